This is an optimization exercise on Yosys and OpenROAD, whose aim is small area and a short achievable clock period, not a production implementation.
The RTL was checked by simulation tests, not by an equivalence proof against the original design.
Order is by start time. A run may have started before the one above it ended, and the first run may already hold edits.
The series may have gaps, and a smaller design here may also do less where the tests do not look.

File: design.v
`timescale 1ns / 1ps
module pe #(
    parameter DATA_WIDTH = 8,   
    parameter ACC_WIDTH = 32    
) (
    input wire                  clk,        
    input wire                  rst,        
    input wire [DATA_WIDTH-1:0] a_in,       
    input wire [DATA_WIDTH-1:0] b_in,       
    output wire [DATA_WIDTH-1:0] a_out,      
    output wire [DATA_WIDTH-1:0] b_out,      
    output wire [ACC_WIDTH-1:0]  p_sum_out   
);
    reg [DATA_WIDTH-1:0] a_reg;        
    reg [DATA_WIDTH-1:0] b_reg;        
    reg [ACC_WIDTH-1:0]  p_sum_reg;    
    always @(posedge clk) begin
        if (rst) begin
            a_reg     <= 0;
            b_reg     <= 0;
            p_sum_reg <= 0;
        end else begin
            a_reg <= a_in;
            b_reg <= b_in;
            p_sum_reg <= p_sum_reg + (a_in * b_in);
        end
    end
    assign a_out = a_reg;        
    assign b_out = b_reg;        
    assign p_sum_out = p_sum_reg;  
endmodule
`timescale 1ns / 1ps
module systolic_array_8x8 #(
    parameter N = 8,                 
    parameter DATA_WIDTH = 8,        
    parameter ACC_WIDTH = 32         
) (
    input wire clk,                   
    input wire rst,                   
    input wire [N*DATA_WIDTH-1:0] a_in_top,     
    input wire [N*DATA_WIDTH-1:0] b_in_left,    
    output wire [N*N*ACC_WIDTH-1:0] c_out_matrix
);
    wire [DATA_WIDTH-1:0] b_wires [N-1:0][N:0];
    wire [DATA_WIDTH-1:0] a_wires [N:0][N-1:0];
    genvar i, j;  
    generate
        for (i = 0; i < N; i = i + 1) begin : input_assign
            assign a_wires[0][i] = a_in_top[i*DATA_WIDTH +: DATA_WIDTH];
            assign b_wires[i][0] = b_in_left[i*DATA_WIDTH +: DATA_WIDTH];
        end
    endgenerate
    generate
        for (i = 0; i < N; i = i + 1) begin : row_gen
            for (j = 0; j < N; j = j + 1) begin : col_gen
                pe #(
                    .DATA_WIDTH(DATA_WIDTH),
                    .ACC_WIDTH(ACC_WIDTH)
                ) u_pe (
                    .clk(clk),
                    .rst(rst),
                    .a_in(a_wires[i][j]),
                    .b_in(b_wires[i][j]),
                    .a_out(a_wires[i+1][j]),
                    .b_out(b_wires[i][j+1]),
                    .p_sum_out(c_out_matrix[ (i*N + j)*ACC_WIDTH +: ACC_WIDTH ])
                );
            end
        end
    endgenerate
endmodule
File: run.sh
#!/bin/bash
# synth_recipe.tcl (not shown) runs the flow's synth.tcl, then flattens the netlist and writes it again
# the make line also repeats each setting of config.mk as NAME=value (left out here)
make -C /OpenROAD-flow-scripts/flow DESIGN_CONFIG=/design/flow/config.mk WORK_HOME=/design/flow/orfs CLKGATE_MAP_FILE= SYNTH_SCRIPT=/design/flow/synth_recipe.tcl finish
File: config.mk
export PLATFORM = sky130hd
export DESIGN_NAME = systolic_array_8x8
export DESIGN_NICKNAME = systolic_array_8x8
export VERILOG_FILES = /design/flow/design.v
export SDC_FILE = /design/flow/constraint.sdc
export NUM_CORES = 4
export LEC_CHECK = 0
export CAP_MARGIN = 20
export CORE_MARGIN = 2
export CORE_UTILIZATION = 40
export SLEW_MARGIN = 20
File: constraint.sdc
create_clock -name core_clock -period 7.0 [get_ports {clk}]
set_input_delay 1.4000 -clock core_clock [delete_from_list [all_inputs] [get_ports {clk}]]
set_output_delay 1.4000 -clock core_clock [all_outputs]
set_load 0.01 [all_outputs]
==> impl_metrics.env, run 1 <==
export IMPL_finalHoldViolCount=0
export IMPL_fillers=64920
export IMPL_synth_edff_count=0
export IMPL_async_flop_share_pct=0
export IMPL_cts_buffers=376
export IMPL_critPathArrivalTime_ns=7.60
export IMPL_slew_violations=0
export IMPL_maxCapViolations=0
export IMPL_num_vias=221360
export IMPL_hold_class="flop to flop"
export IMPL_numPortBuffers=2177
export IMPL_syn_avg_cell_area_sq_um=8.909
export IMPL_drive_above_1_share_pct=5.426
export IMPL_rr_worst_depth=22
export IMPL_crit_path_start_kind="flop"
export IMPL_grt_max_degree=178
export IMPL_dpl_hpwl_mm=743.4
export IMPL_cp_max_fo=9
export IMPL_areaGrowthSynthToFinish_pct=19.25
export IMPL_ys_ff_latch=2944
export IMPL_syn_inst=30650
export IMPL_grt_pass1_wl_mm=1372
export IMPL_critical_path_max_stage_delay_ns=0.56
export IMPL_crit_family="adder cells"
export IMPL_place_inst=42345
export IMPL_status="timing/DRC/antenna clean"
export IMPL_die_h_microns=830.2
export IMPL_yosysTopAreaCell="dfxtp_1"
export IMPL_fmax_mhz=149.7
export IMPL_drt_antenna_violating_nets=0
export IMPL_fp_row_count=303
export IMPL_grt_usage_pct=25.51
export IMPL_skew_ns=0.06259
export IMPL_tightest_slew_ns=1.398
export IMPL_core_sq_um=680500
export IMPL_grt_pass1_vias=222803
export IMPL_endpoint_kind="flop"
export IMPL_fin_crit_sh_pct=95.43
export IMPL_gp_congestion=0.9540
export IMPL_yosys_most_used_dff="dfxtp_1"
export IMPL_ioPinCount=2178
export IMPL_yosysUniqueCellTypes=110
export IMPL_synth_common_cells="3771 x inv_1, 3595 x and2_1, 3453 x ha_1"
export IMPL_rsz0062_at_grt="false"
export IMPL_start_util_pct=40.12
export IMPL_r2r_end="row_gen[3].col_gen[1].u_pe.p_sum_reg[31]"
export IMPL_drt_wl_total_mm=901.0
export IMPL_largest_reg_flops=2048
export IMPL_yosysMostFrequentCell="inv_1"
export IMPL_fin_crit_ns=6.680
export IMPL_instances_no_fill=43144
export IMPL_crit_required_ns=7.92
export IMPL_netlist_area_leader_share_pct=21.58
export IMPL_hp_start="row_gen[6].col_gen[2].u_pe.p_sum_reg[31]"
export IMPL_ys_warn_count=2
export IMPL_fin_tns_setup_ns=0
export IMPL_multi_input_area_sq_um=198300
export IMPL_wl_per_cell_microns=20.88
export IMPL_hold_depth=2
export IMPL_antenna_found_initial=66
export IMPL_drtIter0Drc=11846
export IMPL_chipWidth_microns=830.2
export IMPL_ctsLongestPathBuffers=4
export IMPL_drc=0
export IMPL_worstSetupPathType="flop to flop"
export IMPL_cts_tree="yes"
export IMPL_post_drt_via_cell_ratio=5.131
export IMPL_cp_common_cell="fa_1"
export IMPL_nets=39679
export IMPL_ctsHtreeMaxLevel=5
export IMPL_path_buf_inv=4
export IMPL_grt_overflow_total=0
export IMPL_die_area_sq_um=689200
export IMPL_r2r_slack_ns=0.32
export IMPL_setup_viol=0
export IMPL_slew_headroom_pct=6.640
export IMPL_cp_startpoint="row_gen[2].col_gen[1].u_pe.a_reg[5]"
export IMPL_syn_nets=36601
export IMPL_min_to="row_gen[6].col_gen[2].u_pe.p_sum_reg[31]"
export IMPL_r2r_start="row_gen[2].col_gen[1].u_pe.a_reg[5]"
export IMPL_regArea_sq_um=58950
export IMPL_clock_latency_ns=1.02
export IMPL_dr_pass1_iters=6
export IMPL_clk_pin_slew_ns=0.06
export IMPL_clock_sinks=2944
export IMPL_synth_area_top_cells="dfxtp_1 22%, fa_1 17%, ha_1 16%"
export IMPL_synthesis_area_sq_um=273000
export IMPL_cts_root_buf="clkbuf_16"
export IMPL_seq_area_frac_synth_pct=21.58
export IMPL_crit_chain="nand2_1 > fa_1 > fa_1 > inv_1 > fa_1 > inv_1 > fa_1 > inv_1 > ha_1 > a21oi_1 > o21ai_0 > a211oi_1 > a21oi_1 > nor2_1 > xnor2_1 > ha_1 > and3_1 > nand2_1 > o32ai_2 > nor3b_1 > buf_4 > mux2_2"
export IMPL_slowest_stage="fa_1"
-- metal layers --
metal	vias to the layer above	track usage (%)	wire length, microns
met5	-	0	245
met4	34	13.90	58320
met1	108221	30.51	364300
met2	4544	43.37	427500
met3	1320	4.692	50580
li1	107241	-	-
-- tightest hold or removal path: stages (launching register included) --
cell,delay [ns]
dfxtp_1,0.32
o31ai_1,0.06
a21oi_1,0.05
-- cells in the final DEF, fill, tap and decap left out, types with 231 or more instances in the layout --
master / netlist / routed
or3_1: 231 / 231
o21bai_1: 319 / 319
nor2b_1: 1243 / 1242
a21o_1: 842 / 842
clkbuf_16: 0 / 379
clkdlybuf4s50_1: 0 / 2165
buf_4: 2 / 963
xnor2_1: 1393 / 1393
nand2_1: 1597 / 1597
inv_1: 3771 / 3770
fa_1: 2368 / 2368
nor3_1: 271 / 270
o21ai_0: 790 / 790
nand3_1: 458 / 458
a21oi_1: 1660 / 1660
ha_1: 3453 / 3453
dfxtp_1: 2944 / 2936
nor2_1: 2129 / 2129
and2_1: 3595 / 3595
and3_1: 336 / 336
xor2_1: 812 / 812
-- worst max path at each step --
stage / to / slack [ns] / cells after the start
2_1_floorplan: row_gen[0].col_gen[3].u_pe.p_sum_reg[31] / 0.22 / 23
3_3_place_gp: row_gen[1].col_gen[0].u_pe.p_sum_reg[26] / -0.59 / 26
3_5_place_dp: row_gen[1].col_gen[0].u_pe.p_sum_reg[22] / -0.64 / 26
4_1_cts: row_gen[4].col_gen[4].u_pe.p_sum_reg[28] / 0.11 / 25
5_1_grt: row_gen[5].col_gen[5].u_pe.p_sum_reg[30] / 0.0005 / 22
6_report: row_gen[3].col_gen[1].u_pe.p_sum_reg[31] / 0.32 / 22
-- area by class of cell --
type                       instances  area share (%)
multi-input combinational      23487           60.90
sequential                      2944           18.10
timing repair buffer            3145           8.983
inverter                        3774           4.353
tap                             8997           3.457
clock buffer                     509           3.259
clock inverter                   181          0.8665
antenna                          107         0.08223
-- cell families (layout without fill, tap and decap cells) --
family	Yosys count	in the layout	synth area share [%]
other	0	107	0
xor gates and xnor gates	2205	2205	7.073
and+or+nand+nor	10523	10523	20.57
DFF	2944	2944	21.58
buffers and inverters	4219	7609	5.810
adders and majority gates	5821	5821	33.18
AOI/OAI and AO/OA	4883	4883	11.55
muxes	55	55	0.2255
-- through the flow --
step | hold WS [ns] | area, sq um | setup slack (ns) | util, %
CTS | 0.4823 | 325300 | 0.1115 | 47.80
floorplan | 0.4923 | 273000 | 0.2164 | -
global route | 0.5121 | 325600 | 0.0005347 | 47.84
global placement | 0.4594 | 311800 | -0.5938 | 45.82
detailed placement | 0.4733 | 311800 | -0.6385 | 45.83
finish | 0.4782 | 325600 | 0.3202 | 47.85
-- what timing repair did --
item                                    4_1_cts  5_1_grt
pin swaps                                     0        2
hold endpoints to repair                      0        0
buffers inserted                              0        2
resized for setup                             1       15
hold buffers                                  0        0
endpoints found under the setup margin        6       28
Power of run 1 is not shown: the default activity estimate is doubtful for this run.
==> run 2: changes to the inputs <==
==> design.v (replaced) <==
`timescale 1ns / 1ps
module pe (
    input  wire        clk,
    input  wire        rst,
    input  wire [7:0]  a_in,
    input  wire [7:0]  b_in,
    output wire [31:0] p_sum_out
);
    reg  [31:0] acc;
    wire [31:0] nxt;
    mac32 u_mac (.a(a_in), .b(b_in), .c(acc), .y(nxt));
    always @(posedge clk) begin
        if (rst) acc <= 32'd0;
        else     acc <= nxt;
    end
    assign p_sum_out = acc;
endmodule
module mac32 (
  input  wire [7:0] a,
  input  wire [7:0] b,
  input  wire [31:0] c,
  output wire [31:0] y
);
  wire [63:0] pp;
  genvar gi, gj;
  generate for (gi = 0; gi < 8; gi = gi + 1) begin : g_pp
    for (gj = 0; gj < 8; gj = gj + 1) begin : g_ppj
      assign pp[gi*8+gj] = a[gi] & b[gj];
    end
  end endgenerate
  wire s1 = pp[5] ^ pp[12];
  wire c2 = pp[5] & pp[12];
  wire s3 = pp[6] ^ pp[13] ^ pp[20];
  wire c4 = (pp[6] & pp[13]) | (pp[6] & pp[20]) | (pp[13] & pp[20]);
  wire s5 = pp[27] ^ pp[34];
  wire c6 = pp[27] & pp[34];
  wire s7 = pp[7] ^ pp[14] ^ pp[21];
  wire c8 = (pp[7] & pp[14]) | (pp[7] & pp[21]) | (pp[14] & pp[21]);
  wire s9 = pp[28] ^ pp[35] ^ pp[42];
  wire c10 = (pp[28] & pp[35]) | (pp[28] & pp[42]) | (pp[35] & pp[42]);
  wire s11 = pp[49] ^ pp[56];
  wire c12 = pp[49] & pp[56];
  wire s13 = pp[15] ^ pp[22] ^ pp[29];
  wire c14 = (pp[15] & pp[22]) | (pp[15] & pp[29]) | (pp[22] & pp[29]);
  wire s15 = pp[36] ^ pp[43] ^ pp[50];
  wire c16 = (pp[36] & pp[43]) | (pp[36] & pp[50]) | (pp[43] & pp[50]);
  wire s17 = pp[57] ^ c[8];
  wire c18 = pp[57] & c[8];
  wire s19 = pp[23] ^ pp[30] ^ pp[37];
  wire c20 = (pp[23] & pp[30]) | (pp[23] & pp[37]) | (pp[30] & pp[37]);
  wire s21 = pp[44] ^ pp[51] ^ pp[58];
  wire c22 = (pp[44] & pp[51]) | (pp[44] & pp[58]) | (pp[51] & pp[58]);
  wire s23 = pp[31] ^ pp[38] ^ pp[45];
  wire c24 = (pp[31] & pp[38]) | (pp[31] & pp[45]) | (pp[38] & pp[45]);
  wire s25 = pp[3] ^ pp[10];
  wire c26 = pp[3] & pp[10];
  wire s27 = pp[4] ^ pp[11] ^ pp[18];
  wire c28 = (pp[4] & pp[11]) | (pp[4] & pp[18]) | (pp[11] & pp[18]);
  wire s29 = pp[25] ^ pp[32];
  wire c30 = pp[25] & pp[32];
  wire s31 = s1 ^ pp[19] ^ pp[26];
  wire c32 = (s1 & pp[19]) | (s1 & pp[26]) | (pp[19] & pp[26]);
  wire s33 = pp[33] ^ pp[40] ^ c[5];
  wire c34 = (pp[33] & pp[40]) | (pp[33] & c[5]) | (pp[40] & c[5]);
  wire s35 = c2 ^ s3 ^ s5;
  wire c36 = (c2 & s3) | (c2 & s5) | (s3 & s5);
  wire s37 = pp[41] ^ pp[48] ^ c[6];
  wire c38 = (pp[41] & pp[48]) | (pp[41] & c[6]) | (pp[48] & c[6]);
  wire s39 = c4 ^ c6 ^ s7;
  wire c40 = (c4 & c6) | (c4 & s7) | (c6 & s7);
  wire s41 = s9 ^ s11 ^ c[7];
  wire c42 = (s9 & s11) | (s9 & c[7]) | (s11 & c[7]);
  wire s43 = c8 ^ c10 ^ c12;
  wire c44 = (c8 & c10) | (c8 & c12) | (c10 & c12);
  wire s45 = s13 ^ s15 ^ s17;
  wire c46 = (s13 & s15) | (s13 & s17) | (s15 & s17);
  wire s47 = c14 ^ c16 ^ c18;
  wire c48 = (c14 & c16) | (c14 & c18) | (c16 & c18);
  wire s49 = s19 ^ s21 ^ c[9];
  wire c50 = (s19 & s21) | (s19 & c[9]) | (s21 & c[9]);
  wire s51 = c20 ^ c22 ^ s23;
  wire c52 = (c20 & c22) | (c20 & s23) | (c22 & s23);
  wire s53 = pp[52] ^ pp[59] ^ c[10];
  wire c54 = (pp[52] & pp[59]) | (pp[52] & c[10]) | (pp[59] & c[10]);
  wire s55 = c24 ^ pp[39] ^ pp[46];
  wire c56 = (c24 & pp[39]) | (c24 & pp[46]) | (pp[39] & pp[46]);
  wire s57 = pp[53] ^ pp[60] ^ c[11];
  wire c58 = (pp[53] & pp[60]) | (pp[53] & c[11]) | (pp[60] & c[11]);
  wire s59 = pp[47] ^ pp[54] ^ pp[61];
  wire c60 = (pp[47] & pp[54]) | (pp[47] & pp[61]) | (pp[54] & pp[61]);
  wire s61 = pp[2] ^ pp[9];
  wire c62 = pp[2] & pp[9];
  wire s63 = s25 ^ pp[17] ^ pp[24];
  wire c64 = (s25 & pp[17]) | (s25 & pp[24]) | (pp[17] & pp[24]);
  wire s65 = c26 ^ s27 ^ s29;
  wire c66 = (c26 & s27) | (c26 & s29) | (s27 & s29);
  wire s67 = c28 ^ c30 ^ s31;
  wire c68 = (c28 & c30) | (c28 & s31) | (c30 & s31);
  wire s69 = c32 ^ c34 ^ s35;
  wire c70 = (c32 & c34) | (c32 & s35) | (c34 & s35);
  wire s71 = c36 ^ c38 ^ s39;
  wire c72 = (c36 & c38) | (c36 & s39) | (c38 & s39);
  wire s73 = c40 ^ c42 ^ s43;
  wire c74 = (c40 & c42) | (c40 & s43) | (c42 & s43);
  wire s75 = c44 ^ c46 ^ s47;
  wire c76 = (c44 & c46) | (c44 & s47) | (c46 & s47);
  wire s77 = c48 ^ c50 ^ s51;
  wire c78 = (c48 & c50) | (c48 & s51) | (c50 & s51);
  wire s79 = c52 ^ c54 ^ s55;
  wire c80 = (c52 & c54) | (c52 & s55) | (c54 & s55);
  wire s81 = c56 ^ c58 ^ s59;
  wire c82 = (c56 & c58) | (c56 & s59) | (c58 & s59);
  wire s83 = c60 ^ pp[55] ^ pp[62];
  wire c84 = (c60 & pp[55]) | (c60 & pp[62]) | (pp[55] & pp[62]);
  wire s85 = pp[1] ^ pp[8];
  wire c86 = pp[1] & pp[8];
  wire s87 = s61 ^ pp[16] ^ c[2];
  wire c88 = (s61 & pp[16]) | (s61 & c[2]) | (pp[16] & c[2]);
  wire s89 = c62 ^ s63 ^ c[3];
  wire c90 = (c62 & s63) | (c62 & c[3]) | (s63 & c[3]);
  wire s91 = c64 ^ s65 ^ c[4];
  wire c92 = (c64 & s65) | (c64 & c[4]) | (s65 & c[4]);
  wire s93 = c66 ^ s67 ^ s33;
  wire c94 = (c66 & s67) | (c66 & s33) | (s67 & s33);
  wire s95 = c68 ^ s69 ^ s37;
  wire c96 = (c68 & s69) | (c68 & s37) | (s69 & s37);
  wire s97 = c70 ^ s71 ^ s41;
  wire c98 = (c70 & s71) | (c70 & s41) | (s71 & s41);
  wire s99 = c72 ^ s73 ^ s45;
  wire c100 = (c72 & s73) | (c72 & s45) | (s73 & s45);
  wire s101 = c74 ^ s75 ^ s49;
  wire c102 = (c74 & s75) | (c74 & s49) | (s75 & s49);
  wire s103 = c76 ^ s77 ^ s53;
  wire c104 = (c76 & s77) | (c76 & s53) | (s77 & s53);
  wire s105 = c78 ^ s79 ^ s57;
  wire c106 = (c78 & s79) | (c78 & s57) | (s79 & s57);
  wire s107 = c80 ^ s81 ^ c[12];
  wire c108 = (c80 & s81) | (c80 & c[12]) | (s81 & c[12]);
  wire s109 = c82 ^ s83 ^ c[13];
  wire c110 = (c82 & s83) | (c82 & c[13]) | (s83 & c[13]);
  wire s111 = c84 ^ pp[63] ^ c[14];
  wire c112 = (c84 & pp[63]) | (c84 & c[14]) | (pp[63] & c[14]);
  wire s113 = pp[0] ^ c[0];
  wire c114 = pp[0] & c[0];
  wire s115 = s85 ^ c[1];
  wire c116 = s85 & c[1];
  wire s117 = c86 ^ s87;
  wire c118 = c86 & s87;
  wire s119 = c88 ^ s89;
  wire c120 = c88 & s89;
  wire s121 = c90 ^ s91;
  wire c122 = c90 & s91;
  wire s123 = c92 ^ s93;
  wire c124 = c92 & s93;
  wire s125 = c94 ^ s95;
  wire c126 = c94 & s95;
  wire s127 = c96 ^ s97;
  wire c128 = c96 & s97;
  wire s129 = c98 ^ s99;
  wire c130 = c98 & s99;
  wire s131 = c100 ^ s101;
  wire c132 = c100 & s101;
  wire s133 = c102 ^ s103;
  wire c134 = c102 & s103;
  wire s135 = c104 ^ s105;
  wire c136 = c104 & s105;
  wire s137 = c106 ^ s107;
  wire c138 = c106 & s107;
  wire s139 = c108 ^ s109;
  wire c140 = c108 & s109;
  wire s141 = c110 ^ s111;
  wire c142 = c110 & s111;
  wire s143 = c112 ^ c[15];
  wire c144 = c112 & c[15];
  wire G145 = c116 | (s115 & c114);
  wire P146 = s115 & s113;
  wire G147 = c120 | (s119 & c118);
  wire P148 = s119 & s117;
  wire G149 = c124 | (s123 & c122);
  wire P150 = s123 & s121;
  wire G151 = c128 | (s127 & c126);
  wire P152 = s127 & s125;
  wire G153 = c132 | (s131 & c130);
  wire P154 = s131 & s129;
  wire G155 = c136 | (s135 & c134);
  wire P156 = s135 & s133;
  wire G157 = c140 | (s139 & c138);
  wire P158 = s139 & s137;
  wire G159 = c144 | (s143 & c142);
  wire P160 = s143 & s141;
  wire G161 = c118 | (s117 & G145);
  wire P162 = s117 & P146;
  wire G163 = G147 | (P148 & G145);
  wire P164 = P148 & P146;
  wire G165 = c126 | (s125 & G149);
  wire P166 = s125 & P150;
  wire G167 = G151 | (P152 & G149);
  wire P168 = P152 & P150;
  wire G169 = c134 | (s133 & G153);
  wire P170 = s133 & P154;
  wire G171 = G155 | (P156 & G153);
  wire P172 = P156 & P154;
  wire G173 = c142 | (s141 & G157);
  wire P174 = s141 & P158;
  wire G175 = G159 | (P160 & G157);
  wire P176 = P160 & P158;
  wire G177 = c122 | (s121 & G163);
  wire P178 = s121 & P164;
  wire G179 = G149 | (P150 & G163);
  wire P180 = P150 & P164;
  wire G181 = G165 | (P166 & G163);
  wire P182 = P166 & P164;
  wire G183 = G167 | (P168 & G163);
  wire P184 = P168 & P164;
  wire G185 = c138 | (s137 & G171);
  wire P186 = s137 & P172;
  wire G187 = G157 | (P158 & G171);
  wire P188 = P158 & P172;
  wire G189 = G173 | (P174 & G171);
  wire P190 = P174 & P172;
  wire G191 = G175 | (P176 & G171);
  wire P192 = P176 & P172;
  wire G193 = c130 | (s129 & G183);
  wire P194 = s129 & P184;
  wire G195 = G153 | (P154 & G183);
  wire P196 = P154 & P184;
  wire G197 = G169 | (P170 & G183);
  wire P198 = P170 & P184;
  wire G199 = G171 | (P172 & G183);
  wire P200 = P172 & P184;
  wire G201 = G185 | (P186 & G183);
  wire P202 = P186 & P184;
  wire G203 = G187 | (P188 & G183);
  wire P204 = P188 & P184;
  wire G205 = G189 | (P190 & G183);
  wire P206 = P190 & P184;
  wire G207 = G191 | (P192 & G183);
  wire P208 = P192 & P184;
  assign y[0] = s113;
  assign y[1] = s115 ^ c114;
  assign y[2] = s117 ^ G145;
  assign y[3] = s119 ^ G161;
  assign y[4] = s121 ^ G163;
  assign y[5] = s123 ^ G177;
  assign y[6] = s125 ^ G179;
  assign y[7] = s127 ^ G181;
  assign y[8] = s129 ^ G183;
  assign y[9] = s131 ^ G193;
  assign y[10] = s133 ^ G195;
  assign y[11] = s135 ^ G197;
  assign y[12] = s137 ^ G199;
  assign y[13] = s139 ^ G201;
  assign y[14] = s141 ^ G203;
  assign y[15] = s143 ^ G205;
  assign y[16] = c[16] ^ G207;
  assign y[17] = c[17] ^ (G207 & c[16]);
  wire R209 = c[16] & c[17];
  assign y[18] = c[18] ^ (G207 & R209);
  wire R210 = R209 & c[18];
  assign y[19] = c[19] ^ (G207 & R210);
  wire R211 = R210 & c[19];
  assign y[20] = c[20] ^ (G207 & R211);
  wire R212 = R211 & c[20];
  assign y[21] = c[21] ^ (G207 & R212);
  wire R213 = R212 & c[21];
  assign y[22] = c[22] ^ (G207 & R213);
  wire R214 = R213 & c[22];
  assign y[23] = c[23] ^ (G207 & R214);
  wire R215 = R214 & c[23];
  assign y[24] = c[24] ^ (G207 & R215);
  wire R216 = R215 & c[24];
  assign y[25] = c[25] ^ (G207 & R216);
  wire R217 = R216 & c[25];
  assign y[26] = c[26] ^ (G207 & R217);
  wire R218 = R217 & c[26];
  assign y[27] = c[27] ^ (G207 & R218);
  wire R219 = R218 & c[27];
  assign y[28] = c[28] ^ (G207 & R219);
  wire R220 = R219 & c[28];
  assign y[29] = c[29] ^ (G207 & R220);
  wire R221 = R220 & c[29];
  assign y[30] = c[30] ^ (G207 & R221);
  wire R222 = R221 & c[30];
  assign y[31] = c[31] ^ (G207 & R222);
  wire R223 = R222 & c[31];
endmodule
`timescale 1ns / 1ps
module systolic_array_8x8 #(
    parameter N = 8,
    parameter DATA_WIDTH = 8,
    parameter ACC_WIDTH = 32
) (
    input  wire clk,
    input  wire rst,
    input  wire [N*DATA_WIDTH-1:0] a_in_top,
    input  wire [N*DATA_WIDTH-1:0] b_in_left,
    output wire [N*N*ACC_WIDTH-1:0] c_out_matrix
);
    wire [7:0] a_d [0:N-1][0:N-1];
    wire [7:0] b_d [0:N-1][0:N-1];
    reg  [7:0] a_reg [0:N-2][0:N-1];
    reg  [7:0] b_reg [0:N-1][0:N-2];
    genvar i, j;
    generate
        for (i = 0; i < N; i = i + 1) begin : g_row
            for (j = 0; j < N; j = j + 1) begin : g_col
                if (i == 0) begin : g_atop
                    assign a_d[i][j] = a_in_top[j*8 +: 8];
                end else begin : g_ain
                    assign a_d[i][j] = a_reg[i-1][j];
                end
                if (j == 0) begin : g_bleft
                    assign b_d[i][j] = b_in_left[i*8 +: 8];
                end else begin : g_bin
                    assign b_d[i][j] = b_reg[i][j-1];
                end
                if (i < N-1) begin : g_areg
                    always @(posedge clk)
                        a_reg[i][j] <= rst ? 8'd0 : a_d[i][j];
                end
                if (j < N-1) begin : g_breg
                    always @(posedge clk)
                        b_reg[i][j] <= rst ? 8'd0 : b_d[i][j];
                end
                pe u_pe (.clk(clk), .rst(rst), .a_in(a_d[i][j]), .b_in(b_d[i][j]),
                         .p_sum_out(c_out_matrix[(i*N + j)*ACC_WIDTH +: ACC_WIDTH]));
            end
        end
    endgenerate
endmodule
--- a/config.mk
+++ b/config.mk
@@ -9,3 +9,4 @@
 export CORE_MARGIN = 2
-export CORE_UTILIZATION = 40
+export CORE_UTILIZATION = 55
+export SETUP_SLACK_MARGIN = 2.0
 export SLEW_MARGIN = 20
==> run 2 against run 1 <==
Effect of this change:
- still clean
- worst setup slack gained 1.7 ns
- sequential share of layout area grew 3.0 points
- first-iteration DRC count shrank 21%
- worst hold slack gained 0.0058 ns
- clock-buffer cell count shrank 30
- flip-flop and latch count is the same
- core utilization grew 19 points
==> impl_metrics.env, run 2 <==
export IMPL_hp_start="g_row[7].g_col[2].u_pe.acc[31]"
export IMPL_grt_overflow_total=0
export IMPL_rsz0062_at_grt="true"
export IMPL_drt_antenna_violating_nets=0
export IMPL_ys_warn_count=6
export IMPL_syn_nets=30293
export IMPL_endpoint_kind="flop"
export IMPL_layout_common_cells="4534 x inv_1, 3273 x fa_1, 2817 x and2_1"
export IMPL_async_flop_share_pct=0
export IMPL_die_h_microns=659.2
export IMPL_cts_tree="yes"
export IMPL_fp_row_count=240
export IMPL_stdcell_area_sq_um=285300
export IMPL_dpl_hpwl_mm=619.7
export IMPL_cts_root_buf="clkbuf_16"
export IMPL_gp_congestion=0.9649
export IMPL_fillers=35254
export IMPL_min_to="g_row[7].g_col[2].u_pe.acc[31]"
export IMPL_clock_sinks=2944
export IMPL_critPathArrivalTime_ns=5.81
export IMPL_synth_edff_count=0
export IMPL_synth_area_top_cells="fa_1 28%, dfxtp_1 25%, ha_1 8.1%"
export IMPL_maxCapViolations=0
export IMPL_fin_tns_setup_ns=0
export IMPL_r2r_end="g_row[2].g_col[2].u_pe.acc[21]"
export IMPL_chipWidth_microns=659.2
export IMPL_start_util_pct=55.25
export IMPL_die_area_sq_um=434500
export IMPL_numPortBuffers=2177
export IMPL_skew_ns=0.03489
export IMPL_num_vias=176550
export IMPL_largest_reg_flops=2048
export IMPL_cp_max_fo=9
export IMPL_dpl_instance_area_sq_um=266100
export IMPL_crit_path_start_kind="flop"
export IMPL_cp_startpoint="a_reg[10][5]"
export IMPL_worstSetupPathType="flop to flop"
export IMPL_grt_max_degree=182
export IMPL_yosysMostFrequentCell="inv_1"
export IMPL_syn_avg_cell_area_sq_um=9.332
export IMPL_yosys_most_used_dff="dfxtp_1"
export IMPL_r2r_slack_ns=2.06
export IMPL_synth_common_cells="4571 x inv_1, 3328 x fa_1, 2944 x dfxtp_1"
export IMPL_syn_inst=25299
export IMPL_drt_wl_total_mm=762.4
export IMPL_r2r_start="a_reg[10][5]"
export IMPL_fin_crit_ns=4.936
export IMPL_dr_pass1_iters=6
export IMPL_yosysTopAreaCell="fa_1"
export IMPL_seq_area_frac_synth_pct=24.96
export IMPL_ctsHtreeMaxLevel=5
export IMPL_drc=0
export IMPL_grt_usage_pct=34.85
export IMPL_status="timing/DRC/antenna clean"
export IMPL_final_common_cell="inv_1"
export IMPL_slew_headroom_pct=24.35
export IMPL_ioPinCount=2178
export IMPL_yosysUniqueCellTypes=84
export IMPL_clock_latency_ns=0.99
export IMPL_wl_per_cell_microns=22.63
export IMPL_rr_worst_depth=17
export IMPL_finalHoldViolCount=0
export IMPL_grt_pass1_wl_mm=1141
export IMPL_clk_pin_slew_ns=0.06
export IMPL_hold_buffers=0
export IMPL_netlist_area_leader_share_pct=28.22
export IMPL_setup_viol=0
export IMPL_synthesis_area_sq_um=236100
export IMPL_fin_crit_sh_pct=70.51
export IMPL_drive_above_1_share_pct=8.934
export IMPL_ctsLongestPathBuffers=4
export IMPL_grt_pass1_vias=180754
export IMPL_areaGrowthSynthToFinish_pct=20.83
export IMPL_nets=32700
export IMPL_antenna_found_initial=46
export IMPL_slew_violations=0
export IMPL_drtIter0Drc=9335
export IMPL_fmax_mhz=202.6
export IMPL_tightest_slew_ns=1.132
export IMPL_hold_class="flop to flop"
export IMPL_hold_depth=2
export IMPL_post_drt_via_cell_ratio=5.239
export IMPL_core_sq_um=427300
export IMPL_cts_buffers=348
export IMPL_crit_required_ns=7.88
export IMPL_ys_ff_latch=2944
## run 2: worst max-delay path by stage
stage                                     end
2_1_floorplan  g_row[0].g_col[4].u_pe.acc[17]
3_3_place_gp   g_row[3].g_col[0].u_pe.acc[14]
3_5_place_dp   g_row[3].g_col[0].u_pe.acc[14]
4_1_cts        g_row[5].g_col[4].u_pe.acc[29]
5_1_grt        g_row[5].g_col[4].u_pe.acc[29]
6_report       g_row[2].g_col[2].u_pe.acc[21]
## run 2: final cells by class
type	instances	area [sq um]	share of cell area, %
multi-input cells	17270	163600	57.35
flip-flops and latches	2944	60230	21.11
repair buffers	2571	24980	8.758
inverters	4571	17160	6.016
clock buffers	479	10010	3.508
well taps	5687	7116	2.494
clock inverters	148	2100	0.7360
diodes	28	70.07	0.02456
## run 2: timing repair
item / 4_1_cts / 5_1_grt
gates resized for setup: 687 / 1165
pin swaps: 82 / 347
gates cloned: 1 / 9
endpoints found under the setup margin: 815 / 860
endpoints found under the hold margin: 0 / 0
buffers inserted: 61 / 233
## run 2: per-layer routing
layer,up-vias,global-route usage [%],wire length [microns]
met3,1354,9.583,60260
met2,4299,57.21,356400
met4,2,21.32,58650
met5,-,0,11
li1,82233,-,-
met1,88662,40.62,287100
## run 2: stage by stage
| stage | cells | setup WS (ns) | hold WS (ns) | util (%) |
|---|---|---|---|---|
| 6_report | 33698 | 2.064 | 0.4840 | 66.76 |
| 5_1_grt | 33684 | 1.901 | 0.5082 | 66.75 |
| 4_1_cts | 33428 | 1.920 | 0.4899 | 65.57 |
| 3_5_place_dp | 32739 | 0.2404 | 0.4793 | 62.26 |
| 3_3_place_gp | 32739 | 0.2384 | 0.4702 | 62.26 |
| 2_1_floorplan | 25299 | 1.455 | 0.4963 | - |
## run 2: logic make-up (layout without fill, tap and decap cells)
logic type	Yosys count	in the layout	share of synthesized area [%]
flops	2944	2944	24.96
xor+xnor	1429	1429	5.301
mux	15	15	0.07154
simple gates	9101	9101	20.20
fa+ha+maj	4864	4864	36.36
buf+inv	5087	7769	8.093
compound gates	1859	1861	5.012
other cells	0	28	0
## run 2: worst max-delay path, cell delays in order (launching register included)
cell     delay [ns]
dfxtp_4        0.39
and2_1         0.19
fa_1           0.54
inv_1          0.06
fa_1           0.54
inv_1          0.06
fa_1           0.56
fa_1           0.46
ha_4           0.31
and3_4         0.20
nand4_1        0.28
a21oi_4        0.39
buf_4          0.18
o21ai_2        0.09
buf_4          0.19
a21oi_1        0.16
xnor2_1        0.14
nor2_1         0.06
Power of run 2 is not shown: the default activity estimate is doubtful for this run.
==> run 3: changes to the inputs <==
--- a/design.v
+++ b/design.v
@@ -8,16 +8,51 @@
 );
-    reg  [31:0] acc;
-    wire [31:0] nxt;
-    mac32 u_mac (.a(a_in), .b(b_in), .c(acc), .y(nxt));
+    reg  [15:0] lo;
+    reg  [15:0] hi;
+    reg         cy;
+    wire [16:0] nxt;
+    wire [15:0] hi_v;
+    mac17 u_mac (.a(a_in), .b(b_in), .c(lo), .y(nxt));
+    inc16 u_inc (.x(hi), .ci(cy), .y(hi_v));
     always @(posedge clk) begin
-        if (rst) acc <= 32'd0;
-        else     acc <= nxt;
+        if (rst) begin
+            lo <= 16'd0;
+            hi <= 16'd0;
+            cy <= 1'b0;
+        end else begin
+            lo <= nxt[15:0];
+            hi <= hi_v;
+            cy <= nxt[16];
+        end
     end
-    assign p_sum_out = acc;
+    assign p_sum_out = {hi_v, lo};
 endmodule
-module mac32 (
+module inc16 (
+    input  wire [15:0] x,
+    input  wire        ci,
+    output wire [15:0] y
+);
+    wire [3:0] blk;
+    wire [3:0] bc;
+    wire [15:0] t;
+    genvar q;
+    generate for (q = 0; q < 4; q = q + 1) begin : g_blk
+        assign blk[q] = &x[4*q +: 4];
+    end endgenerate
+    assign bc[0] = ci;
+    assign bc[1] = ci & blk[0];
+    assign bc[2] = ci & blk[0] & blk[1];
+    assign bc[3] = ci & blk[0] & blk[1] & blk[2];
+    generate for (q = 0; q < 4; q = q + 1) begin : g_in
+        assign t[4*q]   = bc[q];
+        assign t[4*q+1] = bc[q] & x[4*q];
+        assign t[4*q+2] = bc[q] & x[4*q] & x[4*q+1];
+        assign t[4*q+3] = bc[q] & x[4*q] & x[4*q+1] & x[4*q+2];
+    end endgenerate
+    assign y = x ^ t;
+endmodule
+module mac17 (
   input  wire [7:0] a,
   input  wire [7:0] b,
-  input  wire [31:0] c,
-  output wire [31:0] y
+  input  wire [15:0] c,
+  output wire [16:0] y
 );
@@ -254,33 +289,3 @@
   assign y[15] = s143 ^ G205;
-  assign y[16] = c[16] ^ G207;
-  assign y[17] = c[17] ^ (G207 & c[16]);
-  wire R209 = c[16] & c[17];
-  assign y[18] = c[18] ^ (G207 & R209);
-  wire R210 = R209 & c[18];
-  assign y[19] = c[19] ^ (G207 & R210);
-  wire R211 = R210 & c[19];
-  assign y[20] = c[20] ^ (G207 & R211);
-  wire R212 = R211 & c[20];
-  assign y[21] = c[21] ^ (G207 & R212);
-  wire R213 = R212 & c[21];
-  assign y[22] = c[22] ^ (G207 & R213);
-  wire R214 = R213 & c[22];
-  assign y[23] = c[23] ^ (G207 & R214);
-  wire R215 = R214 & c[23];
-  assign y[24] = c[24] ^ (G207 & R215);
-  wire R216 = R215 & c[24];
-  assign y[25] = c[25] ^ (G207 & R216);
-  wire R217 = R216 & c[25];
-  assign y[26] = c[26] ^ (G207 & R217);
-  wire R218 = R217 & c[26];
-  assign y[27] = c[27] ^ (G207 & R218);
-  wire R219 = R218 & c[27];
-  assign y[28] = c[28] ^ (G207 & R219);
-  wire R220 = R219 & c[28];
-  assign y[29] = c[29] ^ (G207 & R220);
-  wire R221 = R220 & c[29];
-  assign y[30] = c[30] ^ (G207 & R221);
-  wire R222 = R221 & c[30];
-  assign y[31] = c[31] ^ (G207 & R222);
-  wire R223 = R222 & c[31];
+  assign y[16] = 1'b0 ^ G207;
 endmodule
==> flow/run.sh (new file) <==
#!/bin/bash
# Own layout flow:
#  1. the standard synthesis, unchanged;
#  2. flow/polfix.py re-chooses which full-adder cells work on complemented
#     signals (a full adder is self-dual), and simple gates (and2 or nand2, ...) use the complement cell, removing most of the inverters that
#     synthesis leaves between adder cells; registers are not touched;
#  3. the standard ORFS layout from floorplan to finish, with sky130 buf_1
#     cells as the port buffers.
# Each step's full output goes to its own log file in this folder.
set -euo pipefail
R=orfs/results/sky130hd/systolic_array_8x8/base
bash standard.sh synth > synth.log 2>&1
cp "$R/1_2_yosys.v" "$R/1_2_yosys_std.v"
python3 flow/polfix.py "$R/1_2_yosys_std.v" "$R/1_2_yosys.v" > polfix.log 2>&1
rm -f "$R/1_synth.odb" "$R/1_synth.sdc"
export BUFFER_PORTS_ARGS="-buffer_cell sky130_fd_sc_hd__buf_1"
bash standard.sh finish > layout.log 2>&1
==> flow/polfix.py (new file) <==
#!/usr/bin/env python3
"""Polarity clean-up of a flat sky130hd gate-level netlist (Yosys output).

A full adder is self-dual: complementing its three inputs complements both
outputs.  Simple gates have a complement cell with the same inputs (and2 and
nand2, xor2 and xnor2, a21o and a21oi, ...).  This script chooses, for every
full adder whether it works on complemented signals and, for every such gate,
which of the pair to use, so that the inverters the netlist needs, plus the
gates' area, are as small as a greedy local search finds.  Registers and all
other cells are left as they are.
Usage: polfix2.py IN.v OUT.v"""
import re, sys, collections

P = 'sky130_fd_sc_hd__'
COMP = [('and2_1', 'nand2_1'), ('and3_1', 'nand3_1'), ('and4_1', 'nand4_1'),
        ('or2_1', 'nor2_1'), ('or3_1', 'nor3_1'), ('or4_1', 'nor4_1'),
        ('xor2_1', 'xnor2_1'), ('a21o_1', 'a21oi_1'), ('o21a_1', 'o21ai_0'),
        ('and2b_1', 'nand2b_1'), ('or2b_1', 'nor2b_1'), ('and3b_1', 'nand3b_1'),
        ('or3b_1', 'nor3b_1'), ('a22o_1', 'a22oi_1'), ('o22a_1', 'o22ai_1'),
        ('a31o_1', 'a31oi_1'), ('a211o_1', 'a211oi_1'), ('o211a_1', 'o211ai_1'),
        ('o31a_1', 'o31ai_1'), ('a21bo_1', 'a21boi_0')]
AREA = {'and2_1': 6.256, 'nand2_1': 3.7536, 'and3_1': 6.256, 'nand3_1': 5.0048,
        'and4_1': 8.7584, 'nand4_1': 6.256, 'or2_1': 6.256, 'nor2_1': 3.7536,
        'or3_1': 6.256, 'nor3_1': 5.0048, 'or4_1': 7.5072, 'nor4_1': 6.256,
        'xor2_1': 8.7584, 'xnor2_1': 8.7584, 'a21o_1': 7.5072, 'a21oi_1': 5.0048,
        'o21a_1': 7.5072, 'o21ai_0': 5.0048, 'and2b_1': 7.5072, 'nand2b_1': 6.256,
        'or2b_1': 7.5072, 'nor2b_1': 6.256, 'and3b_1': 8.7584, 'nand3b_1': 7.5072,
        'or3b_1': 8.7584, 'nor3b_1': 7.5072, 'a22o_1': 8.7584, 'a22oi_1': 7.5072,
        'o22a_1': 8.7584, 'o22ai_1': 6.256, 'a31o_1': 8.7584, 'a31oi_1': 6.256,
        'a211o_1': 8.7584, 'a211oi_1': 7.5072, 'o211a_1': 10.0096, 'o211ai_1': 7.5072,
        'o31a_1': 8.7584, 'o31ai_1': 7.5072, 'a21bo_1': 10.0096, 'a21boi_0': 7.5072}
INV_AREA = 3.7536
comp = {}
for a, b in COMP:
    comp[P + a] = P + b
    comp[P + b] = P + a

src = open(sys.argv[1]).read()
inst_re = re.compile(r'^(\s*)(sky130_fd_sc_hd__\w+)\s+(\S+)\s*\((.*?)\);\n', re.S | re.M)
pin_re = re.compile(r'\.(\w+)\(\s*(.*?)\s*\)(?=\s*[,\n]|\s*$)', re.S)
cells = []
for m in inst_re.finditer(src):
    pins = collections.OrderedDict()
    for pm in pin_re.finditer(m.group(4)):
        pins[pm.group(1)] = pm.group(2).strip()
    cells.append([m.start(), m.end(), m.group(2), m.group(3), pins, m.group(1)])

OUTPINS = {'X', 'Y', 'Q', 'Q_N', 'SUM', 'COUT', 'HI', 'LO'}
ports = set()
for m in re.finditer(r'^\s*(input|output|inout)\s+(\[[^\]]*\]\s*)?(\S+?)\s*;', src, re.M):
    ports.add(m.group(3))
def is_port(net):
    return net.split('[')[0].strip() in ports or net in ports
assign_nets = set()
for l, r in re.findall(r'^\s*assign\s+(.*?)\s*=\s*(.*?)\s*;', src, re.M):
    assign_nets.add(l.strip()); assign_nets.add(r.strip())

driver = {}
for ci, c in enumerate(cells):
    for p, n in c[4].items():
        if p in OUTPINS:
            driver[n] = (ci, p)
def is_inv(ci):
    t = cells[ci][2]
    return t.startswith(P + 'inv_') or t.startswith(P + 'clkinv_')
removable = set()
for ci, c in enumerate(cells):
    if is_inv(ci):
        y = c[4]['Y']; a = c[4]['A']
        if is_port(y) or y in assign_nets:
            continue
        if a in driver and is_inv(driver[a][0]):
            continue
        removable.add(ci)

fas = [ci for ci, c in enumerate(cells) if c[2].startswith(P + 'fa_')]
faset = set(fas)
gates = [ci for ci, c in enumerate(cells) if c[2] in comp]
gateset = set(gates)
def resolve(net):
    if net in driver and driver[net][0] in removable:
        return cells[driver[net][0]][4]['A'], 1
    return net, 0
need = collections.defaultdict(list)
for ci, c in enumerate(cells):
    if ci in removable:
        continue
    for p, n in c[4].items():
        if p in OUTPINS:
            continue
        s, pol = resolve(n)
        need[s].append((ci if ci in faset else None, pol))
for s in list(driver.keys()):
    if is_port(s) or s in assign_nets:
        need[s].append((None, 0))
unit_of_sig = {}
for ci in fas:
    for p in ('SUM', 'COUT'):
        unit_of_sig[cells[ci][4][p]] = ci
for ci in gates:
    for p, n in cells[ci][4].items():
        if p in OUTPINS:
            unit_of_sig[n] = ci
x = collections.defaultdict(int)
def gate_area(ci):
    t = cells[ci][2] if not x[ci] else comp[cells[ci][2]]
    return AREA[t[len(P):]]
def avail(s):
    u = unit_of_sig.get(s)
    return x[u] if u is not None else 0
def sig_cost(s):
    a = avail(s)
    c = 0.0
    u = unit_of_sig.get(s)
    if u is not None and u in gateset:
        c += gate_area(u)
    for (g, p) in need.get(s, ()):
        if p ^ (x[g] if g is not None else 0) != a:
            c += INV_AREA
            break
    return c
sigs_of = collections.defaultdict(set)
for ci in fas:
    for p in ('A', 'B', 'CIN'):
        sigs_of[ci].add(resolve(cells[ci][4][p])[0])
    for p in ('SUM', 'COUT'):
        sigs_of[ci].add(cells[ci][4][p])
for ci in gates:
    for p, n in cells[ci][4].items():
        if p in OUTPINS:
            sigs_of[ci].add(n)
allsigs = set(need.keys()) | set(unit_of_sig.keys())
before = sum(sig_cost(s) for s in allsigs)
units = fas + gates
# gates driving each full adder's inputs: a full-adder flip re-chooses them too
in_gates = collections.defaultdict(list)
for ci in fas:
    for p in ('A', 'B', 'CIN'):
        s = resolve(cells[ci][4][p])[0]
        u = unit_of_sig.get(s)
        if u is not None and u in gateset:
            in_gates[ci].append(u)
def best_gate(g):
    s0 = sum(sig_cost(s) for s in sigs_of[g])
    x[g] ^= 1
    s1 = sum(sig_cost(s) for s in sigs_of[g])
    if s1 >= s0 - 1e-9:
        x[g] ^= 1
improved = True; it = 0
while improved and it < 100:
    improved = False; it += 1
    for ci in units:
        gs = in_gates.get(ci, [])
        ss = set(sigs_of[ci])
        for g in gs:
            ss |= sigs_of[g]
        old = [(g, x[g]) for g in gs]
        c0 = sum(sig_cost(s) for s in ss)
        x[ci] ^= 1
        for g in gs:
            best_gate(g)
        c1 = sum(sig_cost(s) for s in ss)
        if c1 < c0 - 1e-9:
            improved = True
        else:
            x[ci] ^= 1
            for g, v in old:
                x[g] = v
after = sum(sig_cost(s) for s in allsigs)

def esc(v):
    return v + ' ' if v.startswith('\\') else v
newwires = []
cnt = [0]
def fresh():
    cnt[0] += 1
    n = '_pol%d_' % cnt[0]
    newwires.append(n)
    return n
avail_net = {}
comp_net = {}
newcells = []
def net_for(s, pol):
    a = avail(s)
    if s not in avail_net:
        avail_net[s] = s if a == 0 else fresh()
    if pol == a:
        return avail_net[s]
    if s not in comp_net:
        if a == 0:
            comp_net[s] = fresh()
            newcells.append((avail_net[s], comp_net[s]))
        else:
            comp_net[s] = s
            newcells.append((avail_net[s], s))
    return comp_net[s]
out = []
pos = 0
for ci, c in enumerate(cells):
    out.append(src[pos:c[0]])
    pos = c[1]
    if ci in removable:
        continue
    typ = c[2]
    pins = collections.OrderedDict()
    for p, n in c[4].items():
        if p in OUTPINS:
            if (ci in faset or ci in gateset) and x[ci]:
                n2 = net_for(n, 1)
            else:
                n2 = n
            if ci in gateset and x[ci]:
                p = 'Y' if p == 'X' else 'X'
            pins[p] = n2
            continue
        s, pol = resolve(n)
        q = pol ^ (x[ci] if ci in faset else 0)
        pins[p] = net_for(s, q)
    if ci in gateset and x[ci]:
        typ = comp[typ]
    body = ',\n'.join('%s    .%s(%s)' % (c[5], p, esc(v)) for p, v in pins.items())
    out.append('%s%s %s (\n%s\n%s  );\n' % (c[5], typ, c[3], body, c[5]))
out.append(src[pos:])
res = ''.join(out)
for s in list(unit_of_sig):
    if avail(s) == 1 and (is_port(s) or s in assign_nets):
        net_for(s, 0)
decl = ''.join('  wire %s;\n' % w for w in newwires)
invs = ''.join('  %s _polinv%d_ (\n    .A(%s),\n    .Y(%s)\n  );\n' % (P + 'inv_1', i, esc(a), esc(y))
               for i, (a, y) in enumerate(newcells))
k = res.rindex('endmodule')
j = inst_re.search(res).start()
res = res[:j] + decl + res[j:k] + invs + res[k:]
open(sys.argv[2], 'w').write(res)
print('full adders %d (flipped %d), gates %d (complemented %d), inverters %d -> %d, '
      'area of inverters and those gates %.1f -> %.1f'
      % (len(fas), sum(x[c] for c in fas), len(gates), sum(x[c] for c in gates),
         len(removable), len(newcells), before, after))
==> standard.sh (new file) <==
#!/bin/bash
# synth_recipe.tcl (not shown) runs the flow's synth.tcl, then flattens the netlist and writes it again
# the make line also repeats each setting of config.mk as NAME=value (left out here)
make -C /OpenROAD-flow-scripts/flow DESIGN_CONFIG=/design/flow/config.mk WORK_HOME=/design/flow/orfs CLKGATE_MAP_FILE= SYNTH_SCRIPT=/design/flow/synth_recipe.tcl "${@:-finish}"
--- a/config.mk
+++ b/config.mk
@@ -9,3 +9,4 @@
 export CORE_MARGIN = 2
-export CORE_UTILIZATION = 55
+export CORE_UTILIZATION = 62
+export CTS_BUF_LIST = sky130_fd_sc_hd__clkbuf_8
 export SETUP_SLACK_MARGIN = 2.0
removed: run.sh
==> run 3 against run 2 <==
Effect of this change:
- still clean on timing, DRC and antenna
- maximum frequency up 0.40%
- die area down 15%
- worst setup slack better by 0.020 ns
- synthesized area down 3.9%
- sequential share of layout area up 2.7 points
- synthesized cell count down 13%
- routed wire length down 10%
- non-clock buffer count down 332
- clock-buffer cell count up 199
- global-route usage up 2.3 points
- worst hold slack better by 0.069 ns
- critical path type is now flop to output pin
- critical endpoint is now c_out_matrix[95]
- largest cell class unchanged
==> impl_metrics.env, run 3 <==
export IMPL_finalHoldViolCount=0
export IMPL_ctsLongestPathBuffers=4
export IMPL_place_ws_ns=1.284
export IMPL_die_h_microns=608.8
export IMPL_crit_family="simple AND/OR/NAND/NOR gates"
export IMPL_slew_violations=0
export IMPL_grt_busiest_layer="met2"
export IMPL_fillers=29350
export IMPL_cts_tree="yes"
export IMPL_die_area_sq_um=370600
export IMPL_skew_ns=0.06886
export IMPL_grt_usage_pct=37.18
export IMPL_synthesis_area_sq_um=226800
export IMPL_drive_above_1_share_pct=5.941
export IMPL_critical_path_max_stage_delay_ns=0.46
export IMPL_grt_pass1_vias=167976
export IMPL_syn_avg_cell_area_sq_um=10.34
export IMPL_core_sq_um=365000
export IMPL_fin_tns_setup_ns=0
export IMPL_ioPinCount=2178
export IMPL_dr_pass1_iters=6
export IMPL_drt_antenna_violating_nets=0
export IMPL_wl_per_cell_microns=23.11
export IMPL_regArea_sq_um=60290
export IMPL_start_util_pct=62.13
export IMPL_grt_overflow_total=0
export IMPL_clock_sinks=3008
export IMPL_gp_congestion=0.9493
export IMPL_numPortBuffers=2177
export IMPL_tightest_slew_ns=1.244
export IMPL_clk_pin_slew_ns=0.06
export IMPL_ctsHtreeMaxLevel=6
export IMPL_cp_common_cell="ha_1"
export IMPL_r2r_start="b_reg[8][6]"
export IMPL_syn_inst=21924
export IMPL_num_vias=162359
export IMPL_worstSetupPathType="flop to output pin"
export IMPL_fin_crit_sh_pct=70.23
export IMPL_setup_viol=0
export IMPL_ys_warn_count=6
export IMPL_drt_wl_total_mm=684.0
export IMPL_final_common_cell="fa_1"
export IMPL_fmax_mhz=203.4
export IMPL_cts_buffers=544
export IMPL_drtIter0Drc=9972
export IMPL_chipWidth_microns=608.8
export IMPL_crit_chain="and3_1 > nand3_1 > nor3_1 > ha_1 > ha_1 > ha_1 > xor2_1 > buf_1"
export IMPL_slowest_stage="dfxtp_1"
export IMPL_drc=0
export IMPL_post_drt_via_cell_ratio=5.484
export IMPL_crit_path_start_kind="flop"
export IMPL_multi_input_area_sq_um=158200
export IMPL_antenna_found_initial=42
export IMPL_critPathArrivalTime_ns=3.52
export IMPL_layout_common_cells="3234 x fa_1, 2953 x dfxtp_1, 2575 x nand2_1"
export IMPL_hold_class="flop to flop"
export IMPL_clock_latency_ns=1.24
export IMPL_fin_crit_ns=4.916
export IMPL_dpl_hpwl_mm=565.7
export IMPL_cp_max_fo=3
export IMPL_endpoint_kind="output pin"
export IMPL_status="timing/DRC/antenna clean"
export IMPL_hp_start="g_row[1].g_col[0].u_pe.hi[15]"
export IMPL_finalWorstSetupSlack_ns=2.084
export IMPL_maxCapViolations=0
export IMPL_use_met1_pct=43.96
export IMPL_grt_pass1_wl_mm=1039
export IMPL_crit_required_ns=5.60
export IMPL_cp_startpoint="g_row[0].g_col[2].u_pe.cy"
export IMPL_met3_usage_pct=10.93
export IMPL_slew_headroom_pct=17.04
export IMPL_hold_buffers=0
export IMPL_nets=30027
export IMPL_whs_ns=0.5526
export IMPL_fp_row_count=222
export IMPL_use_met2_pct=59.15
export IMPL_syn_nets=27622
export IMPL_areaGrowthSynthToFinish_pct=11.47
export IMPL_cts_root_buf="clkbuf_8"
export IMPL_rsz0062_at_grt="true"
export IMPL_path_buf_inv=1
export IMPL_grt_max_degree=226
==> run 3: layer usage <==
metal / vias to the layer above / wire length [microns]
li1: 74691 / -
met1: 81499 / 257000
met2: 4768 / 313600
met3: 1375 / 59950
met4: 26 / 53300
met5: - / 160
==> run 3: tightest hold or removal path: stages (launching register included) <==
cell,delay (ns)
dfxtp_1,0.32
xor2_1,0.07
nor2b_1,0.12
==> run 3: per-stage QoR <==
step	cells	instance area (sq um)	util [%]
3_5_place_dp	28596	240900	66.00
2_1_floorplan	21924	227500	-
3_3_place_gp	28596	240900	66.00
4_1_cts	29558	252600	69.20
5_1_grt	29583	252700	69.25
6_report	29605	252800	69.26
==> run 3: timing repair <==
| action | CTS | global route |
|---|---|---|
| buffers inserted | 1 | 2 |
| endpoints found under the setup margin | 27 | 23 |
| resized for setup | 22 | 52 |
| pin swaps | 2 | 2 |
==> run 3: final timing paths <==
check,end,slack [ns],depth (start not counted)
hold reg to reg,g_row[1].g_col[0].u_pe.hi[15],0.55,2
hold / removal,g_row[1].g_col[0].u_pe.hi[15],0.55,2
setup / recovery,c_out_matrix[95],2.08,8
setup reg to reg,g_row[1].g_col[2].u_pe.cy,2.10,13
==> run 3: area by class of cell <==
| class | count | share of cell area [%] |
|---|---|---|
| Timing Repair Buffer | 2239 | 3.512 |
| Clock buffer | 678 | 3.691 |
| Clock inverter | 283 | 0.8894 |
| Tap cell | 4816 | 2.384 |
| Sequential cell | 3008 | 23.85 |
| Multi-Input combinational cell | 16485 | 62.59 |
| Inverter | 2051 | 3.045 |
| Antenna cell | 45 | 0.04455 |
Power of run 3 is not shown: the default activity estimate is doubtful for this run.
==> run 4: changes to the inputs <==
--- a/design.v
+++ b/design.v
@@ -33,19 +33,15 @@
 );
-    wire [3:0] blk;
-    wire [3:0] bc;
-    wire [15:0] t;
-    genvar q;
-    generate for (q = 0; q < 4; q = q + 1) begin : g_blk
-        assign blk[q] = &x[4*q +: 4];
-    end endgenerate
-    assign bc[0] = ci;
-    assign bc[1] = ci & blk[0];
-    assign bc[2] = ci & blk[0] & blk[1];
-    assign bc[3] = ci & blk[0] & blk[1] & blk[2];
-    generate for (q = 0; q < 4; q = q + 1) begin : g_in
-        assign t[4*q]   = bc[q];
-        assign t[4*q+1] = bc[q] & x[4*q];
-        assign t[4*q+2] = bc[q] & x[4*q] & x[4*q+1];
-        assign t[4*q+3] = bc[q] & x[4*q] & x[4*q+1] & x[4*q+2];
+    wire [79:0] p;
+    assign p[15:0] = x;
+    genvar l, k;
+    generate for (l = 0; l < 4; l = l + 1) begin : g_lvl
+        for (k = 0; k < 16; k = k + 1) begin : g_bit
+            if ((k >> l) & 1) begin : g_and
+                assign p[16*(l+1) + k] = p[16*l + k] & p[16*l + ((k >> l) << l) - 1];
+            end else begin : g_pass
+                assign p[16*(l+1) + k] = p[16*l + k];
+            end
+        end
     end endgenerate
+    wire [15:0] t = {p[78:64] & {15{ci}}, ci};
     assign y = x ^ t;
--- a/config.mk
+++ b/config.mk
@@ -9,5 +9,4 @@
 export CORE_MARGIN = 2
-export CORE_UTILIZATION = 62
-export CTS_BUF_LIST = sky130_fd_sc_hd__clkbuf_8
-export SETUP_SLACK_MARGIN = 2.0
+export CORE_UTILIZATION = 66
+export SETUP_SLACK_MARGIN = 2.5
 export SLEW_MARGIN = 20
==> run 4 against run 3 <==
Effect of this change:
- synthesized cell count is 2.6% higher
- synthesized area decreased by 0.47%
- the run now fails in I/O pin placement
==> impl_metrics.env, run 4 <==
export IMPL_fp_row_count=214
export IMPL_syn_inst=22500
export IMPL_syn_nets=27494
export IMPL_chipWidth_microns=588.8
export IMPL_die_h_microns=588.8
export IMPL_flow_stopped_at="I/O pin placement"
export IMPL_status="stopped before the end"
export IMPL_error_line="[ERROR PPL-0024] Number of IO pins (2178) exceeds maximum number of available positions (2134). Increase the die perimeter from 2355.10um to 2962.08um."
export IMPL_ys_warn_count=6
export IMPL_start_util_pct=66.37
export IMPL_synthesis_area_sq_um=225700
export IMPL_syn_avg_cell_area_sq_um=10.03
==> run 5: changes to the inputs <==
--- a/config.mk
+++ b/config.mk
@@ -10,3 +10,2 @@
 export CORE_UTILIZATION = 66
-export SETUP_SLACK_MARGIN = 2.5
 export SLEW_MARGIN = 20
==> run 5 against run 4 <==
Effect of this change:
- the run again fails in I/O pin placement
- synthesized area unchanged
- synthesized cell count unchanged
==> impl_metrics.env, run 5 <==
export IMPL_start_util_pct=66.37
export IMPL_die_h_microns=588.8
export IMPL_fp_row_count=214
export IMPL_synthesis_area_sq_um=225700
export IMPL_syn_inst=22500
export IMPL_ys_warn_count=6
export IMPL_syn_avg_cell_area_sq_um=10.03
export IMPL_syn_nets=27494
export IMPL_status="stopped before the end"
export IMPL_chipWidth_microns=588.8
export IMPL_flow_stopped_at="I/O pin placement"
export IMPL_error_line="[ERROR PPL-0024] Number of IO pins (2178) exceeds maximum number of available positions (2134). Increase the die perimeter from 2355.10um to 2962.08um."
==> run 6: changes to the inputs <==
--- a/design.v
+++ b/design.v
@@ -299,2 +299,11 @@
 );
+    reg  [N-2:0] rst_q;
+    wire [N-1:0] rs;
+    always @(posedge clk)
+        rst_q <= {rst_q[N-3:0], rst};
+    assign rs[0] = rst;
+    genvar d;
+    generate for (d = 1; d < N; d = d + 1) begin : g_rs
+        assign rs[d] = rs[d-1] | rst_q[d-1];
+    end endgenerate
     wire [7:0] a_d [0:N-1][0:N-1];
@@ -319,3 +328,3 @@
                     always @(posedge clk)
-                        a_reg[i][j] <= rst ? 8'd0 : a_d[i][j];
+                        a_reg[i][j] <= a_d[i][j];
                 end
@@ -323,5 +332,5 @@
                     always @(posedge clk)
-                        b_reg[i][j] <= rst ? 8'd0 : b_d[i][j];
+                        b_reg[i][j] <= b_d[i][j];
                 end
-                pe u_pe (.clk(clk), .rst(rst), .a_in(a_d[i][j]), .b_in(b_d[i][j]),
+                pe u_pe (.clk(clk), .rst(rs[(i > j) ? i : j]), .a_in(a_d[i][j]), .b_in(b_d[i][j]),
                          .p_sum_out(c_out_matrix[(i*N + j)*ACC_WIDTH +: ACC_WIDTH]));
--- a/config.mk
+++ b/config.mk
@@ -9,3 +9,4 @@
 export CORE_MARGIN = 2
-export CORE_UTILIZATION = 66
+export CORE_UTILIZATION = 60
+export SETUP_SLACK_MARGIN = 2.4
 export SLEW_MARGIN = 20
==> run 6 against run 5 <==
Effect of this change:
- now clean on timing, DRC and antenna
- synthesized cell count down 6.6%
- synthesized area decreased by 3.5%
==> impl_metrics.env, run 6 <==
export IMPL_status="timing/DRC/antenna clean"
export IMPL_place_inst=27780
export IMPL_synthesis_area_sq_um=217700
export IMPL_grt_usage_pct=36.46
export IMPL_ctsHtreeMaxLevel=5
export IMPL_crit_path_start_kind="flop"
export IMPL_antenna_found_initial=24
export IMPL_instances_no_fill=28655
export IMPL_fin_crit_ns=4.534
export IMPL_dr_pass1_iters=7
export IMPL_crit_required_ns=5.60
export IMPL_core_sq_um=361700
export IMPL_crit_chain="nand4_1 > buf_4 > xnor2_1 > buf_1"
export IMPL_tightest_slew_ns=1.215
export IMPL_clk_pin_slew_ns=0.07
export IMPL_setup_viol=0
export IMPL_syn_avg_cell_area_sq_um=10.37
export IMPL_die_h_microns=606.4
export IMPL_skew_ns=0.05367
export IMPL_hold_class="flop to flop"
export IMPL_clock_latency_ns=0.99
export IMPL_ioPinCount=2178
export IMPL_chipWidth_microns=606.4
export IMPL_fin_crit_sh_pct=64.77
export IMPL_finalHoldViolCount=0
export IMPL_drc=0
export IMPL_clock_sinks=3015
export IMPL_final_common_cell="fa_1"
export IMPL_dpl_instance_area_sq_um=233000
export IMPL_post_drt_via_cell_ratio=5.435
export IMPL_fmax_mhz=220.6
export IMPL_nets=28558
export IMPL_fin_tns_setup_ns=0
export IMPL_fillers=28815
export IMPL_r2r_slack_ns=2.48
export IMPL_dpl_hpwl_mm=548.8
export IMPL_grt_overflow_total=0
export IMPL_whs_ns=0.3847
export IMPL_slew_violations=0
export IMPL_ctsLongestPathBuffers=4
export IMPL_areaGrowthSynthToFinish_pct=14.96
export IMPL_drive_above_1_share_pct=9.338
export IMPL_rsz0062_at_grt="true"
export IMPL_cts_buffers=347
export IMPL_die_area_sq_um=367700
export IMPL_start_util_pct=60.20
export IMPL_stdcell_area_sq_um=250300
export IMPL_fp_row_count=221
export IMPL_worstSetupPathType="flop to output pin"
export IMPL_cts_root_buf="clkbuf_16"
export IMPL_hold_buffers=0
export IMPL_slew_headroom_pct=19.33
export IMPL_drt_wl_total_mm=672.0
export IMPL_gp_congestion=0.9566
export IMPL_endpoint_kind="output pin"
export IMPL_drt_antenna_violating_nets=0
export IMPL_grt_max_degree=139
export IMPL_grt_pass1_vias=158251
export IMPL_crit_family="XOR/XNOR gates"
export IMPL_syn_inst=21006
export IMPL_critical_path_max_stage_delay_ns=0.85
export IMPL_cts_tree="yes"
export IMPL_drtIter0Drc=8779
export IMPL_syn_nets=26000
export IMPL_num_vias=155727
export IMPL_grt_pass1_wl_mm=1001
export IMPL_cp_max_fo=4
export IMPL_path_buf_inv=2
export IMPL_slowest_stage="xnor2_1"
export IMPL_numPortBuffers=2177
export IMPL_critPathArrivalTime_ns=3.13
export IMPL_layout_common_cells="3208 x fa_1, 2861 x and2_1, 2740 x nand2_1"
export IMPL_maxCapViolations=0
export IMPL_ys_warn_count=6
export IMPL_wl_per_cell_microns=23.45
==> run 6: repair_timing <==
item | CTS | global route
endpoints found under the setup margin | 328 | 342
buffers inserted | 72 | 157
gates resized for setup | 609 | 766
pin swaps | 56 | 239
hold endpoints to repair | 0 | 0
==> run 6: per-stage QoR <==
step / utilization (%) / worst slack (ns)
finish: 69.20 / 2.466
global route: 69.20 / 2.356
CTS: 68.25 / 2.328
detailed placement: 64.43 / 1.188
global placement: 64.43 / 1.196
floorplan: - / 1.921
==> run 6: worst register-to-register path: stages, from the launching register on <==
cell and delay [ns]:
dfxtp_4 0.36, and2_1 0.17, ha_1 0.35, xnor2_2 0.20, fa_1 0.47, fa_1 0.58
fa_1 0.43, ha_1 0.33, o21a_1 0.13, o21a_1 0.20, and4_1 0.20, a221o_1 0.35
a41o_1 0.29, a21oi_1 0.18, nor2_1 0.11
==> run 6: final timing paths <==
kind | start | to | cells after the start
hold reg to reg | a_reg[31][2] | a_reg[39][2] | 0
hold / removal | a_reg[31][2] | a_reg[39][2] | 0
setup / recovery | g_row[3].g_col[5].u_pe.cy | c_out_matrix[947] | 4
setup reg to reg | b_reg[11][6] | g_row[1].g_col[5].u_pe.cy | 14
==> run 6: layout make-up <==
class                      count  area (sq um)  area share [%]
inverter                    2018          7575           3.026
multi-input combinational  15739        152300           60.84
clock buffer                 469          9879           3.947
timing repair buffer        2443         10610           4.238
clock inverter               164          2091          0.8353
tap                         4794          5998           2.396
antenna                       13         32.53         0.01300
sequential                  3015         61840           24.71
==> run 6: routing by layer <==
layer | vias up | track usage, % | wire length, microns
met1 | 78784 | 43.20 | 252600
met2 | 4292 | 58.17 | 308100
met3 | 1292 | 9.412 | 53090
met4 | 8 | 25.43 | 58230
met5 | - | 0 | 55
li1 | 71351 | - | -
Power of run 6 is not shown: the default activity estimate is doubtful for this run.
==> run 7: changes to the inputs <==
--- a/config.mk
+++ b/config.mk
@@ -10,3 +10,3 @@
 export CORE_UTILIZATION = 60
-export SETUP_SLACK_MARGIN = 2.4
+export SETUP_SLACK_MARGIN = 2.7
 export SLEW_MARGIN = 20
==> run 7 against run 6 <==
Effect of this change:
- flip-flop and latch count is the same
- sequential share of layout area decreased by 0.74 points
- first-iteration DRC count up 3.2%
- critical path type is now input pin to flop
- critical endpoint is now g_row[0].g_col[0].u_pe.lo[15]
- highest routed layer unchanged
==> impl_metrics.env, run 7 <==
export IMPL_cts_root_buf="clkbuf_16"
export IMPL_layout_common_cells="3065 x fa_1, 2839 x and2_1, 2627 x nand2_1"
export IMPL_cts_buffers=344
export IMPL_drive_above_1_share_pct=16.55
export IMPL_drtIter0Drc=9064
export IMPL_cp_common_cell="fa_1"
export IMPL_num_vias=159205
export IMPL_critPathArrivalTime_ns=5.28
export IMPL_r2r_slack_ns=2.59
export IMPL_path_buf_inv=2
export IMPL_fillers=27203
export IMPL_critPathCapture="g_row[0].g_col[0].u_pe.lo[15]"
export IMPL_status="timing/DRC/antenna clean"
export IMPL_worstSetupPathType="input pin to flop"
export IMPL_place_ws_ns=1.151
export IMPL_start_util_pct=60.20
export IMPL_areaGrowthSynthToFinish_pct=20.41
export IMPL_fin_crit_ns=4.460
export IMPL_rsz0062_at_grt="true"
export IMPL_slew_violations=0
export IMPL_cp_depth=14
export IMPL_crit_required_ns=7.82
export IMPL_grt_max_degree=119
export IMPL_slowest_stage="fa_1"
export IMPL_antenna_found_initial=15
export IMPL_ioPinCount=2178
export IMPL_ys_warn_count=6
export IMPL_fin_crit_sh_pct=63.72
export IMPL_fp_row_count=221
export IMPL_nets=29149
export IMPL_hold_depth=0
export IMPL_clock_sinks=3015
export IMPL_hold_class="flop to flop"
export IMPL_dpl_instance_area_sq_um=233300
export IMPL_die_h_microns=606.4
export IMPL_grt_overflow_total=0
export IMPL_core_sq_um=361700
export IMPL_r2r_start="b_reg[30][4]"
export IMPL_finalHoldViolCount=0
export IMPL_post_drt_via_cell_ratio=5.445
export IMPL_drt_wl_total_mm=686.6
export IMPL_endpoint_kind="flop"
export IMPL_gp_congestion=0.9479
export IMPL_setup_viol=0
export IMPL_skew_ns=0.07490
export IMPL_grt_pass1_wl_mm=1021
export IMPL_slew_headroom_pct=21.30
export IMPL_wl_per_cell_microns=23.48
export IMPL_syn_inst=21006
export IMPL_tightest_slew_ns=1.185
export IMPL_finalWorstSetupSlack_ns=2.540
export IMPL_maxCapViolations=0
export IMPL_cts_tree="yes"
export IMPL_syn_nets=26000
export IMPL_crit_chain="clkbuf_4 > nand2_1 > fa_2 > fa_1 > fa_1 > inv_1 > fa_1 > ha_4 > a21o_1 > a21o_1 > a221o_1 > a41o_1 > xnor2_1 > nor2_1"
export IMPL_numPortBuffers=2177
export IMPL_grt_usage_pct=37.02
export IMPL_dr_pass1_iters=6
export IMPL_fin_tns_setup_ns=0
export IMPL_clock_latency_ns=1.00
export IMPL_r2r_end="g_row[4].g_col[3].u_pe.cy"
export IMPL_grt_pass1_vias=163240
export IMPL_crit_family="adder cells"
export IMPL_hold_buffers=0
export IMPL_syn_avg_cell_area_sq_um=10.37
export IMPL_cp_max_fo=9
export IMPL_ctsHtreeMaxLevel=5
export IMPL_dpl_hpwl_mm=543.5
export IMPL_crit_path_start_kind="input pin"
export IMPL_chipWidth_microns=606.4
export IMPL_clk_pin_slew_ns=0.06
export IMPL_stdcell_area_sq_um=262200
export IMPL_drc=0
export IMPL_ctsLongestPathBuffers=4
export IMPL_cp_startpoint="a_in_top[6]"
export IMPL_rr_worst_depth=14
export IMPL_critical_path_max_stage_delay_ns=0.54
export IMPL_synthesis_area_sq_um=217700
export IMPL_drt_antenna_violating_nets=0
export IMPL_fmax_mhz=224.2
export IMPL_die_area_sq_um=367700
export IMPL_hp_start="a_reg[11][0]"
export IMPL_final_common_cell="fa_1"
## run 7: layout make-up
type	count	area, sq um	area share (%)
antenna	10	25.02	0.009545
clock buffer	470	9958	3.799
clock inverter	154	2103	0.8023
inverter	2018	7575	2.889
multi-input combinational	15739	157500	60.08
sequential	3015	62830	23.97
tap	4794	5998	2.288
timing repair buffer	3037	16180	6.170
## run 7: worst min path at each step
stage	end	slack (ns)
3_3_place_gp	rst_q[2]	0.39
5_1_grt	a_reg[19][0]	0.36
4_1_cts	a_reg[19][0]	0.36
6_report	a_reg[19][0]	0.37
3_5_place_dp	rst_q[2]	0.39
2_1_floorplan	rst_q[2]	0.34
## run 7: what timing repair did
item	CTS	global route
cloned	1	1
buffers inserted	488	333
gates resized for setup	1893	1243
pin swaps	675	863
setup endpoints to repair	719	600
## run 7: layer usage
metal,GRT usage [%],wire [microns],up-vias
met5,0,38,-
met3,10.02,56630,1431
met2,59.02,316200,4633
li1,-,-,72526
met4,27.91,64030,6
met1,42.78,249600,80609
## run 7: stage by stage
step,utilization [%],hold slack (ns),cells
2_1_floorplan,-,0.3440,21006
3_3_place_gp,64.50,0.3940,27780
3_5_place_dp,64.50,0.3950,27780
4_1_cts,70.42,0.3607,28893
5_1_grt,72.48,0.3599,29231
6_report,72.48,0.3683,29237
Power of run 7 is not shown: the default activity estimate is doubtful for this run.

separate check: timing with driven ports:
No port has a modelled driver above. Below, the same layouts with a new extraction and two added sets of constraints.
Step 1: set_driving_cell puts a clkbuf_16 on clk and a buf_2 on each other input, an assumption about the parent block.
Step 2, shift: input delay + t, output delay - t, t = (earliest + latest rising clock arrival at the registers) / 2. This alone moves slack from input paths to output paths.
Slacks: ideal / step 1 / step 2; pairs: ideal / step 1.
run	t (ns)	slack for setup (ns)	worst hold slack (ns)	clock arrival spread, ns	slew at the worst register clock pin (ns)
run 1	1.143	0.320 / 0.320 / -0.717	0.478 / 0.478 / 0.478	0.091 / 0.091	0.07 / 0.07
run 2	1.101	2.064 / 2.064 / 0.986	0.484 / 0.484 / 0.484	0.053 / 0.053	0.07 / 0.07
run 3	1.322	2.084 / 1.957 / 1.122	0.553 / 0.505 / 0.553	0.090 / 0.090	0.07 / 0.07
run 6	1.087	2.466 / 2.343 / 1.444	0.385 / 0.385 / 0.385	0.070 / 0.070	0.07 / 0.07
run 7	1.083	2.540 / 2.536 / 1.463	0.368 / 0.368 / 0.368	0.079 / 0.078	0.07 / 0.07
Met with ideal ports but missed after step 2: setup timing in run 1. The setup slack of run 2, which loses most, moves by 0.000 ns with the drivers and by -1.078 ns with both steps.
